What follows belongs to an exercise in optimizing a design on an open flow for small area; a production flow would make more cautious choices. In this exercise RTL edits were held to simulation tests only and were not proved equivalent to the original. Order is by start time. A run may have started before the one above it ended, and the first run may already hold edits. The series may have gaps, and a smaller design here may also do less where the tests do not look. No activity file was given, so power comes from the tool's default toggle rates.

<file path="config.mk">
export PLATFORM = sky130hd
export DESIGN_NAME = dispatcher
export DESIGN_NICKNAME = dispatcher
export VERILOG_FILES = /design/flow/design.v
export SDC_FILE = /design/flow/constraint.sdc
export NUM_CORES = 4
export LEC_CHECK = 0
export CAP_MARGIN = 20
export CORE_MARGIN = 2
export CORE_UTILIZATION = 40
export SLEW_MARGIN = 20
</file>
<file path="constraint.sdc">
create_clock -name core_clock -period 10.0 [get_ports {clk}]
set_input_delay 2.0000 -clock core_clock [delete_from_list [all_inputs] [get_ports {clk}]]
set_output_delay 2.0000 -clock core_clock [all_outputs]
set_load 0.01 [all_outputs]
</file>
<file path="design.v">
module decoder(
    input logic [31:0] Instruction,
    output logic [4:0] RS1,
    output logic [4:0] RS2,
    output logic [4:0] RD,
    output logic [6:0] Opcode,
    output logic [2:0] Func3,
    output logic [6:0] Func7,
	 output logic rd_en
);
localparam logic [6:0] R_TYPE = 7'b0110011; 
localparam logic [6:0] I_TYPE = 7'b0010011; 
localparam logic [6:0] S_TYPE = 7'b0100011;
localparam logic [6:0] B_TYPE = 7'b1100011; 
localparam logic [6:0] J_TYPE = 7'b1101111; 
localparam logic [6:0] U_TYPE = 7'b0010111; 
localparam logic [6:0] JALR   = 7'b1100111;
localparam logic [6:0] LW     = 7'b0000011;
assign Opcode = Instruction[6:0];
assign RD = Instruction[11:7];
assign Func3 = Instruction[14:12];
assign RS1 = Instruction[19:15];
assign RS2 = Instruction[24:20];
assign Func7 = Instruction[31:25];
always_comb begin
	case(Opcode)
		R_TYPE, I_TYPE, U_TYPE, J_TYPE: rd_en = (RD != 0) ? 1'b1:1'b0;
		default : rd_en = 1'b0;
	endcase
end
endmodule
module imm_gen (
    input  logic [31:0] Instruction_i,
    output logic [31:0] Imm_o
);
    localparam logic [6:0] I_TYPE = 7'b0010011;  
    localparam logic [6:0] S_TYPE = 7'b0100011;  
    localparam logic [6:0] B_TYPE = 7'b1100011;  
    localparam logic [6:0] J_TYPE = 7'b1101111;  
    localparam logic [6:0] U_TYPE = 7'b0010111;  
    localparam logic [6:0] JALR   = 7'b1100111;
    localparam logic [6:0] LW     = 7'b0000011;
    always_comb begin
        unique case (Instruction_i[6:0])
            I_TYPE: Imm_o = {{20{Instruction_i[31]}}, Instruction_i[31:20]};
            B_TYPE: Imm_o = {{20{Instruction_i[31]}}, Instruction_i[7], Instruction_i[30:25], Instruction_i[11:8], 1'b0};
            S_TYPE: Imm_o = {{21{Instruction_i[31]}}, Instruction_i[30:25], Instruction_i[11:7]};
            J_TYPE: Imm_o = {{12{Instruction_i[31]}}, Instruction_i[19:12], Instruction_i[20], Instruction_i[30:21], 1'b0};
            U_TYPE: Imm_o = {Instruction_i[31:12], 12'b0};
            JALR :  Imm_o = {{20{Instruction_i[31]}}, Instruction_i[31:20]};
            LW   :  Imm_o = {{20{Instruction_i[31]}}, Instruction_i[31:20]};
            default: Imm_o = 32'h0;
        endcase
    end
endmodule
module addr_calc(
    input logic [31:0] PC,
	input logic [6:0] Opcode,
	input logic [31:0] Imm,
    output logic [31:0] Branch_jump_addr,
	output logic branch,
	output logic jump
);
localparam logic [6:0] B_TYPE = 7'b1100011;
localparam logic [6:0] J_TYPE = 7'b1101111;
always_comb begin
	case(Opcode)
		B_TYPE:
		begin
			Branch_jump_addr = PC + Imm;
			branch 			  = 1'b1;
			jump 				  = 1'b0;
		end
		J_TYPE:
		begin
			Branch_jump_addr = PC + Imm;
			branch 			  = 1'b0;
			jump 				  = 1'b1;
		end
		default:
		begin
			Branch_jump_addr = PC;
			branch 			  = 1'b0;
			jump 				  = 1'b0;
		end
	endcase
end
endmodule
module tag_fifo #(parameter DEPTH=64, DATA_WIDTH=6)(
    input logic 								clk,
    input logic 								rst,
    input logic [DATA_WIDTH-1:0] 		cdb_tag_tf,
    input logic 								cdb_tag_tf_valid,
    input logic 								ren_tf,
    output logic [DATA_WIDTH-1:0] 		tagout_tf,
    output logic 								ff_tf,				 
    output logic 								ef_tf					 
);
logic [DATA_WIDTH-1:0] fifo[DEPTH];
logic [6:0] rp;
logic [6:0] wp;
always_ff @(posedge clk or posedge rst) begin
    if (rst) begin
        rp <= 7'b0000000;
        wp <= 7'b1000000;
        for (int i = 0; i < DEPTH; i++) begin
            fifo[i] <= i[DATA_WIDTH-1:0];
        end
    end
    else begin
        if (!ff_tf & cdb_tag_tf_valid) begin
            fifo[wp[5:0]] <= cdb_tag_tf;
            wp <= wp + 1'b1;
        end
        if (ren_tf) begin
            rp <= rp + 1'b1;
				fifo[rp[5:0]] <= 'b0;
        end
    end
end
assign ef_tf = (wp == rp);
assign ff_tf = ((wp[5:0] == rp[5:0]) & (wp[6] != rp[6]));
assign tagout_tf = rst ? 'b0 : fifo[rp[5:0]];
endmodule
module rst(
    input  logic                clk,
    input  logic                rst,
	 input logic [6:0]			  wdata0_rst,
    input logic [4:0]			  waddr0_rst,
	 input logic 				     wen0_rst,
	 input logic [4:0]			  rsaddr_rst,
	 output logic [5:0]			  rstag_rst,
	 output logic 					  rsvalid_rst,
	 input logic [4:0]			  rtaddr_rst,
	 output logic [5:0]			  rttag_rst,
	 output logic 					  rtvalid_rst,
	 input logic					  cdb_valid,
	 input logic [5:0] 			  cdb_tag_rst,
	 output logic [4:0] 		  	  rd_regfile_rst,
	 output logic 					  write_en_regfile
);
reg [6:0] registers [0:31];
reg [4:0] cdb_clear_addr;
reg       cdb_clear_en;
always_ff @(posedge clk or posedge rst) begin
	if(rst) begin
		for (int i = 0; i < 32; i++)
			registers[i] <= 7'h0;
	end
	else begin
		if(cdb_clear_en)
			registers[cdb_clear_addr] <= 7'h0;
		if(wen0_rst) 
			registers[waddr0_rst] <= wdata0_rst;
	end
end
always_comb begin
  rd_regfile_rst = 5'd0;
  cdb_clear_addr  = 5'd0;
  cdb_clear_en = 1'b0;
  write_en_regfile = 1'b0;	
  if (cdb_valid) begin
		for (int i = 0; i < 32; i++) begin
			 if (registers[i] == {1'b1, cdb_tag_rst}) begin
				  rd_regfile_rst = i[4:0];
				  write_en_regfile = 1'b1;
				  if (!((waddr0_rst == i[4:0]) && wen0_rst)) begin
						cdb_clear_addr = i[4:0];
						cdb_clear_en = 1'b1;
				  end
			 end
		end
  end
end
assign rstag_rst = registers[rsaddr_rst][5:0];
assign rsvalid_rst = registers[rsaddr_rst][6];
assign rttag_rst = registers[rtaddr_rst][5:0];
assign rtvalid_rst = registers[rtaddr_rst][6];
endmodule
module register_file #(
    parameter int ADDR  = 5,
    parameter int WIDTH = 32
)(
    input  logic                clk,
    input  logic                rst,
    input  logic                reg_write,
    input  logic [ADDR-1:0]     Read_reg1,
    input  logic [ADDR-1:0]     Read_reg2,
    input  logic [ADDR-1:0]     Write_reg,
    input  logic [WIDTH-1:0]    Write_Data,
    output logic [WIDTH-1:0]    Read_data1,
    output logic [WIDTH-1:0]    Read_data2
);
    logic [WIDTH-1:0] registers_out [0:(2**ADDR)-1];
    always_ff @(posedge clk or posedge rst) begin
        if (rst) begin
            integer i;
            for (i = 0; i < (2**ADDR); i++) begin
                registers_out[i] <= '0;
            end
            registers_out[2] <= 32'h7fffeffc;  
        end
        else if (reg_write && (Write_reg != 5'h0)) begin
            registers_out[Write_reg] <= Write_Data;
        end
    end
    assign Read_data1 = registers_out[Read_reg1];
    assign Read_data2 = registers_out[Read_reg2];
endmodule
module pkg_dispatch(
    input logic [4:0]               	rs1_decoded, rs2_decoded,
	input logic [31:0]					rs1_data, rs2_data,
	input logic 						rs1_sel_cdb_or_regfile, rs2_sel_cdb_or_regfile,
	input logic [6:0]					Opcode,
	input logic [2:0]					Func3,
	input logic [6:0]					Func7,
	input logic [31:0]					Imm,
	input logic [6:0]					rs1_valid_plus_tag, rs2_valid_plus_tag,
	input logic [5:0]					rd_tag,
	output logic [100:0] 				dispatcher_2_int_queue,
	output logic [119:0] 				dispatcher_2_lw_sw_queue,
	output logic [83:0]					dispatcher_2_mult_or_div,
	output logic						en_div_dispatch,
	output logic 						en_mult_dispatch,
	output logic 						en_store_load_dispatch,
	output logic 					    en_int_dispatch
);
localparam logic [6:0] R_TYPE = 7'b0110011;
localparam logic [6:0] I_TYPE = 7'b0010011;
localparam logic [6:0] S_TYPE = 7'b0100011;
localparam logic [6:0] B_TYPE = 7'b1100011;
localparam logic [6:0] J_TYPE = 7'b1101111;
localparam logic [6:0] U_TYPE = 7'b0010111;
localparam logic [6:0] JALR   = 7'b1100111;
localparam logic [6:0] LW     = 7'b0000011;
localparam logic [6:0] LUI    = 7'b0110111;
logic [31:0] q_rs1_data, q_rs2_data;
logic        q_rs1_data_valid, q_rs2_data_valid;
logic [5:0]  q_rs1_tag, q_rs2_tag, q_rd_tag;
logic [83:0] rsv_data_all;
always_comb begin
	q_rs1_data = rs1_data;
    q_rs2_data = rs2_data;
    q_rs1_tag = rs1_valid_plus_tag[5:0];
    q_rs2_tag = rs2_valid_plus_tag[5:0];
    q_rd_tag = rd_tag;
	if(rs1_decoded == 'b0)
		q_rs1_data_valid = 1'b1;
	else if (rs1_sel_cdb_or_regfile)
		q_rs1_data_valid = 1'b1;
	else
		q_rs1_data_valid = ~rs1_valid_plus_tag[6];
	if(rs2_decoded == 'b0)
		q_rs2_data_valid = 1'b1;
	else if (rs2_sel_cdb_or_regfile)
		q_rs2_data_valid = 1'b1;
	else
		q_rs2_data_valid = ~rs2_valid_plus_tag[6];
	case(Opcode)
		R_TYPE: begin
			if(Func3 == 'h4 && Func7 == 'h1)begin 
				en_div_dispatch 		= 1'b1;
				en_mult_dispatch 		= 1'b0;	 
				en_store_load_dispatch	= 1'b0;
				en_int_dispatch			= 1'b0;	
			end
			else if(Func3 == 'h0 && Func7 == 'h1)begin 
				en_div_dispatch 		= 1'b0;
				en_mult_dispatch 		= 1'b1;	 
				en_store_load_dispatch	= 1'b0;
				en_int_dispatch			= 1'b0;	
			end
			else begin 
				en_div_dispatch 		= 1'b0;
				en_mult_dispatch 		= 1'b0;	 
				en_store_load_dispatch	= 1'b0;
				en_int_dispatch			= 1'b1;	
			end			
		end
		I_TYPE, LUI: begin
			en_div_dispatch 		= 1'b0;
			en_mult_dispatch 		= 1'b0;	 
			en_store_load_dispatch	= 1'b0;
			en_int_dispatch			= 1'b1;	
			q_rs2_data_valid = 1'b1;
			q_rs2_data = Imm;
		end
		LW: begin
			en_div_dispatch 		= 1'b0;
			en_mult_dispatch 		= 1'b0;	 
			en_store_load_dispatch	= 1'b1;
			en_int_dispatch			= 1'b0;	
			q_rs2_data_valid = 1'b1;
		end
		S_TYPE: begin
			en_div_dispatch 		= 1'b0;
			en_mult_dispatch 		= 1'b0;	 
			en_store_load_dispatch	= 1'b1;
			en_int_dispatch			= 1'b0;	
		end
		J_TYPE: begin
			en_div_dispatch 		= 1'b0;
			en_mult_dispatch 		= 1'b0;	 
			en_store_load_dispatch	= 1'b0;
			en_int_dispatch			= 1'b0;	
		end
		JALR, B_TYPE, U_TYPE: begin    
			en_div_dispatch 		= 1'b0;
			en_mult_dispatch 		= 1'b0;	 
			en_store_load_dispatch	= 1'b0;
			en_int_dispatch			= 1'b1;	
		end
		default: begin   
			en_div_dispatch 		= 1'b0;
			en_mult_dispatch 		= 1'b0;	 
			en_store_load_dispatch	= 1'b0;
			en_int_dispatch			= 1'b0;	
		end
	endcase
end
assign rsv_data_all = {q_rs1_data, q_rs2_data, q_rs1_data_valid, q_rs2_data_valid,
                       q_rs1_tag, q_rs2_tag, q_rd_tag};
assign dispatcher_2_int_queue = {rsv_data_all, Opcode, Func3, Func7};
assign dispatcher_2_lw_sw_queue = {rsv_data_all, Imm, ((Opcode == LW) ? 1'b0 : 1'b1), Func3};
assign dispatcher_2_mult_or_div = rsv_data_all;
endmodule
module dispatcher(
    input logic                		clk,
	 input logic 					rst,
	 input logic [31:0]			 	ifetch_pc_plus_four,
	 input logic [31:0]			 	ifetch_instruction,
	 input logic 					ifetch_empty_flag,
	 input logic [6:0]			    cdb_tag,
	 input logic 					cdb_valid,
	 input logic [31:0] 			cdb_data,
	 input logic 					cdb_branch,
	 input logic					cdb_branch_taken,  
	 output logic [31:0]			dispatch_jmp_branch_addr,
	 output logic 					dispatch_jump_branch,
	 output logic					dispatch_ren,	 
	 output logic					en_div_dispatch,
	 output logic 					en_mult_dispatch,
	 output logic 					en_store_load_dispatch,
	 output logic 					en_int_dispatch,
	 output logic [100:0]			dispatcher_2_int_queue,
	 output logic [119:0]			dispatcher_2_lw_sw_queue,
	 output logic [83:0]			dispatcher_2_mult_or_div
);
logic [4:0]  instr_rs1_addr, instr_rs2_addr, instr_rd_addr;
logic [6:0]  instr_opcode;
logic [2:0]  instr_func3;
logic [6:0]  instr_func7;
logic 		 read_enable_w;		 
logic [31:0] Instruction_2_decode; 
logic [5:0]			rs1_tag_W;
logic 				rs1_valid_w;
logic [5:0]			rs2_tag_W;
logic 				rs2_valid_w;
logic [4:0]			rd_regfile_rst_w;
logic   			write_en_regfile_w;
logic [31:0] Imm_o_w;
logic [31:0] Branch_jump_addr_w;
logic branch_signal_W, jump_signal_w;
logic [5:0] Tagout_tf_W;
logic ff_tf_w, et_tf_w;
logic sel_data_rs1, sel_data_rs2;
logic [31:0] rs1_data_dispatcher, rs2_data_dispatcher;
logic [31:0] RS1_regfile, RS2_regfile;
assign Instruction_2_decode = ifetch_empty_flag ? 32'b0 : ifetch_instruction;
decoder instruction_decode(
.Instruction(Instruction_2_decode),
.RS1(instr_rs1_addr), .RS2(instr_rs2_addr), .RD(instr_rd_addr),
.Opcode(instr_opcode), .Func3(instr_func3), .Func7(instr_func7),
.rd_en(read_enable_w)
);
imm_gen imm_gen_module (.Instruction_i(Instruction_2_decode), .Imm_o(Imm_o_w));
addr_calc jump_branch_calc(
.PC(ifetch_pc_plus_four), .Opcode(instr_opcode), .Imm(Imm_o_w),
.Branch_jump_addr(Branch_jump_addr_w), .branch(branch_signal_W), .jump(jump_signal_w) 
);
tag_fifo #(.DEPTH(64), .DATA_WIDTH(6))tag_fifo_module(
.clk(clk), .rst(rst),
.cdb_tag_tf(cdb_tag[5:0]), .cdb_tag_tf_valid(cdb_valid),
.ren_tf(read_enable_w),
.tagout_tf(Tagout_tf_W),
.ff_tf(ff_tf_w), .ef_tf(et_tf_w)				
);
rst rst_module(
.clk(clk),
.rst(rst),
.wdata0_rst({1'b1,Tagout_tf_W}),  
.waddr0_rst(instr_rd_addr),		 
.wen0_rst(read_enable_w),
.rsaddr_rst(instr_rs1_addr),		 
.rstag_rst(rs1_tag_W),
.rsvalid_rst(rs1_valid_w),
.rtaddr_rst(instr_rs2_addr),		 
.rttag_rst(rs2_tag_W),
.rtvalid_rst(rs2_valid_w),
.cdb_valid(cdb_valid),
.cdb_tag_rst(cdb_tag[5:0]),
.rd_regfile_rst(rd_regfile_rst_w),
.write_en_regfile(write_en_regfile_w)
);
register_file #(.ADDR(5), .WIDTH(32))RegFile_module(
.clk(clk),
.rst(rst),
.reg_write(write_en_regfile_w),
.Read_reg1(instr_rs1_addr),
.Read_reg2(instr_rs2_addr),
.Write_reg(rd_regfile_rst_w),
.Write_Data(cdb_data),
.Read_data1(RS1_regfile),
.Read_data2(RS2_regfile)
);
assign sel_data_rs1 = cdb_valid && rs1_valid_w && (cdb_tag[5:0] == rs1_tag_W);
assign rs1_data_dispatcher = sel_data_rs1 ? cdb_data : RS1_regfile;
assign sel_data_rs2 = cdb_valid && rs2_valid_w && (cdb_tag[5:0] == rs2_tag_W);
assign rs2_data_dispatcher = sel_data_rs2 ? cdb_data : RS2_regfile;
pkg_dispatch pkg_dispatch_module(
	.rs1_decoded(instr_rs1_addr), .rs2_decoded(instr_rs2_addr),
	.rs1_data(rs1_data_dispatcher), .rs2_data(rs2_data_dispatcher),
	.rs1_sel_cdb_or_regfile(sel_data_rs1), .rs2_sel_cdb_or_regfile(sel_data_rs2),
	.Opcode(instr_opcode), .Func3(instr_func3), .Func7(instr_func7), .Imm(Imm_o_w),
	.rs1_valid_plus_tag({rs1_valid_w,rs1_tag_W}), .rs2_valid_plus_tag({rs2_valid_w,rs2_tag_W}),
	.rd_tag(Tagout_tf_W),
	.dispatcher_2_int_queue(dispatcher_2_int_queue),
	.dispatcher_2_lw_sw_queue(dispatcher_2_lw_sw_queue),
	.dispatcher_2_mult_or_div(dispatcher_2_mult_or_div),
	.en_div_dispatch(en_div_dispatch),
	.en_mult_dispatch(en_mult_dispatch),
	.en_store_load_dispatch(en_store_load_dispatch),
	.en_int_dispatch(en_int_dispatch)
);
assign dispatch_ren = branch_signal_W ? 1'b0 : 1'b1;
assign dispatch_jump_branch = jump_signal_w | cdb_branch_taken;
assign dispatch_jmp_branch_addr = Branch_jump_addr_w;
endmodule
</file>
<file path="run.sh">
#!/bin/bash
# synth_recipe.tcl (not shown) runs the flow's synth.tcl, then flattens the netlist and writes it again
# the make line also repeats each setting of config.mk as NAME=value (left out here)
make -C /OpenROAD-flow-scripts/flow DESIGN_CONFIG=/design/flow/config.mk WORK_HOME=/design/flow/orfs CLKGATE_MAP_FILE= SYNTH_SCRIPT=/design/flow/synth_recipe.tcl finish
</file>
==> metrics.csv, run 1 <==
metric,value,unit
Die W,477.9,um
Clk pwr share,39.1,%
vias in the first global route,78921,
DRC viols,0,
routed wire length,484.3,mm
Slew Limit Fails,0,
largest net degree at the start of global routing,154,
Worst Hold Class,reg -> reg,
cell internal pwr,12.38,mW
Hold Buf Count CTS,0,
WHS,406.3,ps
worst ir drop on vdd,0.1672,mV
XOR/XNOR Fraction of Synth Area,2.456,%
cts repair resizes,0,
Clock Latency Late Sink,880,ps
"Seq/Total Area, Yosys",46.15,%
ANT nets after route,0,
HPWL after detailed placement,309.8,mm
period utilization,98.37,%
DP Area,98100,um^2
PortBufs,449,
post-layout instance area,104300,um^2
vias per cell,7.011,
Synth Area in Adders,0.5654,%
final core utilization,46.81,%
Static Leak,47.30,nW
CTS tree,built,
Worst EP required,8000,ps
CP Capture Type,output pin,
Detailed Route Iter0 Violations,13187,
multiplexer share of the synthesized area,18.33,%
Finished Layout Cells,11705,
clk buf depth,3,
total track usage,41.08,%
CP Launch Type,primary input,
CP cell instances,"clkdlybuf4s50_1, and2_1, buf_4, and3_1, a2111oi_0, nand4_1, o32a_1, xor2_1, or4_1, nor2_4, buf_12, buf_12, mux2i_1, a21oi_1, clkdlybuf4s50_1",
DR WL/cell,41.38,um
syn_area_per_cell,10.66,um^2
Synth Area in Simple Gates,11.44,%
sequential share of power,44.9,%
root buf cell,clkbuf_16,
Final Wtd Congestion,1.055,
die area,228400,um^2
final setup TNS,0,ps
Post-synth EDFFs,0,
CP arrival,7840,ps
FF-to-FF path depth,11,
main combinational cell family by area after synthesis,multiplexers,
cts bufs inserted,183,
clock slew seen by the registers of the worst setup and hold paths,60,ps
io pins,452,
Fmax,101.7,MHz
drt first pass iters,10,
Die Y-Extent,477.9,um
post-place setup slack,149.3,ps
"most common cell after layout, fill and taps aside",dfrtp_1,
Max Cap Viol,0,
Syn. warnings,10,
crit path kind,in -> out,
Crit Path Max Fanout,11,
area grow syn2layout,16.04,%
Compound-Gate Fraction of Synth Area,16.08,%
via count,82064,
status,finished clean,
Syn Std Cell Area,89850,um^2
ratio of cells with drive above 1 in the final layout,24.77,%
Combinational Power Share,16.0,%
"Async S/R FF share, synth",100.0,%
final hold vios,0,
final setup margin,163.3,ps
aggregate global routing overflow,0,
CP peak stage delay,890,ps
Synth Instances,8426,
synth unique cells,108,
syn nets,8575,
PwrDens,171.8,nW/um^2
most frequent cells in the layout,"dfrtp_1 (1425), mux2_2 (1008), a22oi_1 (895)",
max_slew headroom,16.18,%
Sw Share,30.90,%
Worst Hold Depth,0,
row count,173,
first-pass GRT wire length,660.3,mm
initial antenna violation count,30,
slowest cell on the critical path,a2111oi_0,
RSZ-0062 raised after global routing,no,
total power,17.92,mW
crit path time final,9837,ps
Initial Utilization,40.34,%
Placed Instances,11348,
clock sink total,1646,
Slew @ Worst Pin,1257,ps
Post-CTS Repair Setup Buffers,0,
Core Box Area,222700,um^2
Nets,8708,
final setup violation count,0,
Clock Skew,66.90,ps
H-tree depth,4,
dominant synthesized flop cell,dfrtp_1,
Sw Pwr,5.536,mW
"FF+latch count, synth",1646,
-- kinds of logic after synthesis --
kind of cell / Yosys count
simple gates: 2094
compound gates: 1918
flops: 1646
mux: 1517
buf+inv: 959
xor+xnor: 252
fa+ha+maj: 40
-- flip-flops by register name, indices dropped and copies added (netlist names) --
signal,cells
tag_fifo_module.fifo,384
rst_module.registers,224
tag_fifo_module.wp,7
tag_fifo_module.rp,7
RegFile_module.registers_out,1024
-- path summary, 6_finish.rpt --
path	from	to	slack (ps)
min in group asynchronous	rst	tag_fifo_module.fifo[31][5]$_DFF_PP0_	2540
min	RegFile_module.registers_out[0][19]$_DFFE_PP0P_	RegFile_module.registers_out[0][19]$_DFFE_PP0P_	410
max in group asynchronous	rst	RegFile_module.registers_out[12][18]$_DFFE_PP0P_	5430
max	ifetch_instruction[24]	dispatcher_2_lw_sw_queue[69]	160
min reg2reg	RegFile_module.registers_out[0][19]$_DFFE_PP0P_	RegFile_module.registers_out[0][19]$_DFFE_PP0P_	410
max reg2reg	rst_module.registers[23][1]$_DFF_PP0_	RegFile_module.registers_out[5][19]$_DFFE_PP0P_	4170
-- cell usage after synthesis, types with 27 or more instances --
cell type  instances  area share (%)
a2111oi_0         35            0.34
a21oi_1          246             1.4
a221oi_1         194             1.9
a222oi_1          37            0.41
a22o_1           193             1.9
a22oi_1          895             7.5
and2_1            38            0.26
and3_1            77            0.54
buf_1             93            0.39
buf_2             98            0.55
buf_4            196             1.6
clkbuf_1         517             2.2
dfrtp_1         1425              40
dfstp_2          221             6.5
ha_1              39            0.54
inv_1             50            0.21
mux2_2          1008              13
mux2i_1          493             5.5
nand2_1          432             1.8
nand3_1          207             1.2
nand4_1          228             1.6
nor2_1           745             3.1
nor2b_1           30            0.21
nor3_1            94            0.52
nor4_1            75            0.52
o21ai_0          104            0.58
o32a_1            27            0.30
xnor2_1          132             1.3
xor2_1           120             1.2
-- critical path: cells and delay by family --
family	cells	cell delay, ps
XOR/XNOR	1	170
AO/OA/AOI/OAI	3	1510
multiplexers	1	400
buffers and inverters	5	1910
AND/OR/NAND/NOR	5	1750
-- layout make-up --
cell class	count	area (um^2)
fillers	20598	118500
clock buffers	283	5408
diodes	13	32.53
multi-input cells	5821	44840
well taps	2975	3722
repair buffers	856	7869
flip-flops and latches	1646	41470
inverters	51	195.2
clock inverters	60	732.0
-- power groups by stage --
stage               logic, mW  clock network [mW]  registers [mW]
detailed placement       2.80                   0            8.11
CTS                      2.81                7.03            8.00
finish                   2.87                7.01            8.04
global placement         2.74                   0            8.09
floorplan                1.65                   0            7.88
global route             3.00                7.30            8.08
-- routing by layer --
metal  vias up  global-route usage [%]  share of wire, %
met1     41602                   51.89                37
li1      31734                       -                 -
met4        48                   26.89               8.1
met5         -                  0.9874              0.13
met3      1945                   13.41                13
met2      6735                   59.91                42
==> run 2, diff against run 1 <==
==> design.v (replaced) <==
module dispatcher(
	input  logic         clk,
	input  logic         rst,
	input  logic [31:0]  ifetch_pc_plus_four,
	input  logic [31:0]  ifetch_instruction,
	input  logic         ifetch_empty_flag,
	input  logic [6:0]   cdb_tag,
	input  logic         cdb_valid,
	input  logic [31:0]  cdb_data,
	input  logic         cdb_branch,
	input  logic         cdb_branch_taken,
	output logic [31:0]  dispatch_jmp_branch_addr,
	output logic         dispatch_jump_branch,
	output logic         dispatch_ren,
	output logic         en_div_dispatch,
	output logic         en_mult_dispatch,
	output logic         en_store_load_dispatch,
	output logic         en_int_dispatch,
	output logic [100:0] dispatcher_2_int_queue,
	output logic [119:0] dispatcher_2_lw_sw_queue,
	output logic [83:0]  dispatcher_2_mult_or_div
);
logic [31:0] instr;
assign instr = ifetch_empty_flag ? 32'b0 : ifetch_instruction;
logic [6:0] opc;
logic [4:0] rd, rs1, rs2;
logic [2:0] f3;
logic [6:0] f7;
assign opc = instr[6:0];
assign rd  = instr[11:7];
assign f3  = instr[14:12];
assign rs1 = instr[19:15];
assign rs2 = instr[24:20];
assign f7  = instr[31:25];
logic is_r, is_i, is_s, is_b, is_j, is_u, is_jalr, is_lw, is_lui;
assign is_r    = (opc == 7'b0110011);
assign is_i    = (opc == 7'b0010011);
assign is_s    = (opc == 7'b0100011);
assign is_b    = (opc == 7'b1100011);
assign is_j    = (opc == 7'b1101111);
assign is_u    = (opc == 7'b0010111);
assign is_jalr = (opc == 7'b1100111);
assign is_lw   = (opc == 7'b0000011);
assign is_lui  = (opc == 7'b0110111);
logic rename;
assign rename = (is_r | is_i | is_u | is_j) & (rd != 5'd0);
logic [31:0] imm_i, imm_s, imm_b, imm_j, imm_u, imm;
assign imm_i = {{20{instr[31]}}, instr[31:20]};
assign imm_s = {{21{instr[31]}}, instr[30:25], instr[11:7]};
assign imm_b = {{20{instr[31]}}, instr[7], instr[30:25], instr[11:8], 1'b0};
assign imm_j = {{12{instr[31]}}, instr[19:12], instr[20], instr[30:21], 1'b0};
assign imm_u = {instr[31:12], 12'b0};
assign imm = ({32{is_i | is_jalr | is_lw}} & imm_i) |
             ({32{is_s}} & imm_s) |
             ({32{is_b}} & imm_b) |
             ({32{is_j}} & imm_j) |
             ({32{is_u}} & imm_u);
logic [31:0] bj_imm;
assign bj_imm = ({32{is_b}} & imm_b) | ({32{is_j}} & imm_j);
assign dispatch_jmp_branch_addr = ifetch_pc_plus_four + bj_imm;
assign dispatch_jump_branch = is_j | cdb_branch_taken;
assign dispatch_ren = ~is_b;
logic md;
assign md = (f7 == 7'h01);
assign en_div_dispatch        = is_r & md & (f3 == 3'h4);
assign en_mult_dispatch       = is_r & md & (f3 == 3'h0);
assign en_int_dispatch        = (is_r & ~(md & (f3 == 3'h4 || f3 == 3'h0))) |
                                is_i | is_lui | is_jalr | is_b | is_u;
assign en_store_load_dispatch = is_lw | is_s;
logic [5:0] fifo [0:63];
logic [5:0] rp, wp;
logic       lap;        
logic [5:0] head;
always_ff @(posedge clk) begin
	if (cdb_valid)
		fifo[wp] <= cdb_tag[5:0];
end
always_ff @(posedge clk or posedge rst) begin
	if (rst) begin
		rp  <= 6'd0;
		wp  <= 6'd0;
		lap <= 1'b0;
	end else begin
		if (cdb_valid) begin
			wp <= wp + 6'd1;
			if (wp == 6'd63)
				lap <= 1'b1;
		end
		if (rename)
			rp <= rp + 6'd1;
	end
end
assign head = (lap || (rp < wp)) ? fifo[rp] : rp;
logic [31:1] rs_v;
logic [5:0]  rs_tag [1:31];
logic [31:1] match, ren_sel, sel1, sel2;
always_comb begin
	for (int i = 1; i < 32; i++) begin
		ren_sel[i] = rename && (rd == i[4:0]);
		sel1[i]    = (rs1 == i[4:0]);
		sel2[i]    = (rs2 == i[4:0]);
		match[i]   = cdb_valid && rs_v[i] && (rs_tag[i] == cdb_tag[5:0]);
	end
end
always_ff @(posedge clk or posedge rst) begin
	if (rst)
		rs_v <= '0;
	else
		rs_v <= ren_sel | (rs_v & ~match);
end
always_ff @(posedge clk) begin
	for (int i = 1; i < 32; i++)
		if (ren_sel[i])
			rs_tag[i] <= head;
end
logic [31:0] rf [1:31];
logic [31:0] wdata;
assign wdata = rst ? 32'h0 : cdb_data;
always_ff @(posedge clk) begin
	for (int i = 1; i < 32; i++)
		if (rst || match[i])
			rf[i] <= (i == 2) ? (rst ? 32'h7fffeffc : cdb_data) : wdata;
end
logic [31:0] rf1, rf2;
logic [5:0]  t1, t2;
logic        v1, v2;
always_comb begin
	rf1 = '0; rf2 = '0; t1 = '0; t2 = '0; v1 = 1'b0; v2 = 1'b0;
	for (int i = 1; i < 32; i++) begin
		rf1 = rf1 | ({32{sel1[i]}} & rf[i]);
		rf2 = rf2 | ({32{sel2[i]}} & rf[i]);
		t1  = t1  | ({6{sel1[i]}} & rs_tag[i]);
		t2  = t2  | ({6{sel2[i]}} & rs_tag[i]);
		v1  = v1  | (sel1[i] & rs_v[i]);
		v2  = v2  | (sel2[i] & rs_v[i]);
	end
end
logic [5:0]  tag1, tag2;
logic        fwd1, fwd2;
logic [31:0] d1, d2, q_d2;
logic        q_v1, q_v2;
assign tag1 = {6{v1}} & t1;
assign tag2 = {6{v2}} & t2;
assign fwd1 = cdb_valid & v1 & (t1 == cdb_tag[5:0]);
assign fwd2 = cdb_valid & v2 & (t2 == cdb_tag[5:0]);
assign d1 = fwd1 ? cdb_data : rf1;
assign d2 = fwd2 ? cdb_data : rf2;
assign q_v1 = ~v1 | fwd1;
assign q_v2 = (is_i | is_lui | is_lw) | ~v2 | fwd2;
assign q_d2 = (is_i | is_lui) ? imm : d2;
logic [83:0] q;
assign q = {d1, q_d2, q_v1, q_v2, tag1, tag2, head};
assign dispatcher_2_int_queue   = {q, opc, f3, f7};
assign dispatcher_2_lw_sw_queue = {q, imm, ~is_lw, f3};
assign dispatcher_2_mult_or_div = q;
endmodule
==> metrics.csv, run 2 <==
metric,value,unit,change
status,finished clean,,
syn nets,5503,,-36%
ratio of cells with drive above 1 in the final layout,13.96,%,-11 points
FF-to-FF path depth,5,,-6
vias per cell,7.069,,+0.83%
area grow syn2layout,17.41,%,
total power,16.33,mW,-8.8%
Detailed Route Iter0 Violations,12719,,-3.5%
RSZ-0062 raised after global routing,no,,
die area,188500,um^2,-17%
Critical R2R Capture,rs_tag[20][0]$_DFFE_PP_,,
Post-CTS Repair Setup Buffers,0,,unchanged
Die Y-Extent,434.1,um,-9.2%
"FF+latch count, synth",1606,,-2.4%
row count,157,,-9.2%
Worst Hold Depth,2,,+2
CP Depth,14,,-1
vias in the first global route,55237,,-30%
ANT nets after route,0,,unchanged
Clock Latency Late Sink,840,ps,-40 ps
dominant synthesized flop cell,edfxtp_1,,
routed wire length,346.1,mm,-29%
drt first pass iters,14,,+4
HPWL after detailed placement,196.3,mm,-37%
most instantiated cells after synthesis,"edfxtp_1 (1562), a22oi_1 (994), nand2_1 (416)",,
r2r setup slk,5610,ps,+1440 ps
register area,48010,um^2,+16%
Hold Crit Start,lap$_DFFE_PP0P_,,
DR WL/cell,41.78,um,+0.98%
PwrDens,188.0,nW/um^2,+9.4%
final hold vios,0,,unchanged
root buf cell,clkbuf_16,,
largest cells by area after synthesis,"edfxtp_1 (63%), a22oi_1 (10%), mux4_2 (3.8%)",,
aggregate global routing overflow,0,,unchanged
Worst setup startpoint,ifetch_instruction[20],,
FILL cells,15995,,-22%
Die W,434.1,um,-9.2%
Crit Path Max Fanout,33,,+22
clock sink total,1606,,-2.4%
"Most flops, register",rf,,
period utilization,96.11,%,-2.3 points
Fmax,104.0,MHz,+2.3%
PortBufs,447,,-0.45%
Hold Buf Count CTS,0,,unchanged
Top Family by Delay on Critical Path,buffers and inverters,,
final setup TNS,0,ps,unchanged
worst setup path endpoint,dispatcher_2_mult_or_div[22],,
WHS,479.7,ps,+73.47 ps
crit path time final,9611,ps,-225.7 ps
Slew Limit Fails,0,,unchanged
cts repair resizes,0,,unchanged
Core Box Area,183500,um^2,-18%
Syn. warnings,3,,-7
CP cell instances,"clkdlybuf4s50_1, buf_4, nor4b_4, and2_2, buf_4, a22oi_1, nand3_1, or4_1, o211ai_1, or4_4, buf_12, o311a_1, buf_12, clkdlybuf4s50_1",,
Clock Skew,54.60,ps,-12.30 ps
synth unique cells,72,,-33%
Syn Std Cell Area,74010,um^2,-18%
biggest regs,"rf x992, fifo x384, rs_tag x186",,
Placed Instances,7958,,-30%
clk buf depth,3,,unchanged
Slew @ Worst Pin,1229,ps,-28.38 ps
multi-input logic area,23590,um^2,-47%
Final Wtd Congestion,1.052,,-0.28%
Buf/Inv on CP,6,,+1
worst ir drop on vdd,0.1876,mV,+12%
Synth Instances,5356,,-36%
max_slew headroom,18.07,%,+1.9 points
Worst Hold Class,reg -> reg,,
cts bufs inserted,171,,-6.6%
CP Capture Type,output pin,,
CP peak stage delay,870,ps,-20 ps
CP arrival,7610,ps,-230 ps
DRC viols,0,,unchanged
total track usage,35.71,%,-5.4 points
top cell type's share of synthesized area,63.38,%,+24 points
Reg-to-Reg Start,rp[1]$_DFFE_PP0P_,,
CTS tree,built,,
via count,58559,,-29%
most frequent cells in the layout,"edfxtp_1 (1562), a22oi_1 (994), clkdlybuf4s50_1 (438)",,
H-tree depth,4,,unchanged
crit path kind,in -> out,,
"Seq/Total Area, Yosys",64.87,%,+19 points
"most common cell after layout, fill and taps aside",edfxtp_1,,
Max Cap Viol,0,,unchanged
Worst EP required,8000,ps,about the same
slowest cell on the critical path,clkdlybuf4s50_1,,
final setup violation count,0,,unchanged
io pins,452,,unchanged
Nets,5815,,-33%
CP Launch Type,primary input,,
Post-synth EDFFs,1562,,+1562
"area leader, netlist",edfxtp_1,,
clock slew seen by the registers of the worst setup and hold paths,60,ps,about the same
Initial Utilization,40.34,%,about the same
most frequent cell after synthesis,edfxtp_1,,
max reg flops,992,,-3.1%
first-pass GRT wire length,461.3,mm,-30%
final core utilization,47.36,%,+0.55 points
"Async S/R FF share, synth",2.740,%,-97 points
Static Leak,30.21,nW,-36%
syn_area_per_cell,13.82,um^2,+30%
largest net degree at the start of global routing,69,,-55%
Finished Layout Cells,8284,,-29%
initial antenna violation count,14,,-53%
==> run 2: cell count changes after synthesis, sizes merged, moves of 218 or more <==
| cell | previous run | this run |
|---|---|---|
| a21oi | 252 | 34 |
| clkbuf | 519 | 289 |
| dfrtp | 1425 | 44 |
| dfstp | 221 | 0 |
| edfxtp | 0 | 1562 |
| mux2 | 1024 | 39 |
| mux2i | 493 | 2 |
| nor2 | 749 | 183 |
==> run 2: cell families (layout without fill, tap and decap cells) <==
family | count (synthesis) | count (layout) | synth area share [%]
multiplexers | 165 | 165 | 4.394
AO/OA/AOI/OAI | 1349 | 1349 | 13.96
adder cells (fa/ha/maj) | 38 | 38 | 0.6526
other | 0 | 12 | 0
XOR/XNOR | 228 | 228 | 2.698
AND/OR/NAND/NOR | 1391 | 1391 | 9.523
flip-flops | 1606 | 1606 | 64.87
buffers and inverters | 579 | 1031 | 3.905
==> run 2: layout make-up <==
cell class | count | area share [%]
flip-flops and latches | 1606 | 55.26
multi-input cells | 3171 | 27.15
inverters | 29 | 0.1282
diodes | 12 | 0.03456
repair buffers | 689 | 7.364
clock inverters | 99 | 1.250
clock buffers | 214 | 5.263
well taps | 2464 | 3.548
==> run 2: metrics by stage <==
step	setup WS, ps	instance area (um^2)
6_report	389.0	86890
5_1_grt	423.3	86860
4_1_cts	644.0	86850
3_5_place_dp	670.0	81190
3_3_place_gp	669.0	81180
2_1_floorplan	2094	74010
==> run 2: how the worst min path moves through the flow <==
stage	end
after global routing	lap$_DFFE_PP0P_
after global placement	lap$_DFFE_PP0P_
after CTS	lap$_DFFE_PP0P_
after floorplan	lap$_DFFE_PP0P_
after detailed placement	lap$_DFFE_PP0P_
final	lap$_DFFE_PP0P_
==> run 2: metal layers <==
metal	GRT usage [%]	share of wire [%]
met3	13.12	15
met5	0	0.035
met4	23.56	8.3
met2	50.99	42
met1	45.40	35
==> run 2: worst min-delay path, delay by kind of cell (launching register included) <==
family	cells	cell delay [ps]
AO/OA/AOI/OAI	1	50
buffers and inverters	1	50
flip-flops	1	350
==> run 2: report_power, final <==
group	internal (mW)	leakage [nW]	switching (mW)
Clock	3.66	2.75	2.82
Sequential	7.87	15.3	0.256
Combinational	0.629	12.2	1.09
Total	12.2	30.2	4.17
==> run 3, diff against run 2 <==
--- a/design.v
+++ b/design.v
@@ -1,2 +1,40 @@
+module dsp_aoi222 (
+	input  logic a0, b0, a1, b1, a2, b2,
+	output logic y
+);
+assign y = ~((a0 & b0) | (a1 & b1) | (a2 & b2));
+endmodule
+module dsp_aoi22 (
+	input  logic a0, b0, a1, b1,
+	output logic y
+);
+assign y = ~((a0 & b0) | (a1 & b1));
+endmodule
+module dsp_ao22 (
+	input  logic a0, b0, a1, b1,
+	output logic y
+);
+assign y = (a0 & b0) | (a1 & b1);
+endmodule
+module dsp_aoi_or #(parameter int N = 32) (
+	input  logic [N-1:0] sel,
+	input  logic [N-1:0] dat,
+	output logic [(N+2)/3-1:0] y
+);
+localparam int G = N / 3;
+genvar g;
+generate
+	for (g = 0; g < G; g++) begin : grp
+		dsp_aoi222 u (.a0(sel[3*g]), .b0(dat[3*g]), .a1(sel[3*g+1]), .b1(dat[3*g+1]),
+		              .a2(sel[3*g+2]), .b2(dat[3*g+2]), .y(y[g]));
+	end
+	if (N % 3 == 2) begin : rem2
+		dsp_aoi22 u (.a0(sel[N-2]), .b0(dat[N-2]), .a1(sel[N-1]), .b1(dat[N-1]), .y(y[G]));
+	end
+	if (N % 3 == 1) begin : rem1
+		assign y[G] = ~(sel[N-1] & dat[N-1]);
+	end
+endgenerate
+endmodule
 module dispatcher(
 	input  logic         clk,
@@ -21,4 +59,5 @@
 	output logic [83:0]  dispatcher_2_mult_or_div
 );
+genvar gi, gj, gb;
 logic [31:0] instr;
 assign instr = ifetch_empty_flag ? 32'b0 : ifetch_instruction;
@@ -57,5 +96,5 @@
              ({32{is_u}} & imm_u);
 logic [31:0] bj_imm;
-assign bj_imm = ({32{is_b}} & imm_b) | ({32{is_j}} & imm_j);
+assign bj_imm = {32{is_b | is_j}} & imm;
 assign dispatch_jmp_branch_addr = ifetch_pc_plus_four + bj_imm;
 assign dispatch_jump_branch = is_j | cdb_branch_taken;
@@ -68,12 +107,26 @@
                                 is_i | is_lui | is_jalr | is_b | is_u;
 assign en_store_load_dispatch = is_lw | is_s;
-logic [5:0] fifo [0:63];
-logic [5:0] rp, wp;
-logic       lap;        
-logic [5:0] head;
-always_ff @(posedge clk) begin
-	if (cdb_valid)
-		fifo[wp] <= cdb_tag[5:0];
-end
+logic [5:0]  fifo [0:63];
+logic [5:0]  rp, wp;
+logic        lap;         
+logic        written;     
+logic [63:0] fwe;         
+logic [63:0] rsel;        
+logic [5:0]  head;
+always_comb begin
+	for (int j = 0; j < 64; j++) begin
+		fwe[j]  = cdb_valid && (wp == j[5:0]);
+		rsel[j] = written && (rp == j[5:0]);
+	end
+end
+generate
+	for (gj = 0; gj < 64; gj++) begin : fslot
+		logic [5:0] nxt;
+		for (gb = 0; gb < 6; gb++) begin : fbit
+			dsp_ao22 u (.a0(fifo[gj][gb]), .b0(~fwe[gj]), .a1(cdb_tag[gb]), .b1(fwe[gj]), .y(nxt[gb]));
+		end
+		always_ff @(posedge clk) fifo[gj] <= nxt;
+	end
+endgenerate
 always_ff @(posedge clk or posedge rst) begin
 	if (rst) begin
@@ -91,5 +144,18 @@
 	end
 end
-assign head = (lap || (rp < wp)) ? fifo[rp] : rp;
+assign written = lap || (rp < wp);
+generate
+	for (gb = 0; gb < 6; gb++) begin : hbit
+		logic [64:0] s, d;
+		logic [21:0] y;
+		for (gj = 0; gj < 64; gj++) begin : col
+			assign d[gj] = fifo[gj][gb];
+		end
+		assign s = {~written, rsel};
+		assign d[64] = rp[gb];
+		dsp_aoi_or #(.N(65)) u (.sel(s), .dat(d), .y(y));
+		assign head[gb] = ~&y;
+	end
+endgenerate
 logic [31:1] rs_v;
 logic [5:0]  rs_tag [1:31];
@@ -109,46 +175,90 @@
 		rs_v <= ren_sel | (rs_v & ~match);
 end
-always_ff @(posedge clk) begin
-	for (int i = 1; i < 32; i++)
-		if (ren_sel[i])
-			rs_tag[i] <= head;
-end
-logic [31:0] rf [1:31];
-logic [31:0] wdata;
-assign wdata = rst ? 32'h0 : cdb_data;
-always_ff @(posedge clk) begin
-	for (int i = 1; i < 32; i++)
-		if (rst || match[i])
-			rf[i] <= (i == 2) ? (rst ? 32'h7fffeffc : cdb_data) : wdata;
-end
-logic [31:0] rf1, rf2;
-logic [5:0]  t1, t2;
+generate
+	for (gi = 1; gi < 32; gi++) begin : rslot
+		logic [5:0] nxt;
+		for (gb = 0; gb < 6; gb++) begin : tbit
+			dsp_ao22 u (.a0(rs_tag[gi][gb]), .b0(~ren_sel[gi]), .a1(head[gb]), .b1(ren_sel[gi]), .y(nxt[gb]));
+		end
+		always_ff @(posedge clk) rs_tag[gi] <= nxt;
+	end
+endgenerate
+logic [7:0] rt1, rt2;
+generate
+	for (gb = 0; gb < 8; gb++) begin : rtbit
+		logic [30:0] d;
+		logic [10:0] y1, y2;
+		for (gi = 1; gi < 32; gi++) begin : col
+			if (gb == 7) begin : m
+				assign d[gi-1] = match[gi];
+			end else if (gb == 6) begin : v
+				assign d[gi-1] = rs_v[gi];
+			end else begin : t
+				assign d[gi-1] = rs_tag[gi][gb];
+			end
+		end
+		dsp_aoi_or #(.N(31)) u1 (.sel(sel1), .dat(d), .y(y1));
+		dsp_aoi_or #(.N(31)) u2 (.sel(sel2), .dat(d), .y(y2));
+		assign rt1[gb] = ~&y1;
+		assign rt2[gb] = ~&y2;
+	end
+endgenerate
 logic        v1, v2;
-always_comb begin
-	rf1 = '0; rf2 = '0; t1 = '0; t2 = '0; v1 = 1'b0; v2 = 1'b0;
-	for (int i = 1; i < 32; i++) begin
-		rf1 = rf1 | ({32{sel1[i]}} & rf[i]);
-		rf2 = rf2 | ({32{sel2[i]}} & rf[i]);
-		t1  = t1  | ({6{sel1[i]}} & rs_tag[i]);
-		t2  = t2  | ({6{sel2[i]}} & rs_tag[i]);
-		v1  = v1  | (sel1[i] & rs_v[i]);
-		v2  = v2  | (sel2[i] & rs_v[i]);
-	end
-end
-logic [5:0]  tag1, tag2;
-logic        fwd1, fwd2;
-logic [31:0] d1, d2, q_d2;
-logic        q_v1, q_v2;
+logic [5:0]  t1, t2, tag1, tag2;
+logic        fwd1, fwd2, imm2, fwd2g;
+assign v1 = rt1[6];
+assign v2 = rt2[6];
+assign t1 = rt1[5:0];
+assign t2 = rt2[5:0];
 assign tag1 = {6{v1}} & t1;
 assign tag2 = {6{v2}} & t2;
-assign fwd1 = cdb_valid & v1 & (t1 == cdb_tag[5:0]);
-assign fwd2 = cdb_valid & v2 & (t2 == cdb_tag[5:0]);
-assign d1 = fwd1 ? cdb_data : rf1;
-assign d2 = fwd2 ? cdb_data : rf2;
+assign fwd1 = rt1[7];
+assign fwd2 = rt2[7];
+assign imm2 = is_i | is_lui;        
+assign fwd2g = fwd2 & ~imm2;
+logic [31:0] rf [1:31];
+logic [31:1] rf_we;
+logic [31:0] wdata, wdata2;
+assign rf_we  = {31{rst}} | match;
+assign wdata  = rst ? 32'h0 : cdb_data;
+assign wdata2 = rst ? 32'h7fffeffc : cdb_data;
+generate
+	for (gi = 1; gi < 32; gi++) begin : rfrow
+		logic [31:0] nxt;
+		for (gb = 0; gb < 32; gb++) begin : rfbit
+			dsp_ao22 u (.a0(rf[gi][gb]), .b0(~rf_we[gi]), .a1((gi == 2) ? wdata2[gb] : wdata[gb]),
+			            .b1(rf_we[gi]), .y(nxt[gb]));
+		end
+		always_ff @(posedge clk) rf[gi] <= nxt;
+	end
+endgenerate
+logic [31:1] s1g, s2g;
+assign s1g = sel1 & {31{~fwd1}};
+assign s2g = sel2 & {31{~(fwd2 | imm2)}};
+logic [31:0] d1, d2;
+generate
+	for (gb = 0; gb < 32; gb++) begin : rfrd
+		logic [31:0] sa, da;
+		logic [32:0] sb, db;
+		logic [10:0] ya, yb;
+		for (gi = 1; gi < 32; gi++) begin : col
+			assign da[gi-1] = rf[gi][gb];
+			assign db[gi-1] = rf[gi][gb];
+		end
+		assign sa = {fwd1, s1g};
+		assign da[31] = cdb_data[gb];
+		assign sb = {imm2, fwd2g, s2g};
+		assign db[32:31] = {imm[gb], cdb_data[gb]};
+		dsp_aoi_or #(.N(32)) ua (.sel(sa), .dat(da), .y(ya));
+		dsp_aoi_or #(.N(33)) ub (.sel(sb), .dat(db), .y(yb));
+		assign d1[gb] = ~&ya;
+		assign d2[gb] = ~&yb;
+	end
+endgenerate
+logic q_v1, q_v2;
 assign q_v1 = ~v1 | fwd1;
 assign q_v2 = (is_i | is_lui | is_lw) | ~v2 | fwd2;
-assign q_d2 = (is_i | is_lui) ? imm : d2;
 logic [83:0] q;
-assign q = {d1, q_d2, q_v1, q_v2, tag1, tag2, head};
+assign q = {d1, d2, q_v1, q_v2, tag1, tag2, head};
 assign dispatcher_2_int_queue   = {q, opc, f3, f7};
 assign dispatcher_2_lw_sw_queue = {q, imm, ~is_lw, f3};
==> flow/run.sh (new file) <==
#!/bin/bash
# The standard layout (standard.sh), with the port buffers made of the
# smallest buffer cell instead of the resizer's default choice.
set -euo pipefail
export BUFFER_PORTS_ARGS="-buffer_cell sky130_fd_sc_hd__buf_1"
bash standard.sh > standard.log 2>&1
==> standard.sh (new file) <==
#!/bin/bash
# synth_recipe.tcl (not shown) runs the flow's synth.tcl, then flattens the netlist and writes it again
# the make line also repeats each setting of config.mk as NAME=value (left out here)
make -C /OpenROAD-flow-scripts/flow DESIGN_CONFIG=/design/flow/config.mk WORK_HOME=/design/flow/orfs CLKGATE_MAP_FILE= SYNTH_SCRIPT=/design/flow/synth_recipe.tcl "${@:-finish}"
--- a/config.mk
+++ b/config.mk
@@ -10,2 +10,4 @@
 export CORE_UTILIZATION = 40
 export SLEW_MARGIN = 20
+export SYNTH_HIERARCHICAL = 1
+export SYNTH_MINIMUM_KEEP_SIZE = 0
removed: run.sh
==> metrics.csv, run 3 <==
metric,value,unit,change
status,finished clean,,
max reg flops,992,,unchanged
crit path time final,9806,ps,+195.2 ps
area grow syn2layout,16.65,%,
"Seq/Total Area, Yosys",47.20,%,-18 points
"Most flops, register",rf,,
Clk pwr share,38.6,%,-1.1 points
Worst EP required,8000,ps,about the same
Syn Std Cell Area,68580,um^2,-7.3%
Worst Hold Class,reg -> reg,,
period utilization,98.06,%,+2.0 points
Synth Instances,6326,,+18%
root buf cell,clkbuf_16,,
worst ir drop on vdd,0.1823,mV,-2.8%
largest net degree at the start of global routing,65,,-5.8%
Clock Latency Late Sink,830,ps,about the same
drt first pass iters,14,,unchanged
met3 Use GR,8.293,%,-4.8 points
die area,174800,um^2,-7.3%
Clock Skew,36.07,ps,-18.53 ps
Slew @ Worst Pin,1190,ps,-38.71 ps
crit path kind,in -> out,,
synth unique cells,77,,+6.9%
Critical R2R Capture,rs_tag[19][3]$_DFF_P_,,
CP Launch Type,primary input,,
vias in the first global route,62527,,+13%
syn_area_per_cell,10.84,um^2,-22%
Nets,7088,,+22%
Hold Crit Start,fifo[30][5]$_DFF_P_,,
CTS tree,built,,
ANT nets after route,0,,unchanged
vias per cell,7.333,,+3.7%
HPWL after detailed placement,213.7,mm,+8.9%
ratio of cells with drive above 1 in the final layout,10.74,%,-3.2 points
CP Capture Type,output pin,,
most frequent CP cell,nand4_1,,
final setup violation count,0,,unchanged
aggregate global routing overflow,0,,unchanged
top cell type's share of synthesized area,45.60,%,-18 points
dominant synthesized flop cell,dfxtp_1,,
DR WL/cell,34.65,um,-17%
via count,68251,,+17%
Max Cap Viol,0,,unchanged
PortBufs,449,,+0.45%
cts repair resizes,0,,unchanged
clock sink total,1606,,unchanged
final setup margin,193.8,ps,-195.2 ps
routed wire length,322.5,mm,-6.8%
met1 usage,45.38,%,about the same
"area leader, netlist",dfxtp_1,,
first-pass GRT wire length,453.8,mm,-1.6%
Crit Path Max Fanout,24,,-27%
clock slew seen by the registers of the worst setup and hold paths,60,ps,about the same
"FF+latch count, synth",1606,,unchanged
Final Wtd Congestion,0.9807,,-6.7%
FILL cells,15796,,-1.2%
"most common cell after layout, fill and taps aside",a22o_1,,
post-place setup slack,735.3,ps,+65.29 ps
DP Area,74330,um^2,-8.5%
DRC viols,0,,unchanged
biggest regs,"rf x992, fifo x384, rs_tag x186",,
Combinational Power Share,14.5,%,+4.0 points
sequential share of power,46.9,%,-2.9 points
Buf/Inv on CP,4,,-2
H-tree depth,4,,unchanged
Syn. warnings,13,,+10
Sw Pwr,4.845,mW,+16%
total power,16.65,mW,+1.9%
Core Box Area,169800,um^2,-7.4%
RSZ-0062 raised after global routing,no,,
Die W,418.1,um,-3.7%
Initial Utilization,40.38,%,about the same
most instantiated cells after synthesis,"a22o_1 (1566), dfxtp_1 (1562), a222oi_1 (958)",,
Slew Limit Fails,0,,unchanged
Die Y-Extent,418.1,um,-3.7%
Fmax,102.0,MHz,-2.0%
Detailed Route Iter0 Violations,15476,,+22%
final core utilization,47.10,%,-0.26 points
cts bufs inserted,171,,unchanged
CP peak stage delay,690,ps,-180 ps
met2 Track Usage GR,50.75,%,-0.24 points
slowest cell on the critical path,nor2_1,,
GR peak layer,met2,,
Worst Hold Depth,1,,-1
row count,151,,-3.8%
r2r setup slk,4680,ps,-930 ps
CP cell instances,"clkbuf_2, nor2b_1, nand2_1, nor2_1, a222oi_1, nand4_1, nor3_1, buf_4, nand3_1, nor2_4, buf_12, a222oi_1, nand4_1, nor2_1, nand4_1, buf_1",,
most frequent cells in the layout,"a22o_1 (1566), dfxtp_1 (1562), a222oi_1 (958)",,
most frequent cell after synthesis,a22o_1,,
io pins,452,,unchanged
Sw Share,29.10,%,+3.6 points
"Async S/R FF share, synth",2.740,%,unchanged
max_slew headroom,20.31,%,+2.2 points
Top Family by Delay on Critical Path,simple AND/OR/NAND/NOR gates,,
Post-synth EDFFs,0,,-100%
final hold vios,0,,unchanged
initial antenna violation count,28,,+14
largest cells by area after synthesis,"dfxtp_1 (46%), a22o_1 (20%), a222oi_1 (14%)",,
post-layout instance area,80000,um^2,-7.9%
final setup TNS,0,ps,unchanged
syn nets,6480,,+18%
cell internal pwr,11.80,mW,-3.0%
Post-CTS Repair Setup Buffers,0,,unchanged
FF-to-FF path depth,13,,+8
hold endpoint,fifo[30][5]$_DFF_P_,,
PwrDens,208.1,nW/um^2,+11%
CP arrival,7810,ps,+200 ps
Hold Buf Count CTS,0,,unchanged
total track usage,34.89,%,-0.82 points
clk buf depth,3,,unchanged
Reg-to-Reg Start,wp[2]$_DFFE_PP0P_,,
Static Leak,30.98,nW,+2.6%
run 3: power groups by stage:
stage / registers, mW / logic, mW / clock network, mW
2_1_floorplan: 7.71 / 1.60 / 0
3_3_place_gp: 7.87 / 2.29 / 0
3_5_place_dp: 7.89 / 2.35 / 0
4_1_cts: 7.77 / 2.34 / 6.45
5_1_grt: 7.88 / 2.52 / 6.73
6_report: 7.80 / 2.42 / 6.43
run 3: modules after synthesis (local to each module, per instance), a selection:
module      flip-flops and latches  cells inside
dispatcher                    1606          3752
dsp_aoi22                        0             1
dsp_aoi222                       0             1
dsp_ao22                         0             1
run 3: area by class of cell:
cell class	count	area, um^2	share of cell area (%)
antenna	21	52.55	0.06569
clock buffer	253	4989	6.236
timing repair buffer	705	3986	4.983
inverter	193	725.7	0.9071
multi-input combinational	4257	34500	43.12
tap	2218	2775	3.469
sequential	1606	32370	40.46
clock inverter	54	604.3	0.7554
run 3: cell families (layout without fill, tap and decap cells):
family                   count (synthesis)  count (layout)  synth area share, %
XOR/XNOR                               222             222                2.835
adder cells (fa/ha/maj)                 45              45               0.8319
buffers and inverters                  463            1205                3.547
flip-flops                            1606            1606                47.20
AO/OA/AOI/OAI                         2802            2802                36.89
other                                    1              22             0.005468
multiplexers                             4               4              0.06385
AND/OR/NAND/NOR                       1183            1183                8.628
run 3: per-layer routing:
layer	share of wire [%]	vias to the layer above
met3	12	973
li1	-	28306
met2	42	5386
met4	7.7	10
met5	0.016	-
met1	38	33576
run 3: worst max-delay path by stage:
stage / to / start / slack [ps] / cells past startpoint
after floorplan: dispatcher_2_lw_sw_queue[100] / ifetch_empty_flag / 850 / 19
after global placement: dispatch_jmp_branch_addr[25] / ifetch_empty_flag / 790 / 17
after detailed placement: dispatcher_2_lw_sw_queue[118] / ifetch_empty_flag / 740 / 17
after CTS: dispatcher_2_lw_sw_queue[118] / ifetch_empty_flag / 740 / 17
after global routing: dispatcher_2_lw_sw_queue[98] / ifetch_empty_flag / 260 / 17
final: dispatcher_2_lw_sw_queue[98] / ifetch_empty_flag / 190 / 16
run 3: through the flow:
step | hold slack [ps] | instances
2_1_floorplan | 440.3 | 6326
3_3_place_gp | 464.4 | 8979
3_5_place_dp | 469.4 | 8979
4_1_cts | 486.0 | 9286
5_1_grt | 493.9 | 9302
6_report | 482.3 | 9307
==> run 4, diff against run 3 <==
--- a/design.v
+++ b/design.v
@@ -206,5 +206,5 @@
 logic        v1, v2;
 logic [5:0]  t1, t2, tag1, tag2;
-logic        fwd1, fwd2, imm2, fwd2g;
+logic        fwd1, fwd2, imm2;
 assign v1 = rt1[6];
 assign v2 = rt2[6];
@@ -216,5 +216,4 @@
 assign fwd2 = rt2[7];
 assign imm2 = is_i | is_lui;        
-assign fwd2g = fwd2 & ~imm2;
 logic [31:0] rf [1:31];
 logic [31:1] rf_we;
@@ -233,25 +232,16 @@
 	end
 endgenerate
-logic [31:1] s1g, s2g;
-assign s1g = sel1 & {31{~fwd1}};
-assign s2g = sel2 & {31{~(fwd2 | imm2)}};
 logic [31:0] d1, d2;
 generate
 	for (gb = 0; gb < 32; gb++) begin : rfrd
-		logic [31:0] sa, da;
-		logic [32:0] sb, db;
+		logic [30:0] da;
 		logic [10:0] ya, yb;
 		for (gi = 1; gi < 32; gi++) begin : col
 			assign da[gi-1] = rf[gi][gb];
-			assign db[gi-1] = rf[gi][gb];
-		end
-		assign sa = {fwd1, s1g};
-		assign da[31] = cdb_data[gb];
-		assign sb = {imm2, fwd2g, s2g};
-		assign db[32:31] = {imm[gb], cdb_data[gb]};
-		dsp_aoi_or #(.N(32)) ua (.sel(sa), .dat(da), .y(ya));
-		dsp_aoi_or #(.N(33)) ub (.sel(sb), .dat(db), .y(yb));
-		assign d1[gb] = ~&ya;
-		assign d2[gb] = ~&yb;
+		end
+		dsp_aoi_or #(.N(31)) ua (.sel(sel1), .dat(da), .y(ya));
+		dsp_aoi_or #(.N(31)) ub (.sel(sel2), .dat(da), .y(yb));
+		assign d1[gb] = fwd1 ? cdb_data[gb] : ~&ya;
+		assign d2[gb] = imm2 ? imm[gb] : fwd2 ? cdb_data[gb] : ~&yb;
 	end
 endgenerate
==> flow/run.sh (replaced) <==
#!/bin/bash
# The standard layout (standard.sh), with
# - the port buffers made of the smallest buffer cell instead of the
#   resizer's default choice;
# - clock tree synthesis with small clock buffers, larger sink clusters and
#   no dummy loads.
set -euo pipefail
export BUFFER_PORTS_ARGS="-buffer_cell sky130_fd_sc_hd__buf_1"
export CTS_ARGS="-sink_clustering_enable -repair_clock_nets -dont_use_dummy_load -buf_list {sky130_fd_sc_hd__clkbuf_8 sky130_fd_sc_hd__clkbuf_16} -sink_clustering_size 20 -sink_clustering_max_diameter 60"
bash standard.sh > standard.log 2>&1
--- a/config.mk
+++ b/config.mk
@@ -8,5 +8,5 @@
 export CAP_MARGIN = 20
 export CORE_MARGIN = 2
-export CORE_UTILIZATION = 40
+export CORE_UTILIZATION = 55
 export SLEW_MARGIN = 20
 export SYNTH_HIERARCHICAL = 1
==> metrics.csv, run 4 <==
metric,value,unit,change
drt first pass iters,14,,unchanged
Clk pwr share,31.3,%,-7.3 points
r2r setup slk,3420,ps,-1260 ps
PwrDens,193.6,nW/um^2,-7.0%
H-tree depth,4,,unchanged
Fmax,108.5,MHz,+6.4%
"Async S/R FF share, synth",2.740,%,unchanged
HPWL after detailed placement,209.0,mm,-2.2%
DRC viols,0,,unchanged
final setup TNS,0,ps,unchanged
routed wire length,327.8,mm,+1.6%
CP Capture Type,output pin,,
most frequent cells in the layout,"a22o_1 (1566), dfxtp_1 (1562), a222oi_1 (926)",,
Reg-to-Reg Start,wp[2]$_DFFE_PP0P_,,
status,finished clean,,
vias per cell,8.110,,+11%
Core Box Area,123300,um^2,-27%
io pins,452,,unchanged
Clock Skew,54.48,ps,+18.41 ps
most frequent cell after synthesis,a22o_1,,
Combinational Power Share,15.8,%,+1.3 points
vias in the first global route,62431,,-0.15%
Syn. warnings,13,,unchanged
ANT nets after route,0,,unchanged
final core utilization,61.51,%,+14 points
Critical R2R Capture,rs_tag[2][4]$_DFF_P_,,
CTS tree,built,,
Hold Buf Count CTS,0,,unchanged
crit path time final,9216,ps,-590.3 ps
Crit Path Max Fanout,24,,unchanged
cts bufs inserted,130,,-24%
Clock Latency Late Sink,780,ps,-50 ps
Top Family by Delay on Critical Path,simple AND/OR/NAND/NOR gates,,
CP cell instances,"clkbuf_2, buf_4, nor2b_1, nand2b_1, nor2_4, buf_4, a222oi_1, nand3_1, nor3_1, a21oi_1, buf_1",,
Worst EP required,8000,ps,about the same
period utilization,92.16,%,-5.9 points
Hold Crit Start,fifo[56][3]$_DFF_P_,,
final hold vios,0,,unchanged
hold endpoint,fifo[56][3]$_DFF_P_,,
RSZ-0062 raised after global routing,no,,
syn nets,6508,,+0.43%
FF-to-FF path depth,14,,+1
Die W,356.1,um,-15%
Detailed Route Iter0 Violations,16950,,+9.5%
first-pass GRT wire length,454.1,mm,about the same
multi-input logic area,34160,um^2,-0.99%
Sw Share,29.17,%,+0.066 points
Slew @ Worst Pin,1433,ps,+242.5 ps
dominant synthesized flop cell,dfxtp_1,,
Nets,7021,,-0.95%
PortBufs,449,,unchanged
Post-CTS Repair Setup Buffers,0,,unchanged
synth unique cells,71,,-7.8%
Final Wtd Congestion,0.9977,,+1.7%
clock sink total,1606,,unchanged
sequential share of power,53.0,%,+6.1 points
DR WL/cell,38.48,um,+11%
Sw Pwr,4.283,mW,-12%
Initial Utilization,55.31,%,+15 points
worst ir drop on vdd,0.2214,mV,+21%
CP Launch Type,primary input,,
ratio of cells with drive above 1 in the final layout,7.677,%,-3.1 points
initial antenna violation count,27,,-3.6%
register area,32370,um^2,unchanged
crit path kind,in -> out,,
Post-synth EDFFs,0,,unchanged
final setup violation count,0,,unchanged
WHS,486.1,ps,+3.833 ps
aggregate global routing overflow,0,,unchanged
"Seq/Total Area, Yosys",47.46,%,+0.26 points
most instantiated cells after synthesis,"a22o_1 (1566), dfxtp_1 (1562), a222oi_1 (926)",,
syn_area_per_cell,10.73,um^2,-0.99%
Slew Limit Fails,0,,unchanged
cts repair resizes,0,,unchanged
Synth Instances,6354,,+0.44%
slowest cell on the critical path,nor3_1,,
area grow syn2layout,11.22,%,
max_slew headroom,4.294,%,-16 points
biggest regs,"rf x992, fifo x384, rs_tag x186",,
via count,69086,,+1.2%
clock slew seen by the registers of the worst setup and hold paths,60,ps,about the same
Die Y-Extent,356.1,um,-15%
Syn Std Cell Area,68200,um^2,-0.55%
max reg flops,992,,unchanged
CP peak stage delay,890,ps,+200 ps
largest cells by area after synthesis,"dfxtp_1 (46%), a22o_1 (20%), a222oi_1 (14%)",,
root buf cell,clkbuf_16,,
most frequent CP cell,buf_4,,
total track usage,48.81,%,+14 points
clk buf depth,3,,unchanged
row count,129,,-15%
top cell type's share of synthesized area,45.85,%,+0.25 points
FILL cells,10495,,-34%
Static Leak,29.42,nW,-5.0%
die area,126800,um^2,-27%
cell internal pwr,10.40,mW,-12%
Max Cap Viol,0,,unchanged
"Most flops, register",rf,,
"area leader, netlist",dfxtp_1,,
Worst Hold Class,reg -> reg,,
"most common cell after layout, fill and taps aside",a22o_1,,
"FF+latch count, synth",1606,,unchanged
Buf/Inv on CP,4,,unchanged
largest net degree at the start of global routing,66,,+1.5%
CP arrival,7220,ps,-590 ps
Worst Hold Depth,1,,unchanged
[run 4: area by class of cell]
cell class                 instances  area share [%]
sequential                      1606           42.68
clock buffer                     130           4.289
inverter                         175          0.8676
tap                             1637           2.700
multi-input combinational       4297           45.03
timing repair buffer             657           4.384
antenna                           17         0.05608
[run 4: worst max-delay path by stage]
stage | startpoint | endpoint | cells after the start
after floorplan | ifetch_empty_flag | dispatcher_2_lw_sw_queue[71] | 14
after global placement | ifetch_empty_flag | dispatch_jmp_branch_addr[28] | 14
after detailed placement | ifetch_empty_flag | dispatch_jmp_branch_addr[28] | 14
after CTS | ifetch_empty_flag | dispatch_jmp_branch_addr[28] | 14
after global routing | ifetch_empty_flag | dispatch_jmp_branch_addr[28] | 14
final | ifetch_empty_flag | dispatcher_2_lw_sw_queue[114] | 11
[run 4: power groups by stage]
| stage | clock (mW) | combinational [mW] | sequential [mW] |
|---|---|---|---|
| after global routing | 4.80 | 2.37 | 7.85 |
| after floorplan | 0 | 1.49 | 7.69 |
| after global placement | 0 | 2.17 | 7.85 |
| after CTS | 4.57 | 2.21 | 7.74 |
| after detailed placement | 0 | 2.21 | 7.87 |
| final | 4.59 | 2.31 | 7.77 |
[run 4: per-stage QoR]
| step | cell area [um^2] | cells | total power, mW | setup slack (ps) |
|---|---|---|---|---|
| after global placement | 72500 | 8369 | 10.02 | 1219 |
| after floorplan | 68200 | 6354 | 9.183 | 2257 |
| after CTS | 75780 | 8500 | 14.53 | 1176 |
| after global routing | 75810 | 8502 | 15.02 | 722.0 |
| after detailed placement | 72520 | 8370 | 10.08 | 1197 |
| final | 75850 | 8519 | 14.68 | 784.1 |
[run 4: modules after synthesis, one instance, submodules excluded, excerpt]
module	copies in the design	area [um^2]	flip-flops and latches	cells inside
dispatcher	1	44880	1606	3780
dsp_aoi222	926	10.01	0	1
dsp_ao22	1562	8.758	0	1
dsp_aoi22	6	12.51	0	1
[run 4: cell families (layout without fill, tap and decap cells)]
group,Yosys count,count (layout),synth area share (%)
compound gates,2779,2779,36.32
flops,1606,1606,47.46
simple gates,1246,1246,9.000
buf+inv,451,962,3.465
xor+xnor,225,225,2.900
fa+ha+maj,45,45,0.8365
other cells,1,18,0.005498
mux,1,1,0.01468
[run 4: layer usage]
layer  up-vias  part of all wire [%]  GRT usage, %
li1      27921                     -             -
met4        38                   9.9         39.30
met3      1672                    16         20.16
met2      6429                    40         69.72
met5         -                  0.10        0.5556
met1     33026                    34         57.44
==> run 5, diff against run 4 <==
==> flow/run.sh (replaced) <==
#!/bin/bash
# The standard layout (standard.sh), with
# - the port buffers made of the smallest buffer cell instead of the
#   resizer's default choice;
# - clock tree synthesis with small clock buffers, larger sink clusters and
#   no dummy loads.
set -euo pipefail
export BUFFER_PORTS_ARGS="-buffer_cell sky130_fd_sc_hd__buf_1"
export CTS_ARGS="-sink_clustering_enable -repair_clock_nets -dont_use_dummy_load -buf_list {sky130_fd_sc_hd__clkbuf_16} -sink_clustering_size 28 -sink_clustering_max_diameter 80"
bash standard.sh > standard.log 2>&1
--- a/config.mk
+++ b/config.mk
@@ -8,5 +8,5 @@
 export CAP_MARGIN = 20
 export CORE_MARGIN = 2
-export CORE_UTILIZATION = 55
+export CORE_UTILIZATION = 65
 export SLEW_MARGIN = 20
 export SYNTH_HIERARCHICAL = 1
==> metrics.csv, run 5 <==
metric,value,unit,change
Syn. warnings,13,,unchanged
Slew @ Worst Pin,1490,ps,+57.61 ps
Detailed Route Iter0 Violations,20771,,+23%
HPWL after detailed placement,201.3,mm,-3.7%
Worst EP required,8000,ps,about the same
worst ir drop on vdd,0.2214,mV,about the same
final setup TNS,0,ps,unchanged
FILL cells,7870,,-25%
die area,107500,um^2,-15%
final core utilization,71.40,%,+9.9 points
Post-CTS Repair Setup Buffers,0,,unchanged
status,"complete, but fails checks",,
aggregate global routing overflow,0,,unchanged
ANT nets after route,0,,unchanged
"FF+latch count, synth",1606,,unchanged
DR WL/cell,37.77,um,-1.9%
post-layout instance area,74110,um^2,-2.3%
CTS tree,built,,
area grow syn2layout,8.653,%,
Static Leak,28.74,nW,-2.3%
CP Capture Type,output pin,,
WHS,492.1,ps,+6.048 ps
first-pass GRT wire length,435.6,mm,-4.1%
sequential share of power,58.1,%,+5.1 points
Final Wtd Congestion,1.029,,+3.2%
initial antenna violation count,31,,+15%
clock sink total,1606,,unchanged
syn_area_per_cell,10.73,um^2,unchanged
Clock Latency Late Sink,710,ps,-70 ps
clk buf depth,3,,unchanged
Nets,6975,,-0.66%
cell internal pwr,9.353,mW,-10%
cts bufs inserted,69,,-47%
crit path kind,in -> out,,
most frequent cell after synthesis,a22o_1,,
H-tree depth,3,,-1
Syn Std Cell Area,68200,um^2,unchanged
DRC viols,0,,unchanged
Die Y-Extent,327.9,um,-7.9%
Fmax,105.5,MHz,-2.8%
routed wire length,310.8,mm,-5.2%
most instantiated cells after synthesis,"a22o_1 (1566), dfxtp_1 (1562), a222oi_1 (926)",,
Sw Pwr,4.009,mW,-6.4%
vias in the first global route,63557,,+1.8%
Slew Limit Fails,1,,+1
vias per cell,8.560,,+5.6%
"area leader, netlist",dfxtp_1,,
Max Cap Viol,1,,+1
io pins,452,,unchanged
"Seq/Total Area, Yosys",47.46,%,unchanged
syn nets,6508,,unchanged
CP Launch Type,primary input,,
Sw Share,30.00,%,+0.83 points
"most common cell after layout, fill and taps aside",a22o_1,,
Core Box Area,103800,um^2,-16%
biggest regs,"rf x992, fifo x384, rs_tag x186",,
cts repair resizes,0,,unchanged
max reg flops,992,,unchanged
FF-to-FF path depth,14,,unchanged
Die W,327.9,um,-7.9%
clock slew seen by the registers of the worst setup and hold paths,100,ps,+40 ps
PwrDens,180.3,nW/um^2,-6.8%
total power,13.36,mW,-9.0%
Worst Hold Depth,1,,unchanged
final setup violation count,0,,unchanged
period utilization,94.78,%,+2.6 points
Combinational Power Share,17.3,%,+1.5 points
root buf cell,clkbuf_16,,
Clk pwr share,24.5,%,-6.8 points
"Async S/R FF share, synth",2.740,%,unchanged
Synth Instances,6354,,unchanged
DP Area,72290,um^2,-0.33%
"Most flops, register",rf,,
via count,70433,,+1.9%
dominant synthesized flop cell,dfxtp_1,,
RSZ-0062 raised after global routing,no,,
SO Viols,max-capacitance violations,,
most frequent cells in the layout,"a22o_1 (1566), dfxtp_1 (1562), a222oi_1 (926)",,
Crit Path Max Fanout,65,,+170%
synth unique cells,71,,unchanged
Clock Skew,75.03,ps,+20.55 ps
drt first pass iters,27,,+13
Post-synth EDFFs,0,,unchanged
largest net degree at the start of global routing,66,,unchanged
PortBufs,449,,unchanged
final hold vios,0,,unchanged
crit path time final,9478,ps,+262.5 ps
row count,118,,-8.5%
Initial Utilization,65.71,%,+10 points
Worst Hold Class,reg -> reg,,
ratio of cells with drive above 1 in the final layout,6.922,%,-0.75 points
largest cells by area after synthesis,"dfxtp_1 (46%), a22o_1 (20%), a222oi_1 (14%)",,
top cell type's share of synthesized area,45.85,%,unchanged
total track usage,54.32,%,+5.5 points
Hold Buf Count CTS,0,,unchanged
CP arrival,7480,ps,+260 ps
max_slew headroom,-0.1141,%,-4.4 points
-- run 5: final cells by class --
class,instances,area (um^2),area share [%]
well taps,1380,1727,2.330
flip-flops and latches,1606,32370,43.68
clock buffers,69,1727,2.330
multi-input cells,4297,34070,45.97
inverters,175,658.1,0.8881
repair buffers,672,3481,4.697
diodes,29,72.57,0.09793
-- run 5: critical path, cell delays in order --
cell and delay [ps]:
clkbuf_2 110, buf_4 320, nor2b_1 960, nand2b_1 740, nor2_4 1120, a222oi_1 260
nand4_1 270, nor3_2 80, buf_4 320, a21oi_1 860, buf_1 230
-- run 5: power groups by stage --
| stage | combinational (mW) | sequential [mW] | clock [mW] |
|---|---|---|---|
| after floorplan | 1.49 | 7.69 | 0 |
| after global routing | 2.35 | 7.84 | 3.44 |
| after CTS | 2.17 | 7.73 | 3.22 |
| final | 2.31 | 7.77 | 3.28 |
| after detailed placement | 2.17 | 7.86 | 0 |
| after global placement | 2.11 | 7.84 | 0 |
-- run 5: final timing paths --
path                                          start                         end  slack, ps
max in group asynchronous                       rst          rs_v[21]$_DFF_PP0_       7260
worst max-delay path              ifetch_empty_flag  dispatcher_2_int_queue[87]        520
min in group asynchronous                       rst           wp[0]$_DFFE_PP0P_       1610
worst min register to register  fifo[37][4]$_DFF_P_         fifo[37][4]$_DFF_P_        490
worst max register to register    wp[2]$_DFFE_PP0P_       rs_tag[31][2]$_DFF_P_       3820
worst min-delay path            fifo[37][4]$_DFF_P_         fifo[37][4]$_DFF_P_        490
-- run 5: Yosys stat by module (local to each module, per instance), excerpt --
| module | times used | area (um^2) | cells | flops+latches |
|---|---|---|---|---|
| dispatcher | 1 | 44880 | 3780 | 1606 |
| dsp_ao22 | 1562 | 8.758 | 1 | 0 |
| dsp_aoi22 | 6 | 12.51 | 1 | 0 |
| dsp_aoi222 | 926 | 10.01 | 1 | 0 |
-- run 5: cell families (layout without fill, tap and decap cells) --
kind of cell             Yosys count  in the layout  share of synthesized area (%)
other                              1             30                       0.005498
AO/OA/AOI/OAI                   2779           2779                          36.32
buffers and inverters            451            916                          3.465
multiplexers                       1              1                        0.01468
adder cells (fa/ha/maj)           45             45                         0.8365
flip-flops                      1606           1606                          47.46
AND/OR/NAND/NOR                 1246           1246                          9.000
XOR/XNOR                         225            225                          2.900
-- run 5: routing by layer --
layer	track usage (%)	part of all wire (%)	vias to the layer above
li1	-	-	27810
met1	65.35	33	33097
met2	72.67	38	7327
met3	28.76	18	2142
met4	39.05	9.8	57
met5	7.010	0.47	-
-- run 5: metrics by stage --
| stage | worst slack (ps) | std cells |
|---|---|---|
| finish | 521.6 | 8228 |
| global route | 931.2 | 8203 |
| CTS | 1417 | 8198 |
| detailed placement | 1420 | 8129 |
| global placement | 1447 | 8127 |
| floorplan | 2257 | 6354 |
==> run 6, diff against run 5 <==
--- a/flow/run.sh
+++ b/flow/run.sh
@@ -7,4 +7,4 @@
 set -euo pipefail
 export BUFFER_PORTS_ARGS="-buffer_cell sky130_fd_sc_hd__buf_1"
-export CTS_ARGS="-sink_clustering_enable -repair_clock_nets -dont_use_dummy_load -buf_list {sky130_fd_sc_hd__clkbuf_16} -sink_clustering_size 28 -sink_clustering_max_diameter 80"
+export CTS_ARGS="-sink_clustering_enable -repair_clock_nets -dont_use_dummy_load -buf_list {sky130_fd_sc_hd__clkbuf_8 sky130_fd_sc_hd__clkbuf_16} -sink_clustering_size 20 -sink_clustering_max_diameter 60"
 bash standard.sh > standard.log 2>&1
--- a/config.mk
+++ b/config.mk
@@ -6,8 +6,8 @@
 export NUM_CORES = 4
 export LEC_CHECK = 0
-export CAP_MARGIN = 20
+export CAP_MARGIN = 5
 export CORE_MARGIN = 2
-export CORE_UTILIZATION = 65
-export SLEW_MARGIN = 20
+export CORE_UTILIZATION = 55
+export SLEW_MARGIN = 5
 export SYNTH_HIERARCHICAL = 1
 export SYNTH_MINIMUM_KEEP_SIZE = 0
==> metrics.csv, run 6 <==
metric,value,unit,change
multi-input logic area,34150,um^2,+0.22%
final setup violation count,0,,unchanged
worst ir drop on vdd,0.1896,mV,-14%
Core Box Area,123300,um^2,+19%
Syn Std Cell Area,68200,um^2,unchanged
ratio of cells with drive above 1 in the final layout,7.515,%,+0.59 points
clk buf depth,3,,unchanged
CP Launch Type,primary input,,
most frequent cells in the layout,"a22o_1 (1566), dfxtp_1 (1562), a222oi_1 (926)",,
CTS tree,built,,
Post-CTS Repair Setup Buffers,0,,unchanged
crit path kind,in -> out,,
DP Area,72500,um^2,+0.29%
Max Cap Viol,2,,+1
most instantiated cells after synthesis,"a22o_1 (1566), dfxtp_1 (1562), a222oi_1 (926)",,
CP arrival,7090,ps,-390 ps
largest cells by area after synthesis,"dfxtp_1 (46%), a22o_1 (20%), a222oi_1 (14%)",,
metal2 WL,130.7,mm,+11%
main combinational cell family by area after synthesis,compound AO/OA/AOI/OAI gates,,
max reg flops,992,,unchanged
dominant synthesized flop cell,dfxtp_1,,
FF-to-FF path depth,14,,unchanged
Clock Latency Late Sink,770,ps,+60 ps
SO Viols,"max-capacitance violations, max-slew violations",,
Static Leak,29.29,nW,+1.9%
syn_area_per_cell,10.73,um^2,unchanged
RSZ-0062 raised after global routing,no,,
vias in the first global route,62130,,-2.2%
WHS,487.6,ps,-4.543 ps
most frequent cell after synthesis,a22o_1,,
Syn. warnings,13,,unchanged
io pins,452,,unchanged
Synth Area in Simple Gates,9.000,%,unchanged
PwrDens,191.1,nW/um^2,+6.0%
synth unique cells,71,,unchanged
"area leader, netlist",dfxtp_1,,
initial antenna violation count,20,,-35%
final hold vios,0,,unchanged
CP peak stage delay,730,ps,-390 ps
Placed Instances,8369,,+3.0%
DRC viols,0,,unchanged
syn nets,6508,,unchanged
FILL cells,10456,,+33%
die area,126800,um^2,+18%
Synth Area in Adders,0.8365,%,unchanged
largest net degree at the start of global routing,66,,unchanged
Hold Buf Count CTS,0,,unchanged
row count,129,,+9.3%
final setup TNS,0,ps,unchanged
PortBufs,449,,unchanged
CP cell instances,"clkbuf_2, nand3b_1, a21oi_1, a22o_1, nand2b_1, fa_1, nand2b_1, a21o_1, a31oi_1, o311ai_1, a31oi_1, o41ai_1, a311oi_1, buf_1",,
vias per cell,8.083,,-5.6%
H-tree depth,3,,unchanged
Clock Skew,66.14,ps,-8.892 ps
final core utilization,61.28,%,-10 points
Finished Layout Cells,8507,,+3.4%
ANT nets after route,0,,unchanged
Slew Limit Fails,13,,+12
first-pass GRT wire length,450.6,mm,+3.5%
biggest regs,"rf x992, fifo x384, rs_tag x186",,
routed wire length,325.5,mm,+4.7%
"most common cell after layout, fill and taps aside",a22o_1,,
total power,14.44,mW,+8.1%
register area,32370,um^2,unchanged
area grow syn2layout,10.80,%,
period utilization,90.89,%,-3.9 points
Final Wtd Congestion,0.9977,,-3.1%
met3 WL post-DR,49.59,mm,-13%
Worst Hold Depth,1,,unchanged
DR WL/cell,38.26,um,+1.3%
metal1 wirelength,111.8,mm,+7.8%
total track usage,48.37,%,-6.0 points
Slew @ Worst Pin,1501,ps,+10.67 ps
drt first pass iters,14,,-48%
top cell type's share of synthesized area,45.85,%,unchanged
XOR/XNOR Fraction of Synth Area,2.900,%,unchanged
cts repair resizes,0,,unchanged
Die W,356.1,um,+8.6%
multiplexer share of the synthesized area,0.01468,%,unchanged
Initial Utilization,55.31,%,-10 points
root buf cell,clkbuf_16,,
Worst Hold Class,reg -> reg,,
Worst EP required,8000,ps,about the same
Synth Instances,6354,,unchanged
Fmax,110.0,MHz,+4.3%
via count,68763,,-2.4%
max layer used,met5,,
"Async S/R FF share, synth",2.740,%,unchanged
Post-synth EDFFs,0,,unchanged
clock sink total,1606,,unchanged
post-place setup slack,1169,ps,-250.9 ps
Crit Path Max Fanout,24,,-63%
CP Capture Type,output pin,,
Detailed Route Iter0 Violations,17560,,-15%
"Seq/Total Area, Yosys",47.46,%,unchanged
clock slew seen by the registers of the worst setup and hold paths,60,ps,-40 ps
crit path time final,9089,ps,-389.3 ps
cts bufs inserted,121,,+75%
final setup margin,910.8,ps,+389.3 ps
slowest cell on the critical path,a21oi_1,,
Nets,7009,,+0.49%
"Most flops, register",rf,,
aggregate global routing overflow,0,,unchanged
Die Y-Extent,356.1,um,+8.6%
HPWL after detailed placement,208.9,mm,+3.8%
post-layout instance area,75570,um^2,+2.0%
Compound-Gate Fraction of Synth Area,36.32,%,unchanged
max_slew headroom,-0.3592,%,-0.25 points
status,"complete, but fails checks",,
"FF+latch count, synth",1606,,unchanged
-- run 6: power by group --
group / internal [mW] / total (mW) / switching (mW)
sequential: 7.20 / 7.77 / 0.574
combinational: 0.908 / 2.30 / 1.40
clock: 2.11 / 4.37 / 2.25
total: 10.2 / 14.4 / 4.22
-- run 6: kinds of logic after synthesis --
kind of cell | count (synthesis)
multiplexers | 1
other | 1
AND/OR/NAND/NOR | 1246
AO/OA/AOI/OAI | 2779
adder cells (fa/ha/maj) | 45
XOR/XNOR | 225
flip-flops | 1606
buffers and inverters | 451
-- run 6: worst max-delay path, delay by kind of cell --
kind	cells	cell delay [ps]
buf+inv	2	680
compound gates	8	2980
fa+ha+maj	1	460
simple gates	3	950
-- run 6: area by class of cell --
| class | count | area share, % |
|---|---|---|
| Tap cell | 1637 | 2.710 |
| Multi-Input combinational cell | 4297 | 45.18 |
| Clock buffer | 121 | 4.007 |
| Antenna cell | 17 | 0.05629 |
| Sequential cell | 1606 | 42.84 |
| Inverter | 175 | 0.8709 |
| Timing Repair Buffer | 654 | 4.335 |
-- run 6: per-module statistics from Yosys, one instance, submodules excluded, excerpt --
| module | copies in the design | flip-flops and latches | area, um^2 |
|---|---|---|---|
| dispatcher | 1 | 1606 | 44880 |
| dsp_aoi22 | 6 | 0 | 12.51 |
| dsp_aoi222 | 926 | 0 | 10.01 |
| dsp_ao22 | 1562 | 0 | 8.758 |
-- run 6: metal layers --
| metal | GRT usage [%] | vias to the layer above |
|---|---|---|
| li1 | - | 27895 |
| met1 | 57.88 | 32959 |
| met2 | 68.59 | 6258 |
| met3 | 18.88 | 1631 |
| met4 | 39.46 | 20 |
| met5 | 0.07407 | - |
-- run 6: worst paths after layout --
kind	startpoint	end	slack (ps)
worst max-delay path	ifetch_empty_flag	dispatch_jmp_branch_addr[28]	910
worst min register to register	fifo[14][2]$_DFF_P_	fifo[14][2]$_DFF_P_	490
worst max register to register	wp[2]$_DFFE_PP0P_	rs_tag[7][4]$_DFF_P_	3430
worst min-delay path	fifo[14][2]$_DFF_P_	fifo[14][2]$_DFF_P_	490
max in group asynchronous	rst	rp[2]$_DFFE_PP0P_	7500
min in group asynchronous	rst	rs_v[4]$_DFF_PP0_	1660
==> run 7, diff against run 6 <==
==> flow/run.sh (replaced) <==
#!/bin/bash
# The standard layout (standard.sh), with
# - the port buffers made of the smallest buffer cell instead of the
#   resizer's default choice;
# - clock tree synthesis with one clock buffer type, larger sink clusters and
#   no dummy loads.
set -euo pipefail
export BUFFER_PORTS_ARGS="-buffer_cell sky130_fd_sc_hd__buf_1"
export CTS_ARGS="-sink_clustering_enable -repair_clock_nets -dont_use_dummy_load -buf_list {sky130_fd_sc_hd__clkbuf_16} -sink_clustering_size 24 -sink_clustering_max_diameter 70"
bash standard.sh > standard.log 2>&1
--- a/config.mk
+++ b/config.mk
@@ -6,8 +6,8 @@
 export NUM_CORES = 4
 export LEC_CHECK = 0
-export CAP_MARGIN = 5
+export CAP_MARGIN = 20
 export CORE_MARGIN = 2
-export CORE_UTILIZATION = 55
-export SLEW_MARGIN = 5
+export CORE_UTILIZATION = 58
+export SLEW_MARGIN = 20
 export SYNTH_HIERARCHICAL = 1
 export SYNTH_MINIMUM_KEEP_SIZE = 0
==> metrics.csv, run 7 <==
metric,value,unit,change
status,finished clean,,
total track usage,47.98,%,-0.38 points
Die Y-Extent,346.9,um,-2.6%
"FF+latch count, synth",1606,,unchanged
Nets,6983,,-0.37%
area grow syn2layout,9.510,%,
final hold vios,0,,unchanged
Reg-to-Reg Start,wp[2]$_DFFE_PP0P_,,
crit path time final,8928,ps,-161.6 ps
Fmax,112.0,MHz,+1.8%
Detailed Route Iter0 Violations,16796,,-4.4%
DRC viols,0,,unchanged
io pins,452,,unchanged
max_slew headroom,10.02,%,+10 points
first-pass GRT wire length,433.8,mm,-3.7%
Worst Hold Class,reg -> reg,,
most instantiated cells after synthesis,"a22o_1 (1566), dfxtp_1 (1562), a222oi_1 (926)",,
largest cells by area after synthesis,"dfxtp_1 (46%), a22o_1 (20%), a222oi_1 (14%)",,
PortBufs,449,,unchanged
Max Cap Viol,0,,-2
RSZ-0062 raised after global routing,no,,
aggregate global routing overflow,0,,unchanged
CP Capture Type,output pin,,
Clock Latency Late Sink,750,ps,-20 ps
Initial Utilization,58.61,%,+3.3 points
final setup TNS,0,ps,unchanged
Syn Std Cell Area,68200,um^2,unchanged
CP arrival,6930,ps,-160 ps
syn_area_per_cell,10.73,um^2,unchanged
Crit Path Max Fanout,43,,+79%
most frequent cell after synthesis,a22o_1,,
initial antenna violation count,18,,-10%
Die W,346.9,um,-2.6%
Synth Instances,6354,,unchanged
Core Box Area,116400,um^2,-5.6%
ratio of cells with drive above 1 in the final layout,6.943,%,-0.57 points
cts bufs inserted,95,,-21%
clk buf depth,3,,unchanged
Clock Skew,79.57,ps,+13.43 ps
CP Launch Type,primary input,,
HPWL after detailed placement,197.1,mm,-5.6%
worst ir drop on vdd,0.1650,mV,-13%
largest net degree at the start of global routing,66,,unchanged
Hold Buf Count CTS,0,,unchanged
post-place setup slack,1375,ps,+206.2 ps
Worst setup startpoint,ifetch_empty_flag,,
drt first pass iters,14,,unchanged
"Most flops, register",rf,,
crit path kind,in -> out,,
"most common cell after layout, fill and taps aside",a22o_1,,
root buf cell,clkbuf_16,,
PwrDens,185.4,nW/um^2,-3.0%
Syn. warnings,13,,unchanged
max reg flops,992,,unchanged
Slew @ Worst Pin,1346,ps,-154.5 ps
vias in the first global route,62438,,+0.50%
Final Wtd Congestion,1.019,,+2.2%
syn nets,6508,,unchanged
Worst EP required,8000,ps,about the same
ANT nets after route,0,,unchanged
synth unique cells,71,,unchanged
routed wire length,307.0,mm,-5.7%
via count,68151,,-0.89%
clock slew seen by the registers of the worst setup and hold paths,70,ps,about the same
H-tree depth,3,,unchanged
final setup violation count,0,,unchanged
"area leader, netlist",dfxtp_1,,
"Seq/Total Area, Yosys",47.46,%,unchanged
clock sink total,1606,,unchanged
biggest regs,"rf x992, fifo x384, rs_tag x186",,
Post-synth EDFFs,0,,unchanged
dominant synthesized flop cell,dfxtp_1,,
DR WL/cell,36.73,um,-4.0%
Hold Crit Start,fifo[19][0]$_DFF_P_,,
Post-CTS Repair Setup Buffers,0,,unchanged
Slew Limit Fails,0,,-13
cts repair resizes,0,,unchanged
row count,125,,-3.1%
Static Leak,28.93,nW,-1.2%
top cell type's share of synthesized area,45.85,%,unchanged
"Async S/R FF share, synth",2.740,%,unchanged
die area,120400,um^2,-5.1%
vias per cell,8.154,,+0.88%
WHS,487.2,ps,-0.3610 ps
most frequent cells in the layout,"a22o_1 (1566), dfxtp_1 (1562), a222oi_1 (926)",,
period utilization,89.28,%,-1.6 points
CTS tree,built,,
FILL cells,9589,,-8.3%
final setup margin,1072,ps,+161.6 ps
==> run 7: cell counts after synthesis <==
Identical to the previous run, type by type.
==> run 7: worst max-delay path, cell delays in order <==
cell	delay, ps
clkbuf_2	80
buf_4	520
nor2b_1	140
and2_1	230
nand3_1	160
a21o_1	790
buf_4	400
nor2_1	80
ha_1	380
o21a_1	200
o211ai_1	150
a31oi_1	100
o311ai_1	650
a31oi_1	340
a311oi_1	480
buf_1	200
==> run 7: area by class of cell <==
class | count | area (um^2) | share of cell area [%]
multi-input combinational | 4297 | 34070 | 45.62
sequential | 1606 | 32370 | 43.34
timing repair buffer | 654 | 3288 | 4.402
clock buffer | 95 | 2377 | 3.183
tap | 1524 | 1907 | 2.553
inverter | 175 | 658.1 | 0.8811
antenna | 7 | 17.52 | 0.02345
==> run 7: cell families after synthesis <==
| logic type | synth area share (%) |
|---|---|
| multiplexers | 0.01468 |
| other | 0.005498 |
| AO/OA/AOI/OAI | 36.32 |
| buffers and inverters | 3.465 |
| AND/OR/NAND/NOR | 9.000 |
| flip-flops | 47.46 |
| adder cells (fa/ha/maj) | 0.8365 |
| XOR/XNOR | 2.900 |
==> run 7: path summary, 6_finish.rpt <==
| path | end | slack (ps) | cells past startpoint |
|---|---|---|---|
| worst max-delay path | dispatch_jmp_branch_addr[28] | 1070 | 16 |
| worst min-delay path | fifo[19][0]$_DFF_P_ | 490 | 1 |
| worst max register to register | rs_tag[25][2]$_DFF_P_ | 3960 | 14 |
| worst min register to register | fifo[19][0]$_DFF_P_ | 490 | 1 |
| max in group asynchronous | rs_v[25]$_DFF_PP0_ | 7070 | 4 |
| min in group asynchronous | rs_v[7]$_DFF_PP0_ | 1920 | 3 |
==> run 7: stage by stage <==
step | utilization (%) | power [mW] | cell area, um^2 | instances
after floorplan | - | 9.183 | 68200 | 6354
after global placement | 62.12 | 9.953 | 72290 | 8256
after detailed placement | 62.12 | 10.02 | 72290 | 8256
after CTS | 64.16 | 13.70 | 74660 | 8351
after global routing | 64.18 | 14.20 | 74680 | 8352
final | 64.19 | 13.85 | 74690 | 8358
==> run 7: where the power goes <==
part	switching [mW]	internal [mW]	leakage [nW]	total (mW)
Clock	2.15	1.68	1.17	3.84
Sequential	0.570	7.19	13.5	7.76
Combinational	1.34	0.906	14.3	2.25
Total	4.07	9.78	28.9	13.9
==> run 7: modules after synthesis (local to each module, per instance), a selection <==
module,flops+latches,copies in the design
dsp_aoi22,0,6
dsp_aoi222,0,926
dsp_ao22,0,1562
dispatcher,1606,1
==> run 7: per-layer routing <==
metal	wire, um	track usage [%]	share of wire (%)
met5	266	0.6403	0.087
met4	22560	28.69	7.3
met2	123300	67.73	40
met1	108400	59.70	35
met3	52490	21.72	17
==> run 8, diff against run 7 <==
--- a/flow/run.sh
+++ b/flow/run.sh
@@ -7,4 +7,4 @@
 set -euo pipefail
 export BUFFER_PORTS_ARGS="-buffer_cell sky130_fd_sc_hd__buf_1"
-export CTS_ARGS="-sink_clustering_enable -repair_clock_nets -dont_use_dummy_load -buf_list {sky130_fd_sc_hd__clkbuf_16} -sink_clustering_size 24 -sink_clustering_max_diameter 70"
+export CTS_ARGS="-sink_clustering_enable -repair_clock_nets -dont_use_dummy_load -buf_list {sky130_fd_sc_hd__clkbuf_16} -sink_clustering_size 28 -sink_clustering_max_diameter 80"
 bash standard.sh > standard.log 2>&1
==> metrics.csv, run 8 <==
metric,value,unit,change
Static Leak,28.70,nW,-0.79%
Initial Utilization,58.61,%,unchanged
Hold Buf Count CTS,0,,unchanged
Post-synth EDFFs,0,,unchanged
CTS tree,built,,
Die Y-Extent,346.9,um,unchanged
most instantiated cells after synthesis,"a22o_1 (1566), dfxtp_1 (1562), a222oi_1 (926)",,
Final Wtd Congestion,1.019,,unchanged
drt first pass iters,15,,+1
"Async S/R FF share, synth",2.740,%,unchanged
Crit Path Max Fanout,11,,-74%
dominant synthesized flop cell,dfxtp_1,,
Syn. warnings,13,,unchanged
Detailed Route Iter0 Violations,17232,,+2.6%
slowest cell on the critical path,a22o_1,,
syn nets,6508,,unchanged
XOR/XNOR Fraction of Synth Area,2.900,%,unchanged
ANT nets after route,0,,unchanged
worst ir drop on vdd,0.1499,mV,-9.2%
routed wire length,306.4,mm,-0.22%
largest net degree at the start of global routing,66,,unchanged
most frequent cell after synthesis,a22o_1,,
Fmax,112.3,MHz,+0.22%
synth unique cells,71,,unchanged
Syn Std Cell Area,68200,um^2,unchanged
PwrDens,181.0,nW/um^2,-2.4%
Compound-Gate Fraction of Synth Area,36.32,%,unchanged
ratio of cells with drive above 1 in the final layout,6.697,%,-0.25 points
io pins,452,,unchanged
Nets,6965,,-0.26%
crit path time final,8908,ps,-19.73 ps
root buf cell,clkbuf_16,,
Synth Instances,6354,,unchanged
status,finished clean,,
vias per cell,8.137,,-0.20%
initial antenna violation count,23,,+5
"Most flops, register",rf,,
Slew @ Worst Pin,1312,ps,-34.84 ps
row count,125,,unchanged
total track usage,47.94,%,about the same
register area,32370,um^2,unchanged
die area,120400,um^2,unchanged
PortBufs,449,,unchanged
total power,13.44,mW,-3.0%
HPWL after detailed placement,197.1,mm,unchanged
Combinational Power Share,16.7,%,+0.5 points
period utilization,89.08,%,-0.20 points
clock sink total,1606,,unchanged
Worst Hold Class,reg -> reg,,
biggest regs,"rf x992, fifo x384, rs_tag x186",,
FILL cells,9648,,+0.62%
largest cells by area after synthesis,"dfxtp_1 (46%), a22o_1 (20%), a222oi_1 (14%)",,
Slew Limit Fails,0,,unchanged
Clk pwr share,25.5,%,-2.2 points
WHS,490.6,ps,+3.390 ps
DP Area,72290,um^2,unchanged
Buf/Inv on CP,2,,-2
CP peak stage delay,670,ps,-120 ps
Clock Latency Late Sink,730,ps,-20 ps
DR WL/cell,36.73,um,about the same
post-layout instance area,74230,um^2,-0.62%
H-tree depth,3,,unchanged
main combinational cell family by area after synthesis,compound AO/OA/AOI/OAI gates,,
CP Capture Type,output pin,,
Sw Share,29.66,%,+0.30 points
aggregate global routing overflow,0,,unchanged
clk buf depth,3,,unchanged
cts bufs inserted,75,,-21%
most frequent cells in the layout,"a22o_1 (1566), dfxtp_1 (1562), a222oi_1 (926)",,
crit path kind,in -> out,,
Worst EP required,8000,ps,about the same
CP cell instances,"buf_1, or2_2, nor2_1, and2_0, a22o_1, nand2b_1, fa_1, nand2b_1, a21o_1, a31oi_1, o311ai_1, a31oi_1, o41ai_1, a311oi_1, buf_1",,
Synth Area in Simple Gates,9.000,%,unchanged
Max Cap Viol,0,,unchanged
final setup violation count,0,,unchanged
vias in the first global route,62329,,-0.17%
"most common cell after layout, fill and taps aside",a22o_1,,
sequential share of power,57.8,%,+1.7 points
cell internal pwr,9.451,mW,-3.4%
DRC viols,0,,unchanged
CP Launch Type,primary input,,
max_slew headroom,12.56,%,+2.5 points
"Seq/Total Area, Yosys",47.46,%,unchanged
RSZ-0062 raised after global routing,no,,
cts repair resizes,0,,unchanged
Core Box Area,116400,um^2,unchanged
Die W,346.9,um,unchanged
via count,67874,,-0.41%
multiplexer share of the synthesized area,0.01468,%,unchanged
top cell type's share of synthesized area,45.85,%,unchanged
Post-CTS Repair Setup Buffers,0,,unchanged
area grow syn2layout,8.831,%,
first-pass GRT wire length,433.8,mm,about the same
Synth Area in Adders,0.8365,%,unchanged
"FF+latch count, synth",1606,,unchanged
Sw Pwr,3.985,mW,-2.0%
multi-input logic area,34070,um^2,about the same
clock slew seen by the registers of the worst setup and hold paths,70,ps,about the same
"area leader, netlist",dfxtp_1,,
Top Family by Delay on Critical Path,compound AO/OA/AOI/OAI gates,,
final setup TNS,0,ps,unchanged
Clock Skew,81.85,ps,+2.280 ps
CP arrival,6910,ps,-20 ps
final hold vios,0,,unchanged
max reg flops,992,,unchanged
syn_area_per_cell,10.73,um^2,unchanged
-- run 8: cell counts after synthesis --
No cell type changed its count.
-- run 8: cells by family after synthesis --
group | Yosys count
buf+inv | 451
flops | 1606
xor+xnor | 225
simple gates | 1246
other cells | 1
compound gates | 2779
fa+ha+maj | 45
mux | 1
-- run 8: worst paths after layout --
path	startpoint	end	slack, ps	cells after the start
worst max register to register	wp[2]$_DFFE_PP0P_	rs_tag[23][2]$_DFF_P_	3900	14
max in group asynchronous	rst	rs_v[27]$_DFF_PP0_	7070	4
worst min-delay path	fifo[30][3]$_DFF_P_	fifo[30][3]$_DFF_P_	490	1
worst min register to register	fifo[30][3]$_DFF_P_	fifo[30][3]$_DFF_P_	490	1
worst max-delay path	ifetch_instruction[2]	dispatch_jmp_branch_addr[28]	1090	15
min in group asynchronous	rst	wp[1]$_DFFE_PP0P_	1950	3
-- run 8: per-stage QoR --
step | setup WS, ps | std cells | utilization (%)
floorplan | 2257 | 6354 | -
global placement | 1402 | 8256 | 62.12
detailed placement | 1375 | 8256 | 62.12
CTS | 1355 | 8331 | 63.73
global route | 964.5 | 8336 | 63.78
finish | 1092 | 8341 | 63.79
-- run 8: layout make-up --
type	count	area share, %
multi-input cells	4297	45.89
flip-flops and latches	1606	43.61
well taps	1524	2.569
repair buffers	656	4.484
diodes	8	0.02697
clock buffers	75	2.528
inverters	175	0.8866
-- run 8: power by group through the flow --
stage	clock network [mW]	registers [mW]	logic, mW
floorplan	0	7.69	1.49
CTS	3.39	7.73	2.15
finish	3.43	7.76	2.25
detailed placement	0	7.86	2.16
global placement	0	7.84	2.11
global route	3.62	7.84	2.33
-- run 8: worst reg2reg max path, stage by stage (launching register included) --
cell and delay, ps:
dfrtp_1 580, inv_1 160, ha_1 300, a21o_1 100, a21oi_1 90, o22a_1 230
inv_1 250, or3_1 710, nor2_1 300, a222oi_1 500, nand4_1 300, nor4_1 770
nand4_1 810, buf_4 560, a22o_1 280
-- run 8: routing by layer --
layer / up-vias / wire length (um) / track usage, %
li1: 27762 / - / -
met1: 32559 / 108300 / 59.82
met2: 6086 / 123000 / 67.40
met3: 1437 / 51880 / 21.58
met4: 30 / 22560 / 28.70
met5: - / 591 / 1.921
-- run 8: modules after synthesis, one instance, submodules excluded, excerpt --
module / area (um^2) / flops+latches / times used
dsp_aoi222: 10.01 / 0 / 926
dsp_ao22: 8.758 / 0 / 1562
dispatcher: 44880 / 1606 / 1
dsp_aoi22: 12.51 / 0 / 6

-- re-timing with driven ports --
The flow's constraints put no driver on any port. The routed layouts listed below were extracted and timed again, unchanged, in two steps. Step 1 (the two cells are an assumption about what drives the block):
set clk [get_ports {clk}]
set_driving_cell -lib_cell sky130_fd_sc_hd__clkbuf_16 $clk
set_driving_cell -lib_cell sky130_fd_sc_hd__buf_2 [delete_from_list [all_inputs] $clk]
Step 2 adds t to the input delays and takes it off the output delays; t is the mean of the earliest and latest rising clock arrival at the registers after step 1. Input paths then give back, and output paths get back, about the clock's delay inside the block. Three values: no drivers, after step 1, after step 2; two values: the first two.
| run | t, ns | setup slack, ns | worst hold slack (ns) | worst slew at a driven data input, ns | pins driven straight from the clock port |
|---|---|---|---|---|---|
| run 1 | 0.938 | 0.163 / 0.139 / 0.139 | 0.406 / 0.406 / 0.406 | 0.13 | 1 |
| run 2 | 0.902 | 0.389 / 0.357 / 0.357 | 0.480 / 0.480 / 0.480 | 0.07 | 1 |
| run 3 | 0.904 | 0.194 / 0.170 / 0.170 | 0.482 / 0.482 / 0.482 | 0.17 | 1 |
| run 4 | 0.858 | 0.784 / 0.762 / 0.762 | 0.486 / 0.486 / 0.486 | 0.24 | 1 |
| run 5 | 0.762 | 0.522 / 0.498 / 0.498 | 0.492 / 0.492 / 0.492 | 0.20 | 1 |
| run 6 | 0.839 | 0.911 / 0.888 / 0.888 | 0.488 / 0.488 / 0.488 | 0.25 | 1 |
| run 7 | 0.803 | 1.072 / 1.045 / 1.045 | 0.487 / 0.487 / 0.487 | 0.18 | 1 |
| run 8 | 0.780 | 1.092 / 1.053 / 1.053 | 0.491 / 0.491 / 0.491 | 0.20 | 1 |
The setup slack of run 8, which loses most, moves by -0.039 ns with the drivers and by -0.039 ns with both steps.
